What follows belongs to an exercise in optimizing a design on an open flow for small area and few clock cycles per item; a production flow would make more cautious choices. In this exercise RTL edits were held to simulation tests only and were not proved equivalent to the original. The runs stand in the order in which they began. Some may have run side by side, so a run need not build on the results above it, and the first need not be the original design. The series may have gaps, and a smaller design here may also do less where the tests do not look. No driver is modelled on the clock port, so clocking that relies on it looks cheaper here than on a real chip.

===== flow/design.v =====
module FIFO(
    input clk,
    input reset, 
    input [15:0] data_in,
    input read_en,
    input write_en,
    output reg [15:0] data_out,
    output  full,
    output  empty
    );
    reg [15:0]mem[15:0];
    reg [4:0]rd_pointer;
    reg [4:0]wr_pointer;
    always@(posedge clk)
    begin
        if(reset) begin
            data_out <= 16'd0;
            rd_pointer <= 5'd0;
            wr_pointer <= 5'd0;
        end
        else begin
            if(write_en && !full)
            begin
                    mem[wr_pointer[3:0]] <= data_in;
                    wr_pointer <= wr_pointer + 1; 
            end
            if(read_en && !empty)begin
                data_out <= mem[rd_pointer[3:0]]; 
                rd_pointer <= rd_pointer + 1; 
            end
        end
    end
    assign full = (wr_pointer == {~rd_pointer[4],rd_pointer[3:0]});
    assign empty = wr_pointer == rd_pointer;
endmodule
module cdc_sync (
    input   clk_dest,  
    input   rst_dest,  
    input   signal_in, 
    output  signal_out 
);
    reg s1_sync_reg ;
    reg s2_sync_reg ;
    always @(posedge clk_dest or posedge rst_dest) begin
        if (rst_dest) begin
            s1_sync_reg <= 1'b0;
            s2_sync_reg <= 1'b0;
        end
        else begin
            s1_sync_reg <= signal_in;
            s2_sync_reg <= s1_sync_reg;
        end
    end
    assign signal_out = s2_sync_reg;
endmodule
`timescale 1ns / 1ps
module transmitter (
    input          clk_tx,
    input          rst_tx,
    input   [15:0] data_in,  
    input          wr_en,   
    output         fifo_full, 
    output reg  [15:0] parallel_data_out,
    output reg         parallel_valid_out,
    input          parallel_ready_in
);
    wire [15:0] fifo_rd_data;
    wire        fifo_empty;
    wire        fifo_rd_en; 
    FIFO fifo(
         .clk(clk_tx),
         .reset(rst_tx), 
         .data_in(data_in),
         .read_en(fifo_rd_en),
         .write_en(wr_en),
         .data_out(fifo_rd_data),
         .full(fifo_full),
         .empty(fifo_empty)
    );
    parameter IDLE             = 3'b000;
    parameter DATA_READY        = 3'b001;
    parameter WAIT_ACK         = 3'b010;
    parameter WAIT_READY_LOW   = 3'b100; 
    reg [2:0] state;
    wire ready_sync;
    cdc_sync sync_ready (
        .clk_dest   (clk_tx),
        .rst_dest   (rst_tx),
        .signal_in  (parallel_ready_in),
        .signal_out (ready_sync)
    );
    assign fifo_rd_en = (state == IDLE) && !fifo_empty;
    always @(posedge clk_tx or posedge rst_tx) begin
        if (rst_tx) begin
            state                <= IDLE;
            parallel_data_out    <= 16'b0;
            parallel_valid_out   <= 1'b0;
        end
        else begin
            case (state)
                IDLE: begin
                    parallel_valid_out <= 1'b0;
                    if (fifo_rd_en) begin 
                        state <= DATA_READY;
                    end
                end
                DATA_READY: begin
                    parallel_data_out <= fifo_rd_data; 
                    parallel_valid_out <= 1'b1;      
                    state              <= WAIT_ACK;
            end
                WAIT_ACK: begin
                    if (ready_sync) begin
                        parallel_valid_out <= 1'b0;  
                        state              <= WAIT_READY_LOW;
                    end
                end
                WAIT_READY_LOW: begin
                    if (!ready_sync) begin
                        state <= IDLE; 
                    end
                end
                default: begin
                    state <= IDLE;
                end
            endcase
        end
    end
endmodule
`timescale 1ns / 1ps
module Receiver (
    input  wire        clk_rx,
    input  wire        rst_rx,
    output wire [15:0] data_out,  
    input  wire        rd_en,    
    output wire        fifo_empty, 
    input  wire [15:0] parallel_data_in,
    input  wire        parallel_valid_in,
    output reg         parallel_ready_out
);
    wire        fifo_wr_en;
    wire        fifo_full;
    reg  [15:0] data_to_fifo; 
    FIFO fifo(
         .clk(clk_rx),
         .reset(rst_rx), 
         .data_in(data_to_fifo),
         .read_en(rd_en),
         .write_en(fifo_wr_en),
         .data_out(data_out),
         .full(fifo_full),
         .empty(fifo_empty)
    );
    parameter IDLE             = 2'b00;
    parameter WAIT_VALID_LOW   = 2'b01;
    reg [1:0] state;
    wire valid_sync;
    cdc_sync sync_valid (
        .clk_dest   (clk_rx),
        .rst_dest   (rst_rx),
        .signal_in  (parallel_valid_in),
        .signal_out (valid_sync)
    );
    assign fifo_wr_en = (state == WAIT_VALID_LOW) && !valid_sync;
    always @(posedge clk_rx or posedge rst_rx) begin
        if (rst_rx) begin
            state              <= IDLE;
            parallel_ready_out <= 1'b0;
            data_to_fifo       <= 16'b0;
        end
        else begin
            case (state)
                IDLE: begin
                    parallel_ready_out <= 1'b0;
                    if (valid_sync && !fifo_full) begin 
                        data_to_fifo       <= parallel_data_in; 
                        parallel_ready_out <= 1'b1;         
                        state              <= WAIT_VALID_LOW;
                    end
                end
                WAIT_VALID_LOW: begin
                    if (!valid_sync) begin
                        parallel_ready_out <= 1'b0; 
                        state              <= IDLE;
                    end
                end
                default: begin
                    state <= IDLE;
                end
            endcase
        end
    end
endmodule
`timescale 1ns / 1ps
module link_node (
    input  wire        clk,
    input  wire        rst,
    input  wire [15:0] tx_data_in,
    input  wire        tx_wr_en,
    output wire        tx_fifo_full,
    output wire [15:0] tx_parallel_data_out,
    output wire        tx_parallel_valid_out,
    input  wire        tx_parallel_ready_in,
    output wire [15:0] rx_data_out,
    input  wire        rx_rd_en,
    output wire        rx_fifo_empty,
    input  wire [15:0] rx_parallel_data_in,
    input  wire        rx_parallel_valid_in,
    output wire        rx_parallel_ready_out
);
    transmitter u_tx (
        .clk_tx             (clk),
        .rst_tx             (rst),
        .data_in            (tx_data_in),
        .wr_en              (tx_wr_en),
        .fifo_full          (tx_fifo_full),
        .parallel_data_out  (tx_parallel_data_out),
        .parallel_valid_out (tx_parallel_valid_out),
        .parallel_ready_in  (tx_parallel_ready_in)
    );
    Receiver u_rx (
        .clk_rx             (clk),
        .rst_rx             (rst),
        .data_out           (rx_data_out),
        .rd_en              (rx_rd_en),
        .fifo_empty         (rx_fifo_empty),
        .parallel_data_in   (rx_parallel_data_in),
        .parallel_valid_in  (rx_parallel_valid_in),
        .parallel_ready_out (rx_parallel_ready_out)
    );
endmodule

===== flow/run.sh =====
#!/bin/bash
# synth_recipe.tcl (not shown) runs the flow's synth.tcl, then flattens the netlist and writes it again
# the make line also repeats each setting of config.mk as NAME=value (left out here)
make -C /OpenROAD-flow-scripts/flow DESIGN_CONFIG=/design/flow/config.mk WORK_HOME=/design/flow/orfs CLKGATE_MAP_FILE= SYNTH_SCRIPT=/design/flow/synth_recipe.tcl finish

===== flow/config.mk =====
export PLATFORM = sky130hd
export DESIGN_NAME = link_node
export DESIGN_NICKNAME = link_node
export VERILOG_FILES = /design/flow/design.v
export SDC_FILE = /design/flow/constraint.sdc
export NUM_CORES = 4
export LEC_CHECK = 0
export CAP_MARGIN = 20
export CORE_MARGIN = 2
export CORE_UTILIZATION = 40
export PLACE_DENSITY = 0.6
export SLEW_MARGIN = 20

===== flow/constraint.sdc =====
create_clock -name core_clock -period 10.0 [get_ports {clk}]
set_input_delay 2.0000 -clock core_clock [delete_from_list [all_inputs] [get_ports {clk}]]
set_output_delay 2.0000 -clock core_clock [all_outputs]
set_load 0.01 [all_outputs]

==> flow_summary.toml, run 1 <==
[status]
status = "no timing/DRC/antenna violations"

[sta]
rsz0062_at_grt = "false"
setup_viol = 0
finalHoldViolCount = 0
skew_ns = 0.0402
period_share = 0.491
clock.fmax_mhz = 204
final.min_clock_period_ns = 4.91
max_slew_margin = 0.312
maxSlewViolCount = 0
worstMarginPinSlew_ns = 1.03
setup_tns_ns = 0

[critical_path]
crit_slowest_cell = "dfxtp_1"
rr_startpoint = "u_tx.fifo.rd_pointer[1]"
path_cells = "xnor2_1 -> nand4_1 -> nor2_1 -> clkdlybuf4s50_1"
r2r_slack_ns = 6.82
reg2reg_depth = 6
endpoint_kind = "primary output"
r2r_end = "u_tx.fifo.data_out[7]"
cp.arrival_ns = 2.91
worstPathRequired_ns = 8.00
cp-start-kind = "register"
worst-path-max-fanout = 17
worst-setup-path-type = "reg2out"
crit_buf_inv = 1
cp-endpoint = "tx_fifo_full"
crit_family = "flip-flops"
max_stage_delay_ns = 0.81
crit_start = "u_tx.fifo.wr_pointer[3]"
cp.depth = 4

[cts]
clkLatencyLatePin_ns = 0.63
path_clk_slew_ns = 0.06
cts_tree = "built"
cts-buffers-inserted = 59
htreeDepth = 2
postCtsHoldBufs = 0
cts_sinks = 606
ctsRootBufferMaster = "clkbuf_16"
post-cts-setup-buffers = 0
cts.path.max_buffers = 3
cts-resized-gates = 0

[yosys]
synthFlopType = "edfxtp_1"
synthesis.nets = 1324
synthArstFlopShare = 0.0693
synthCells = 1276
synth_warnings = 4
synth_cell_types = 49
ys_seq_area_frac = 0.742
synth_seq_cells = 606
syn_area_mm2 = 0.0236
synth_edf_count = 512
synth_area_per_cell_um2 = 18.5

[layout]
syn_to_final_growth_pct = 15.9
nNetsFinal = 1413
final_common_cell = "edfxtp_1"
n_antenna_cell = 0
drive_gt1_frac = 0.256
final_cell_mix = "edfxtp_1 (512), mux4_2 (96), mux2_2 (88), clkdlybuf4s50_1 (73), a21oi_1 (71)"

[routing]
drt_iter0_markers = 802
wirelength_um = 49700
vias = 11776
ant_nets = 0
drc = 0
first_pass_iters = 6
avgRoutedWirePerCell_um = 22.8
vias_per_cell = 5.40

[floorplan]
core_area_mm2 = 0.0579
floorplan.rows = 88
die_x_um = 247
ios = 74
die_h_um = 247
initial_utilization = 0.407
die_area_mm2 = 0.0608

[place]
io_buffers = 73
hpwl_um = 30200
globalplace.congestion = 0.791

[global_routing]
grt_pass1_wl_um = 75500
grt_usage = 0.166
grt_pass1_vias = 12144
grt.met2_usage = 0.266
grt-ovfl-total = 0
grtUsageMet3 = 0.0266
use_met1 = 0.232
top_usage_layer = "met2"
grt_max_degree = 65
antenna_found_initial = 0

[min_path]
holdCritPathClass = "reg2reg"

[flow_run]
maxCapViolCount = 0
kinds of logic after synthesis:
logic type	synth area share
AND/OR/NAND/NOR	0.0390
multiplexers	0.141
flip-flops	0.742
AO/OA/AOI/OAI	0.0464
XOR/XNOR	0.00802
buffers and inverters	0.0188
adder cells (fa/ha/maj)	0.00531
synthesized netlist by cell type, drive strengths merged (4+ instances only):
| library cell | count | area, µm² |
|---|---|---|
| o22ai | 32 | 200 |
| nor4b | 4 | 35.0 |
| clkbuf | 37 | 140 |
| o21a | 5 | 37.5 |
| nor2 | 23 | 86.3 |
| nor4 | 8 | 50.1 |
| edfxtp | 512 | 15400 |
| nand3 | 8 | 40.0 |
| xnor2 | 16 | 163 |
| inv | 8 | 30.0 |
| nand2 | 22 | 85.1 |
| dfrtp | 42 | 1050 |
| nor2b | 33 | 206 |
| nor3 | 48 | 240 |
| mux4 | 96 | 2160 |
| ha | 10 | 125 |
| and4 | 9 | 81.3 |
| mux2 | 97 | 1130 |
| buf | 45 | 272 |
| a211oi | 32 | 240 |
| o21ai | 40 | 208 |
| a21oi | 71 | 355 |
| dfxtp | 52 | 1040 |
routing by layer:
metal / part of all wire / up-vias
met5: 0 / -
met4: 0.026 / 0
met3: 0.054 / 80
met2: 0.48 / 305
met1: 0.44 / 6092
li1: - / 5299
metrics by stage:
stage | instance area, µm² | hold slack (ns) | worst slack, ns | cells | utilization
global route | 27300 | 0.364 | 4.79 | 2181 | 0.471
floorplan | 23600 | 0.331 | 5.27 | 1276 | -
detailed placement | 25300 | 0.339 | 5.21 | 2069 | 0.436
CTS | 27300 | 0.355 | 5.02 | 2181 | 0.471
global placement | 25300 | 0.338 | 5.23 | 2069 | 0.436
finish | 27300 | 0.354 | 5.09 | 2181 | 0.471
worst min-delay path by stage:
stage / start / to / slack, ns / depth (start not counted)
floorplan: u_rx.sync_valid.s1_sync_reg / u_rx.sync_valid.s2_sync_reg / 0.33 / 0
global placement: u_tx.sync_ready.s1_sync_reg / u_tx.sync_ready.s2_sync_reg / 0.34 / 0
detailed placement: u_rx.sync_valid.s1_sync_reg / u_rx.sync_valid.s2_sync_reg / 0.34 / 0
CTS: u_tx.sync_ready.s1_sync_reg / u_tx.sync_ready.s2_sync_reg / 0.35 / 0
global route: u_rx.sync_valid.s1_sync_reg / u_rx.sync_valid.s2_sync_reg / 0.36 / 0
finish: u_tx.sync_ready.s1_sync_reg / u_tx.sync_ready.s2_sync_reg / 0.35 / 0
worst register-to-register path, stage by stage (launching register included):
cell,delay (ns)
dfxtp_4,0.64
buf_4,0.63
nand2b_1,0.67
o22ai_1,0.18
nor3_1,0.69
a21oi_1,0.12
a21oi_1,0.18
layout make-up:
class | instances | area (µm²)
Fill cell | 4872 | 30600
Clock inverter | 35 | 445
Clock buffer | 77 | 1600
Timing Repair Buffer | 110 | 1010
Sequential cell | 606 | 17500
Inverter | 8 | 31.3
Multi-Input combinational cell | 580 | 5780
Tap cell | 765 | 957
Testbench counts, summed over its fixed seeds: cycles 6,120, items 1,024.
Power of run 1 is not shown: the default activity estimate is doubtful for this run.
==> run 2: changes to the inputs <==
==> flow/design.v (replaced) <==
module FIFO (
    input         clk,
    input         we,
    input  [3:0]  waddr,
    input  [15:0] wdata,
    input  [3:0]  raddr,
    output [15:0] rdata
);
    reg [15:0] mem [15:0];
    always @(posedge clk) begin
        if (we)
            mem[waddr] <= wdata;
    end
    assign rdata = mem[raddr];
endmodule
module cdc_sync (
    input   clk_dest,  
    input   rst_dest,  
    input   signal_in, 
    output  signal_out 
);
    reg s1_sync_reg ;
    reg s2_sync_reg ;
    always @(posedge clk_dest or posedge rst_dest) begin
        if (rst_dest) begin
            s1_sync_reg <= 1'b0;
            s2_sync_reg <= 1'b0;
        end
        else begin
            s1_sync_reg <= signal_in;
            s2_sync_reg <= s1_sync_reg;
        end
    end
    assign signal_out = s2_sync_reg;
endmodule
`timescale 1ns / 1ps
module transmitter (
    input          clk_tx,
    input          rst_tx,
    input   [15:0] data_in,
    input          wr_en,
    output         fifo_full,
    output  [15:0] parallel_data_out,
    output         parallel_valid_out,
    input          parallel_ready_in
);
    reg  [4:0] wr_ptr;
    reg  [4:0] rd_ptr;
    reg        not_empty;      
    reg        ready_seen;     
    wire ready_sync;
    cdc_sync sync_ready (
        .clk_dest   (clk_tx),
        .rst_dest   (rst_tx),
        .signal_in  (parallel_ready_in),
        .signal_out (ready_sync)
    );
    wire sent  = ready_sync && !ready_seen && not_empty;
    wire held16 = (wr_ptr == {~rd_ptr[4], rd_ptr[3:0]});
    assign fifo_full          = held16 && !sent;
    assign parallel_valid_out = not_empty && !ready_sync;
    wire write = wr_en && !fifo_full;
    wire [4:0] wr_next = wr_ptr + {4'd0, write};
    wire [4:0] rd_next = rd_ptr + {4'd0, sent};
    FIFO fifo (
        .clk   (clk_tx),
        .we    (write),
        .waddr (wr_ptr[3:0]),
        .wdata (data_in),
        .raddr (rd_ptr[3:0]),
        .rdata (parallel_data_out)
    );
    always @(posedge clk_tx or posedge rst_tx) begin
        if (rst_tx) begin
            wr_ptr     <= 5'd0;
            rd_ptr     <= 5'd0;
            not_empty  <= 1'b0;
            ready_seen <= 1'b0;
        end else begin
            wr_ptr     <= wr_next;
            rd_ptr     <= rd_next;
            not_empty  <= (wr_next != rd_next);
            ready_seen <= ready_sync;
        end
    end
endmodule
`timescale 1ns / 1ps
module Receiver (
    input  wire        clk_rx,
    input  wire        rst_rx,
    output wire [15:0] data_out,
    input  wire        rd_en,
    output wire        fifo_empty,
    input  wire [15:0] parallel_data_in,
    input  wire        parallel_valid_in,
    output wire        parallel_ready_out
);
    reg  [4:0] wr_ptr;      
    reg  [4:0] rd_ptr;      
    reg        taking;      
    reg        armed;       
    wire valid_sync;
    cdc_sync sync_valid (
        .clk_dest   (clk_rx),
        .rst_dest   (rst_rx),
        .signal_in  (parallel_valid_in),
        .signal_out (valid_sync)
    );
    wire [4:0] rd_head = rd_ptr + 5'd1;
    wire       full    = (wr_ptr == {~rd_head[4], rd_head[3:0]});
    assign fifo_empty  = (wr_ptr == rd_head);
    assign parallel_ready_out = valid_sync && armed;
    wire load  = !taking && !full && !parallel_ready_out;
    wire take  = !taking && parallel_ready_out;
    wire read  = rd_en && !fifo_empty;
    wire taking_next = taking ? valid_sync : take;
    FIFO fifo (
        .clk   (clk_rx),
        .we    (load),
        .waddr (wr_ptr[3:0]),
        .wdata (parallel_data_in),
        .raddr (rd_ptr[3:0]),
        .rdata (data_out)
    );
    always @(posedge clk_rx or posedge rst_rx) begin
        if (rst_rx) begin
            wr_ptr <= 5'd0;
            rd_ptr <= 5'h1f;
            taking <= 1'b0;
            armed  <= 1'b0;
        end else begin
            wr_ptr <= wr_ptr + {4'd0, take};
            rd_ptr <= rd_ptr + {4'd0, read};
            taking <= taking_next;
            armed  <= taking_next || load;
        end
    end
endmodule
`timescale 1ns / 1ps
module link_node (
    input  wire        clk,
    input  wire        rst,
    input  wire [15:0] tx_data_in,
    input  wire        tx_wr_en,
    output wire        tx_fifo_full,
    output wire [15:0] tx_parallel_data_out,
    output wire        tx_parallel_valid_out,
    input  wire        tx_parallel_ready_in,
    output wire [15:0] rx_data_out,
    input  wire        rx_rd_en,
    output wire        rx_fifo_empty,
    input  wire [15:0] rx_parallel_data_in,
    input  wire        rx_parallel_valid_in,
    output wire        rx_parallel_ready_out
);
    transmitter u_tx (
        .clk_tx             (clk),
        .rst_tx             (rst),
        .data_in            (tx_data_in),
        .wr_en              (tx_wr_en),
        .fifo_full          (tx_fifo_full),
        .parallel_data_out  (tx_parallel_data_out),
        .parallel_valid_out (tx_parallel_valid_out),
        .parallel_ready_in  (tx_parallel_ready_in)
    );
    Receiver u_rx (
        .clk_rx             (clk),
        .rst_rx             (rst),
        .data_out           (rx_data_out),
        .rd_en              (rx_rd_en),
        .fifo_empty         (rx_fifo_empty),
        .parallel_data_in   (rx_parallel_data_in),
        .parallel_valid_in  (rx_parallel_valid_in),
        .parallel_ready_out (rx_parallel_ready_out)
    );
endmodule
==> flow_summary.toml, run 2 <==
[status]
status = "no timing/DRC/antenna violations"

[cts]
cts_tree = "built"
cts.path.max_buffers = 3
path_clk_slew_ns = 0.07
clkLatencyLatePin_ns = 0.61
cts_sinks = 540
htreeDepth = 2
cts-resized-gates = 0
postCtsHoldBufs = 0
cts-buffers-inserted = 56
ctsRootBufferMaster = "clkbuf_16"
post-cts-setup-buffers = 0

[sta]
period_share = 0.601
clock.fmax_mhz = 166
skew_ns = 0.0271
maxSlewViolCount = 0
rsz0062_at_grt = "false"
max_slew_margin = 0.307
final.min_clock_period_ns = 6.01
finalHoldViolCount = 0
setup_tns_ns = 0
worstMarginPinSlew_ns = 1.04
setup_viol = 0

[routing]
vias_per_cell = 5.42
drc = 0
first_pass_iters = 4
wirelength_um = 44500
drt_iter0_markers = 777
ant_nets = 0
avgRoutedWirePerCell_um = 24.4
vias = 9889

[min_path]
worstHoldEndpoint = "u_rx.sync_valid.s2_sync_reg"
holdCritPathClass = "reg2reg"
hp-start = "u_rx.sync_valid.s1_sync_reg"
hold_depth = 0

[yosys]
yosysTopAreaCellShare = 0.731
synthesis.nets = 1019
synthFlopType = "edfxtp_1"
synth_seq_cells = 540
synth_area_per_cell_um2 = 21.6
synth_edf_count = 512
ys_seq_area_frac = 0.765
synth_warnings = 4
synthCells = 972
synthTopCellsByArea = "edfxtp_1 (73%), mux4_2 (10%), mux2i_1 (3.0%)"
synth_cell_types = 40
syn_area_mm2 = 0.0210
synth_common_cells = "edfxtp_1 (512), mux4_2 (96), mux2i_1 (64), a221oi_1 (32), nor3_1 (27)"
synthArstFlopShare = 0.0519
synth_top_area_cell = "edfxtp_1"
synth.most_common_cell = "edfxtp_1"

[floorplan]
floorplan.rows = 84
die_x_um = 233
core_area_mm2 = 0.0522
die_h_um = 233
initial_utilization = 0.403
die_area_mm2 = 0.0544
ios = 74

[critical_path]
worst-path-max-fanout = 54
r2r_end = "u_tx.not_empty"
cp.arrival_ns = 4.01
reg2reg_depth = 11
crit_family = "buffers and inverters"
max_stage_delay_ns = 1.08
rr_startpoint = "u_tx.rd_ptr[0]"
worstPathRequired_ns = 8.00
cp-start-kind = "register"
path_cells = "buf_4 -> mux4_2 -> a22oi_1 -> nand2_1 -> clkdlybuf4s50_1"
endpoint_kind = "primary output"
r2r_slack_ns = 5.25
worst-setup-path-type = "reg2out"
crit_slowest_cell = "dfrtp_4"
crit_buf_inv = 2

[global_routing]
grt_max_degree = 67
grt_pass1_wl_um = 65900
grt_usage = 0.166
grt_pass1_vias = 10203
antenna_found_initial = 1
grt-ovfl-total = 0

[place]
globalplace.congestion = 0.718
hpwl_um = 24500
io_buffers = 73

[layout]
final_common_cell = "edfxtp_1"
n_antenna_cell = 0
syn_to_final_growth_pct = 16.4
nNetsFinal = 1140
final_cell_mix = "edfxtp_1 (512), mux4_2 (96), clkdlybuf4s50_1 (73), mux2i_1 (64), clkbuf_16 (56)"
drive_gt1_frac = 0.223

[flow_run]
maxCapViolCount = 0
run 2: cell types whose count changed after synthesis, sizes merged, moves of 24 or more:
cell / previous run / this run
a221oi: 0 / 32
mux2i: 3 / 64
a21oi: 71 / 1
dfxtp: 52 / 0
a211oi: 32 / 0
o22ai: 32 / 0
o21ai: 40 / 16
mux2: 97 / 0
nor2b: 33 / 2
run 2: worst max-delay path by stage:
stage	from	endpoint	slack, ns	depth (start not counted)
floorplan	tx_wr_en	u_tx.fifo.mem[12][0]	5.82	2
global placement	u_rx.rd_ptr[0]	rx_data_out[0]	4.58	4
detailed placement	u_rx.rd_ptr[0]	rx_data_out[0]	4.57	4
CTS	u_rx.rd_ptr[0]	rx_data_out[0]	3.92	4
global route	u_tx.rd_ptr[0]	tx_parallel_data_out[0]	3.69	6
finish	u_tx.rd_ptr[0]	tx_parallel_data_out[2]	3.99	5
run 2: per-layer routing:
metal  GRT usage  part of all wire  vias up
met5           0           0.00027        -
met4      0.0408             0.019        2
met3      0.0277             0.045       61
met2       0.277              0.50      232
met1       0.228              0.44     5256
li1            -                 -     4338
run 2: worst register-to-register path: stages (launching register included):
cell       delay [ns]
dfrtp_4          1.08
buf_4            0.85
xnor2_1          0.24
o2111ai_1        0.20
o31ai_4          0.94
inv_2            0.04
ha_1             0.22
ha_1             0.23
xor2_1           0.19
xnor2_1          0.13
nand3_1          0.08
or3_1            0.39
run 2: area by class of cell:
cell class                 count  area (µm²)
multi-input combinational    375        4790
clock inverter                34         226
fill                        4334       27800
clock buffer                  67        1440
inverter                       4        15.0
sequential                   540       16100
timing repair buffer         116        1050
tap                          688         861
run 2: per-stage QoR:
step | utilization | hold slack, ns | instance area (µm²) | instances | worst slack, ns
2_1_floorplan | - | 0.331 | 21000 | 972 | 5.82
3_3_place_gp | 0.436 | 0.333 | 22800 | 1722 | 4.58
3_5_place_dp | 0.437 | 0.336 | 22800 | 1723 | 4.57
4_1_cts | 0.469 | 0.363 | 24500 | 1824 | 3.92
5_1_grt | 0.469 | 0.377 | 24500 | 1824 | 3.69
6_report | 0.469 | 0.360 | 24500 | 1824 | 3.99
run 2: cell families after synthesis:
kind of cell	synth area share
XOR/XNOR	0.0129
adder cells (fa/ha/maj)	0.00535
multiplexers	0.153
flip-flops	0.765
AO/OA/AOI/OAI	0.0252
buffers and inverters	0.0170
AND/OR/NAND/NOR	0.0216
Testbench counts for the RTL of run 2, summed over its fixed seeds: cycles 4,080, items 1,024.
Power of run 2 is not shown: the default activity estimate is doubtful for this run.
==> run 3: changes to the inputs <==
--- a/flow/config.mk
+++ b/flow/config.mk
@@ -6,7 +6,9 @@
 export NUM_CORES = 4
 export LEC_CHECK = 0
+export ABC_AREA = 1
 export CAP_MARGIN = 20
 export CORE_MARGIN = 2
-export CORE_UTILIZATION = 40
-export PLACE_DENSITY = 0.6
+export CORE_UTILIZATION = 55
+export CTS_BUF_LIST = sky130_fd_sc_hd__clkbuf_4 sky130_fd_sc_hd__clkbuf_8
+export PLACE_DENSITY = 0.65
 export SLEW_MARGIN = 20
==> flow_summary.toml, run 3 <==
[yosys]
synth_seq_cells = 540
synth.most_common_cell = "edfxtp_1"
yosysTopAreaCellShare = 0.714
synthTopCellsByArea = "edfxtp_1 (71%), nor2_1 (5.0%), o21ai_0 (4.9%)"
synth_cell_types = 31
synth_area_per_cell_um2 = 12.6
synthArstFlopShare = 0.0519
synthFlopType = "edfxtp_1"
synth_edf_count = 512
synthCells = 1713
syn_area_mm2 = 0.0215
synth_common_cells = "edfxtp_1 (512), nor2_1 (284), nand2_1 (265), o21ai_0 (210), nand3_1 (91)"
synthesis.nets = 1760
ys_seq_area_frac = 0.747
synth_warnings = 4
synth_top_area_cell = "edfxtp_1"

[routing]
avgRoutedWirePerCell_um = 21.5
ant_nets = 0
drt_iter0_markers = 1020
drc = 0
first_pass_iters = 8
wirelength_um = 51500
vias = 13609
vias_per_cell = 5.68

[cts]
clkLatencyLatePin_ns = 0.64
ctsRootBufferMaster = "clkbuf_8"
cts.path.max_buffers = 3
path_clk_slew_ns = 0.06
cts-buffers-inserted = 85
htreeDepth = 3
cts_sinks = 540
cts_tree = "built"
cts-resized-gates = 0
post-cts-setup-buffers = 0
postCtsHoldBufs = 0

[global_routing]
antenna_found_initial = 4
grt_usage = 0.257
grt_pass1_wl_um = 78300
grt_max_degree = 78
top_usage_layer = "met2"
grt_pass1_vias = 13131
use_met1 = 0.334
grt.met2_usage = 0.433
grt-ovfl-total = 0
grtUsageMet3 = 0.0535

[sta]
setup_tns_ns = 0
skew_ns = 0.0312
setup_viol = 0
clock.fmax_mhz = 158
worstMarginPinSlew_ns = 1.09
maxSlewViolCount = 0
finalHoldViolCount = 0
period_share = 0.633
final.min_clock_period_ns = 6.33
rsz0062_at_grt = "false"
max_slew_margin = 0.272

[floorplan]
die_h_um = 202
die_area_mm2 = 0.0407
initial_utilization = 0.557
core_area_mm2 = 0.0386
ios = 74
die_x_um = 202
floorplan.rows = 72

[critical_path]
cp-start-kind = "register"
worst-setup-path-type = "reg2out"
worstPathRequired_ns = 8.00
cp.arrival_ns = 4.33
worst-path-max-fanout = 77
endpoint_kind = "primary output"
reg2reg_depth = 8

[layout]
syn_to_final_growth_pct = 13.9
drive_gt1_frac = 0.120
fillers = 2888
final_common_cell = "edfxtp_1"
final_cell_mix = "edfxtp_1 (512), nand2_1 (265), nor2_1 (251), o21ai_0 (210), nand3_1 (91)"
nNetsFinal = 1859

[status]
status = "no timing/DRC/antenna violations"

[place]
globalplace.congestion = 0.785
hpwl_um = 28700
io_buffers = 73

[min_path]
holdCritPathClass = "reg2reg"
hold_depth = 0

[flow_run]
maxCapViolCount = 0
==> run 3: changes by cell type after synthesis, moves of 64 or more <==
cell / before / now
mux2i_1: 64 / 0
mux4_2: 96 / 0
nand2_1: 24 / 265
nand3_1: 12 / 91
nor2_1: 5 / 284
o21ai_0: 16 / 210
==> run 3: layer usage <==
metal,part of all wire,wire length [µm],up-vias
met5,0.00045,23,-
met4,0.025,1300,4
met3,0.071,3670,96
met2,0.50,25700,488
met1,0.41,20900,6654
li1,-,-,6367
==> run 3: path summary, 6_finish.rpt <==
path	to	start	slack [ns]
max	rx_data_out[3]	u_rx.rd_ptr[0]	3.67
min reg2reg	u_rx.sync_valid.s2_sync_reg	u_rx.sync_valid.s1_sync_reg	0.35
max reg2reg	u_tx.fifo.mem[10][5]	u_tx.rd_ptr[0]	5.51
min	u_rx.sync_valid.s2_sync_reg	u_rx.sync_valid.s1_sync_reg	0.35
max in group asynchronous	u_tx.rd_ptr[0]	rst	7.79
min in group asynchronous	u_tx.sync_ready.s1_sync_reg	rst	1.76
==> run 3: cells by family after synthesis <==
group / share of synthesized area
AO/OA/AOI/OAI: 0.0878
XOR/XNOR: 0.00610
adder cells (fa/ha/maj): 0.00523
buffers and inverters: 0.0297
flip-flops: 0.747
AND/OR/NAND/NOR: 0.124
==> run 3: critical path, stage by stage, from the launching register on <==
cell,delay (ns)
dfstp_4,1.01
clkinv_2,0.74
buf_4,0.59
o21ai_0,0.28
o211ai_1,0.11
nand3_1,0.13
nand3_1,0.21
clkdlybuf4s50_1,0.55
==> run 3: final cells by class <==
type	instances	area (µm²)	share of cell area
Sequential cell	540	16100	0.656
Multi-Input combinational cell	1023	4910	0.200
Timing Repair Buffer	111	1040	0.0425
Antenna cell	2	5.00	0.000204
Clock buffer	126	1510	0.0615
Inverter	51	194	0.00791
Clock inverter	25	121	0.00495
Tap cell	518	648	0.0264
==> run 3: metrics by stage <==
stage	area, µm²	hold WS [ns]	std cells	setup WS (ns)	util
2_1_floorplan	21500	0.331	1713	6.52	-
3_3_place_gp	22800	0.338	2241	4.39	0.591
3_5_place_dp	22900	0.340	2242	4.42	0.592
4_1_cts	24500	0.352	2393	3.75	0.634
5_1_grt	24500	0.357	2395	3.40	0.635
6_report	24500	0.349	2396	3.67	0.635
Power of run 3 is not shown: the default activity estimate is doubtful for this run.
==> run 4: changes to the inputs <==
==> flow/flow/run.sh (new file) <==
#!/bin/bash
# Own layout flow: the standard ORFS flow (standard.sh) with two changes:
#  - port buffers are sky130_fd_sc_hd__buf_1 (every input and output port still
#    gets its own buffer, as in the standard flow);
#  - clock tree synthesis without dummy loads, from small clock buffers.
# Everything else (synthesis, floorplan, power grid, placement, routing) is the
# standard flow. make's full output goes to flow_make.log here; ORFS's per-step
# logs stay under orfs/logs.
set -euo pipefail
cd "$(dirname "$0")/.."
export BUFFER_PORTS_ARGS="-buffer_cell sky130_fd_sc_hd__buf_1"
export CTS_ARGS="-sink_clustering_enable -repair_clock_nets -dont_use_dummy_load -buf_list {sky130_fd_sc_hd__clkbuf_4 sky130_fd_sc_hd__clkbuf_8}"
bash standard.sh finish > flow_make.log 2>&1
==> flow/standard.sh (new file) <==
#!/bin/bash
# synth_recipe.tcl (not shown) runs the flow's synth.tcl, then flattens the netlist and writes it again
# the make line also repeats each setting of config.mk as NAME=value (left out here)
make -C /OpenROAD-flow-scripts/flow DESIGN_CONFIG=/design/flow/config.mk WORK_HOME=/design/flow/orfs CLKGATE_MAP_FILE= SYNTH_SCRIPT=/design/flow/synth_recipe.tcl "${@:-finish}"
==> flow/config.mk (replaced) <==
export PLATFORM = sky130hd
export DESIGN_NAME = link_node
export DESIGN_NICKNAME = link_node
export VERILOG_FILES = /design/flow/design.v
export SDC_FILE = /design/flow/constraint.sdc
export NUM_CORES = 4
export LEC_CHECK = 0
export CAP_MARGIN = 20
export CORE_MARGIN = 2
export CORE_UTILIZATION = 40
export PLACE_DENSITY = 0.6
export SLEW_MARGIN = 20
removed: flow/run.sh
==> flow_summary.toml, run 4 <==
[status]
status = "no timing/DRC/antenna violations"

[global_routing]
antenna_found_initial = 1
grt-ovfl-total = 0
grt_usage = 0.168
grt_pass1_wl_um = 66400
grt_max_degree = 65
grt_pass1_vias = 10434

[routing]
wirelength_um = 44600
vias = 9974
drc = 0
drt_iter0_markers = 755
vias_per_cell = 5.50
ant_nets = 0
first_pass_iters = 5
avgRoutedWirePerCell_um = 24.6

[yosys]
synthMuxAreaShare = 0.153
synthXorXnorAreaFrac = 0.0129
synth_compound_area_frac = 0.0252
synth_seq_cells = 540
synth-simple-area-share = 0.0216
synth_warnings = 4
syn_area_mm2 = 0.0210
synth_edf_count = 512
synthArstFlopShare = 0.0519
synth_common_cells = "edfxtp_1 (512), mux4_2 (96), mux2i_1 (64), a221oi_1 (32), nor3_1 (27)"
synth_cell_types = 40
ys_seq_area_frac = 0.765
synthTopCellsByArea = "edfxtp_1 (73%), mux4_2 (10%), mux2i_1 (3.0%)"
yosysTopAreaCellShare = 0.731
synth_fa_ha_area_frac = 0.00535
synth.most_common_cell = "edfxtp_1"
synthFlopType = "edfxtp_1"
synthesis.nets = 1019
synthCells = 972
synth_top_area_cell = "edfxtp_1"
synth_area_per_cell_um2 = 21.6
synth_top_family_by_area = "multiplexers"

[critical_path]
max_stage_delay_ns = 1.00
worst-setup-path-type = "reg2out"
rr_startpoint = "u_rx.rd_ptr[0]"
crit_buf_inv = 2
worst-path-max-fanout = 35
cp-start-kind = "register"
endpoint_kind = "primary output"
worstPathRequired_ns = 8.00
crit_family = "multiplexers"
path_cells = "buf_4 -> mux4_1 -> mux4_2 -> buf_1"
r2r_slack_ns = 6.45
reg2reg_depth = 7
cp.arrival_ns = 3.62
crit_slowest_cell = "dfstp_4"
r2r_end = "u_rx.fifo.mem[13][3]"

[place]
post-place-ws_ns = 4.92
hpwl_um = 24100
placed_area_mm2 = 0.0223
io_buffers = 73
globalplace.congestion = 0.739

[min_path]
holdCritPathClass = "reg2reg"
hp-start = "u_tx.sync_ready.s1_sync_reg"
hold_depth = 0
worstHoldEndpoint = "u_tx.sync_ready.s2_sync_reg"

[sta]
max_slew_margin = 0.294
worstMarginPinSlew_ns = 1.06
skew_ns = 0.0538
fin_ws_ns = 4.38
period_share = 0.562
maxSlewViolCount = 0
setup_viol = 0
final.min_clock_period_ns = 5.62
setup_tns_ns = 0
rsz0062_at_grt = "false"
finalHoldViolCount = 0
clock.fmax_mhz = 178

[cts]
cts-buffers-inserted = 89
cts.path.max_buffers = 3
postCtsHoldBufs = 0
clkLatencyLatePin_ns = 0.66
cts_tree = "built"
post-cts-setup-buffers = 0
path_clk_slew_ns = 0.05
htreeDepth = 3
cts-resized-gates = 0
ctsRootBufferMaster = "clkbuf_8"
cts_sinks = 540

[layout]
syn_to_final_growth_pct = 12.3
drive_gt1_frac = 0.242
final_cell_mix = "edfxtp_1 (512), mux4_2 (96), clkbuf_8 (89), buf_1 (73), mux2i_1 (64)"
fillers = 4406
register_area_mm2 = 0.0161
multi_input_area_mm2 = 0.00480
nNetsFinal = 1173
final_common_cell = "edfxtp_1"
finalInstanceArea_mm2 = 0.0236

[floorplan]
core_area_mm2 = 0.0522
floorplan.rows = 84
die_h_um = 233
die_x_um = 233
ios = 74
die_area_mm2 = 0.0544
initial_utilization = 0.403

[flow_run]
maxCapViolCount = 0
==> run 4: changes by cell type after synthesis, sizes merged, moves of 44 or more <==
cell,delta
nor2,-279
nand3,-81
inv,-44
o211ai,-56
nand2,-242
o21ai,-195
mux4,+112
mux2i,+64
==> run 4: worst max path at each step <==
stage / from / slack [ns] / cells past startpoint / end
floorplan: tx_wr_en / 5.82 / 2 / u_tx.fifo.mem[12][0]
global placement: u_rx.rd_ptr[0] / 4.92 / 4 / rx_data_out[11]
detailed placement: u_rx.rd_ptr[0] / 4.92 / 4 / rx_data_out[11]
CTS: u_rx.rd_ptr[0] / 4.23 / 4 / rx_data_out[11]
global route: u_rx.rd_ptr[0] / 4.14 / 4 / rx_data_out[11]
finish: u_rx.rd_ptr[0] / 4.38 / 4 / rx_data_out[11]
==> run 4: metal layers <==
metal,global-route usage,part of all wire,vias to the layer above
met5,0,0,-
met4,0.0547,0.021,0
met3,0.0392,0.057,70
met2,0.270,0.49,290
met1,0.227,0.44,5281
li1,-,-,4333
==> run 4: area by class of cell <==
cell class / count / area share
sequential: 540 / 0.681
multi-input combinational: 375 / 0.203
clock buffer: 89 / 0.0519
tap: 688 / 0.0365
timing repair buffer: 116 / 0.0263
inverter: 4 / 0.000636
antenna: 1 / 0.000106
==> run 4: cells by family (layout without fill, tap and decap cells) <==
family / count (synthesis) / count (layout)
multiplexers: 176 / 176
AND/OR/NAND/NOR: 89 / 89
other: 0 / 1
adder cells (fa/ha/maj): 9 / 9
XOR/XNOR: 31 / 31
buffers and inverters: 57 / 209
flip-flops: 540 / 540
AO/OA/AOI/OAI: 70 / 70
==> run 4: stage by stage <==
| stage | hold WS (ns) | instances | util |
|---|---|---|---|
| 2_1_floorplan | 0.331 | 972 | - |
| 3_3_place_gp | 0.335 | 1721 | 0.428 |
| 3_5_place_dp | 0.340 | 1721 | 0.428 |
| 4_1_cts | 0.352 | 1810 | 0.451 |
| 5_1_grt | 0.362 | 1812 | 0.452 |
| 6_report | 0.347 | 1813 | 0.452 |
Power of run 4 is not shown: the default activity estimate is doubtful for this run.
==> run 5: changes to the inputs <==
--- a/flow/design.v
+++ b/flow/design.v
@@ -4,5 +4,5 @@
     input  [3:0]  waddr,
     input  [15:0] wdata,
-    input  [3:0]  raddr,
+    input  [15:0] rsel,
     output [15:0] rdata
 );
@@ -12,5 +12,12 @@
             mem[waddr] <= wdata;
     end
-    assign rdata = mem[raddr];
+    reg [15:0] r;
+    integer i;
+    always @(*) begin
+        r = 16'd0;
+        for (i = 0; i < 16; i = i + 1)
+            r = r | (mem[i] & {16{rsel[i]}});
+    end
+    assign rdata = r;
 endmodule
 module cdc_sync (
@@ -45,6 +52,7 @@
     input          parallel_ready_in
 );
-    reg  [4:0] wr_ptr;
-    reg  [4:0] rd_ptr;
+    reg  [3:0] wr_ptr;         
+    reg [15:0] rd_sel;         
+    reg  [4:0] count;          
     reg        not_empty;      
     reg        ready_seen;     
@@ -56,29 +64,30 @@
         .signal_out (ready_sync)
     );
-    wire sent  = ready_sync && !ready_seen && not_empty;
-    wire held16 = (wr_ptr == {~rd_ptr[4], rd_ptr[3:0]});
-    assign fifo_full          = held16 && !sent;
+    wire sent = ready_sync && !ready_seen && not_empty;
+    assign fifo_full          = count[4] && !sent;
     assign parallel_valid_out = not_empty && !ready_sync;
     wire write = wr_en && !fifo_full;
-    wire [4:0] wr_next = wr_ptr + {4'd0, write};
-    wire [4:0] rd_next = rd_ptr + {4'd0, sent};
+    wire [4:0] count_next = count + {4'd0, write} - {4'd0, sent};
     FIFO fifo (
         .clk   (clk_tx),
         .we    (write),
-        .waddr (wr_ptr[3:0]),
+        .waddr (wr_ptr),
         .wdata (data_in),
-        .raddr (rd_ptr[3:0]),
+        .rsel  (rd_sel),
         .rdata (parallel_data_out)
     );
     always @(posedge clk_tx or posedge rst_tx) begin
         if (rst_tx) begin
-            wr_ptr     <= 5'd0;
-            rd_ptr     <= 5'd0;
+            wr_ptr     <= 4'd0;
+            rd_sel     <= 16'd1;
+            count      <= 5'd0;
             not_empty  <= 1'b0;
             ready_seen <= 1'b0;
         end else begin
-            wr_ptr     <= wr_next;
-            rd_ptr     <= rd_next;
-            not_empty  <= (wr_next != rd_next);
+            wr_ptr     <= wr_ptr + {3'd0, write};
+            if (sent)
+                rd_sel <= {rd_sel[14:0], rd_sel[15]};
+            count      <= count_next;
+            not_empty  <= (count_next != 5'd0);
             ready_seen <= ready_sync;
         end
@@ -96,6 +105,7 @@
     output wire        parallel_ready_out
 );
-    reg  [4:0] wr_ptr;      
-    reg  [4:0] rd_ptr;      
+    reg  [3:0] wr_ptr;      
+    reg [15:0] rd_sel;      
+    reg  [4:0] count;       
     reg        taking;      
     reg        armed;       
@@ -107,7 +117,6 @@
         .signal_out (valid_sync)
     );
-    wire [4:0] rd_head = rd_ptr + 5'd1;
-    wire       full    = (wr_ptr == {~rd_head[4], rd_head[3:0]});
-    assign fifo_empty  = (wr_ptr == rd_head);
+    wire full         = count[4];
+    assign fifo_empty = (count == 5'd0);
     assign parallel_ready_out = valid_sync && armed;
     wire load  = !taking && !full && !parallel_ready_out;
@@ -118,18 +127,21 @@
         .clk   (clk_rx),
         .we    (load),
-        .waddr (wr_ptr[3:0]),
+        .waddr (wr_ptr),
         .wdata (parallel_data_in),
-        .raddr (rd_ptr[3:0]),
+        .rsel  (rd_sel),
         .rdata (data_out)
     );
     always @(posedge clk_rx or posedge rst_rx) begin
         if (rst_rx) begin
-            wr_ptr <= 5'd0;
-            rd_ptr <= 5'h1f;
+            wr_ptr <= 4'd0;
+            rd_sel <= 16'h8000;
+            count  <= 5'd0;
             taking <= 1'b0;
             armed  <= 1'b0;
         end else begin
-            wr_ptr <= wr_ptr + {4'd0, take};
-            rd_ptr <= rd_ptr + {4'd0, read};
+            wr_ptr <= wr_ptr + {3'd0, take};
+            if (read)
+                rd_sel <= {rd_sel[14:0], rd_sel[15]};
+            count  <= count + {4'd0, take} - {4'd0, read};
             taking <= taking_next;
             armed  <= taking_next || load;
==> flow/flow/run.sh (replaced) <==
#!/bin/bash
# Own layout flow: the standard ORFS flow (standard.sh, standard synthesis
# unchanged) with two changes made through ORFS's own variables:
#  - BUFFER_PORTS_ARGS: each input and output port still gets its own buffer,
#    as in the standard flow, but a sky130_fd_sc_hd__buf_1;
#  - CTS_ARGS: clock tree synthesis as ORFS runs it, but without dummy loads
#    and with larger sink clusters driven by clkbuf_8/clkbuf_16.
# make's full output goes to flow_make.log in the work folder; ORFS's per-step
# logs are under orfs/logs.
set -euo pipefail
cd "$(dirname "$0")/.."
export BUFFER_PORTS_ARGS="-buffer_cell sky130_fd_sc_hd__buf_1"
export CTS_ARGS="-sink_clustering_enable -repair_clock_nets -dont_use_dummy_load -buf_list {sky130_fd_sc_hd__clkbuf_8 sky130_fd_sc_hd__clkbuf_16} -sink_clustering_size 30 -sink_clustering_max_diameter 120"
bash standard.sh finish > flow_make.log 2>&1
--- a/flow/config.mk
+++ b/flow/config.mk
@@ -8,5 +8,5 @@
 export CAP_MARGIN = 20
 export CORE_MARGIN = 2
-export CORE_UTILIZATION = 40
-export PLACE_DENSITY = 0.6
+export CORE_UTILIZATION = 65
+export PLACE_DENSITY = 0.75
 export SLEW_MARGIN = 20
==> flow_summary.toml, run 5 <==
[cts]
cts-resized-gates = 0
post-cts-setup-buffers = 0
path_clk_slew_ns = 0.11
htreeDepth = 1
cts_sinks = 570
cts_tree = "built"
postCtsHoldBufs = 0
cts.path.max_buffers = 3
cts-buffers-inserted = 22
ctsRootBufferMaster = "clkbuf_16"
clkLatencyLatePin_ns = 0.56

[yosys]
yosysTopAreaCellShare = 0.742
synthCells = 1083
synthArstFlopShare = 0.102
synth_common_cells = "edfxtp_1 (512), a221oi_1 (128), a22o_1 (128), clkbuf_1 (59), dfrtp_1 (56)"
synth_top_area_cell = "edfxtp_1"
ys_seq_area_frac = 0.812
syn_area_mm2 = 0.0207
synthesis.nets = 1138
synth_seq_cells = 570
synth.most_common_cell = "edfxtp_1"
synth_edf_count = 512
synth_area_per_cell_um2 = 19.1
synth_cell_types = 35
synthFlopType = "edfxtp_1"
synthTopCellsByArea = "edfxtp_1 (74%), dfrtp_1 (6.8%), a221oi_1 (5.4%)"
synth_warnings = 4

[floorplan]
die_area_mm2 = 0.0333
initial_utilization = 0.659
ios = 74
die_h_um = 183
floorplan.rows = 65
die_x_um = 183
core_area_mm2 = 0.0315

[layout]
drive_gt1_frac = 0.0992
register_area_mm2 = 0.0168
syn_to_final_growth_pct = 6.60
final_cell_mix = "edfxtp_1 (512), a22o_1 (128), a221oi_1 (128), buf_1 (73), dfrtp_1 (56)"
final_common_cell = "edfxtp_1"
nNetsFinal = 1186
fillers = 1970
multi_input_area_mm2 = 0.00367

[min_path]
holdCritPathClass = "reg2reg"

[sta]
final.min_clock_period_ns = 4.46
setup_tns_ns = 0
rsz0062_at_grt = "false"
maxSlewViolCount = 0
worstMarginPinSlew_ns = 1.14
period_share = 0.446
skew_ns = 0.0274
max_slew_margin = 0.240
finalHoldViolCount = 0
clock.fmax_mhz = 224
setup_viol = 0

[critical_path]
cp.arrival_ns = 2.46
worst-path-max-fanout = 18
crit_family = "flip-flops"
worstPathRequired_ns = 8.00
worst-setup-path-type = "reg2out"
endpoint_kind = "primary output"
cp-start-kind = "register"
path_cells = "a22o_1 -> a221oi_1 -> nand4_1 -> buf_1"
max_stage_delay_ns = 0.76
crit_buf_inv = 1
crit_slowest_cell = "dfrtp_1"

[routing]
wirelength_um = 45800
drt_iter0_markers = 1142
ant_nets = 0
first_pass_iters = 5
drc = 0
avgRoutedWirePerCell_um = 29.8
vias_per_cell = 7.03
vias = 10770

[global_routing]
grt_usage = 0.279
grt_pass1_vias = 10739
grt_max_degree = 59
antenna_found_initial = 1
grt_pass1_wl_um = 67500
grt-ovfl-total = 0

[status]
status = "no timing/DRC/antenna violations"

[flow_run]
maxCapViolCount = 0

[place]
io_buffers = 73
globalplace.congestion = 0.774
hpwl_um = 25400
run 5: cell count changes in the layout (fill, tap and decap cells not counted), sizes merged, moves of 18 or more:
cell and delta:
clkbuf -67, mux2 +31, nand2 -18, nor2 +21, a221oi +96, mux2i -64
a22o +128, dfrtp +33, nand4 +32, buf -22, nor3 -19, mux4 -112
run 5: layout make-up:
type / count / area share
flip-flops and latches: 570 / 0.761
multi-input cells: 423 / 0.166
clock buffers: 22 / 0.0249
well taps: 402 / 0.0228
repair buffers: 94 / 0.0209
inverters: 20 / 0.00340
diodes: 2 / 0.000226
run 5: per-stage QoR:
step                      instances  setup slack [ns]  hold WS [ns]  area, µm²   util
after floorplan                1083              6.09         0.331      20700      -
after detailed placement       1508              5.75         0.341      21500  0.684
after global placement         1506              5.80         0.333      21500  0.682
after CTS                      1530              5.55         0.348      22100  0.701
final                          1533              5.54         0.348      22100  0.702
after global routing           1531              5.51         0.369      22100  0.702
run 5: cell families after synthesis:
logic type / synth area share
DFF: 0.812
AOI/OAI and AO/OA: 0.112
and+or+nand+nor: 0.0256
buffers and inverters: 0.0176
muxes: 0.0168
adders and majority gates: 0.0110
xor gates and xnor gates: 0.00507
run 5: routing by layer:
metal	up-vias	wire [µm]	track usage
met4	2	1450	0.0890
met2	503	23200	0.481
met1	5603	17800	0.378
met5	-	13	0
met3	84	3310	0.0331
li1	4578	-	-
run 5: final timing paths:
kind	to	slack (ns)	start	depth (start not counted)
worst max-delay path	tx_parallel_data_out[8]	5.54	u_tx.rd_sel[9]	4
max in group asynchronous	u_tx.rd_sel[12]	7.88	rst	3
worst max register to register	u_tx.fifo.mem[1][2]	6.53	u_tx.ready_seen	5
worst min register to register	u_rx.sync_valid.s2_sync_reg	0.35	u_rx.sync_valid.s1_sync_reg	0
min in group asynchronous	u_rx.sync_valid.s2_sync_reg	1.63	rst	3
worst min-delay path	u_rx.sync_valid.s2_sync_reg	0.35	u_rx.sync_valid.s1_sync_reg	0
Testbench counts for the RTL of run 5, summed over its fixed seeds: cycles 4,080, items 1,024.
Power of run 5 is not shown: the default activity estimate is doubtful for this run.
==> run 6: changes to the inputs <==
--- a/flow/design.v
+++ b/flow/design.v
@@ -120,5 +120,5 @@
     assign fifo_empty = (count == 5'd0);
     assign parallel_ready_out = valid_sync && armed;
-    wire load  = !taking && !full && !parallel_ready_out;
+    wire load  = !taking && !full && valid_sync && !armed;
     wire take  = !taking && parallel_ready_out;
     wire read  = rd_en && !fifo_empty;
==> flow_summary.toml, run 6 <==
[status]
status = "no timing/DRC/antenna violations"

[global_routing]
grt_max_degree = 59
antenna_found_initial = 2
grt_pass1_wl_um = 69200
grt_usage = 0.287
grt_pass1_vias = 11112
grt-ovfl-total = 0

[place]
io_buffers = 73
hpwl_um = 25800
globalplace.congestion = 0.779
post-place-ws_ns = 5.68

[yosys]
syn_area_mm2 = 0.0208
yosysTopAreaCellShare = 0.741
synth_area_per_cell_um2 = 19.1
synthTopCellsByArea = "edfxtp_1 (74%), dfrtp_1 (6.8%), a221oi_1 (5.4%)"
synthFlopType = "edfxtp_1"
synth_warnings = 4
ys_seq_area_frac = 0.811
synth_top_area_cell = "edfxtp_1"
synth_seq_cells = 570
synth_cell_types = 39
synthesis.nets = 1142
synth.most_common_cell = "edfxtp_1"
synthArstFlopShare = 0.102
synth_common_cells = "edfxtp_1 (512), a221oi_1 (128), a22o_1 (128), clkbuf_1 (57), dfrtp_1 (56)"
synthCells = 1087
synth_edf_count = 512

[critical_path]
max_stage_delay_ns = 0.79
worst-setup-path-type = "reg2out"
crit_slowest_cell = "dfrtp_1"
worstPathRequired_ns = 8.00
path_cells = "a22o_1 -> a221oi_1 -> nand4_1 -> buf_1"
cp-start-kind = "register"
r2r_slack_ns = 6.82
reg2reg_depth = 14
endpoint_kind = "primary output"
r2r_end = "u_rx.count[4]"
cp.arrival_ns = 2.43
rr_startpoint = "u_rx.count[2]"
worst-path-max-fanout = 18

[routing]
wirelength_um = 46900
avgRoutedWirePerCell_um = 30.5
drt_iter0_markers = 1302
drc = 0
vias = 11069
ant_nets = 0
vias_per_cell = 7.18
first_pass_iters = 5

[floorplan]
die_x_um = 183
initial_utilization = 0.659
floorplan.rows = 65
ios = 74
core_area_mm2 = 0.0315
die_area_mm2 = 0.0334
die_h_um = 183

[cts]
path_clk_slew_ns = 0.11
cts.path.max_buffers = 3
postCtsHoldBufs = 0
clkLatencyLatePin_ns = 0.56
cts_tree = "built"
post-cts-setup-buffers = 0
ctsRootBufferMaster = "clkbuf_16"
cts-buffers-inserted = 22
cts-resized-gates = 0
cts_sinks = 570
htreeDepth = 1

[sta]
maxSlewViolCount = 0
fin_ws_ns = 5.57
finalHoldViolCount = 0
clock.fmax_mhz = 226
worstMarginPinSlew_ns = 1.13
final.min_clock_period_ns = 4.43
rsz0062_at_grt = "false"
max_slew_margin = 0.246
setup_viol = 0
period_share = 0.443
setup_tns_ns = 0
whs_ns = 0.361
skew_ns = 0.0166

[min_path]
worstHoldEndpoint = "u_tx.sync_ready.s2_sync_reg"
holdCritPathClass = "reg2reg"
hold_depth = 0
hp-start = "u_tx.sync_ready.s1_sync_reg"

[layout]
final_common_cell = "edfxtp_1"
final_cell_mix = "edfxtp_1 (512), a221oi_1 (128), a22o_1 (128), buf_1 (73), dfrtp_1 (56)"
nNetsFinal = 1195
drive_gt1_frac = 0.107
syn_to_final_growth_pct = 6.67

[flow_run]
maxCapViolCount = 0
==> run 6: cell types whose count changed after synthesis, sizes merged, moves of 2 or more <==
cell    previous run  this run
buf               11        13
clkbuf            59        57
inv               20        23
nor4               0         3
==> run 6: how the worst max path moves through the flow <==
| stage | startpoint | cells after the start | endpoint | slack [ns] |
|---|---|---|---|---|
| 6_report | u_rx.rd_sel[1] | 4 | rx_data_out[1] | 5.57 |
| 5_1_grt | u_tx.rd_sel[11] | 4 | tx_parallel_data_out[1] | 5.45 |
| 4_1_cts | u_rx.rd_sel[1] | 4 | rx_data_out[1] | 5.57 |
| 3_5_place_dp | rx_rd_en | 12 | u_rx.count[4] | 5.68 |
| 3_3_place_gp | rx_rd_en | 12 | u_rx.count[4] | 5.74 |
| 2_1_floorplan | tx_wr_en | 2 | u_tx.fifo.mem[0][0] | 5.75 |
==> run 6: kinds of logic (layout without fill, tap and decap cells) <==
logic type	after synthesis	after routing	synth area share
flops	570	570	0.811
compound gates	265	265	0.111
simple gates	99	99	0.0278
buf+inv	93	144	0.0175
mux	31	31	0.0168
fa+ha+maj	17	17	0.0110
xor+xnor	12	12	0.00506
other cells	0	1	0
==> run 6: cell type report <==
cell class | instances | area [µm²]
flip-flops and latches | 570 | 16800
fillers | 1892 | 9330
multi-input cells | 424 | 3700
clock buffers | 22 | 551
well taps | 402 | 503
repair buffers | 99 | 469
inverters | 23 | 86.3
diodes | 1 | 2.50
==> run 6: per-layer routing <==
| metal | part of all wire | vias to the layer above | global-route usage |
|---|---|---|---|
| li1 | - | 4606 | - |
| met1 | 0.39 | 5650 | 0.430 |
| met2 | 0.47 | 720 | 0.452 |
| met3 | 0.12 | 89 | 0.0489 |
| met4 | 0.022 | 4 | 0.0723 |
| met5 | 0.00064 | - | 0 |
==> run 6: worst max-delay path: cells and delay by family, from the launching register on <==
kind | cells | cell delay [ns]
compound gates | 2 | 0.64
simple gates | 1 | 0.25
flops | 1 | 0.79
buf+inv | 1 | 0.19
==> run 6: stage by stage <==
step | std cells | util | cell area (µm²)
global route | 1540 | 0.703 | 22100
CTS | 1540 | 0.703 | 22100
global placement | 1518 | 0.685 | 21600
detailed placement | 1518 | 0.686 | 21600
finish | 1541 | 0.703 | 22100
floorplan | 1087 | - | 20800
Testbench counts for the RTL of run 6, summed over its fixed seeds: cycles 4,584, items 1,024.
Power of run 6 is not shown: the default activity estimate is doubtful for this run.
==> run 7: changes to the inputs <==
--- a/flow/design.v
+++ b/flow/design.v
@@ -120,5 +120,5 @@
     assign fifo_empty = (count == 5'd0);
     assign parallel_ready_out = valid_sync && armed;
-    wire load  = !taking && !full && valid_sync && !armed;
+    wire load  = !taking && !full && !parallel_ready_out;
     wire take  = !taking && parallel_ready_out;
     wire read  = rd_en && !fifo_empty;
--- a/flow/config.mk
+++ b/flow/config.mk
@@ -8,5 +8,5 @@
 export CAP_MARGIN = 20
 export CORE_MARGIN = 2
-export CORE_UTILIZATION = 65
-export PLACE_DENSITY = 0.75
+export CORE_UTILIZATION = 80
+export PLACE_DENSITY = 0.88
 export SLEW_MARGIN = 20
==> flow_summary.toml, run 7 <==
[critical_path]
r2r_slack_ns = 6.52
max_stage_delay_ns = 0.76
reg2reg_depth = 4
endpoint_kind = "primary output"
worst-path-max-fanout = 18
rr_startpoint = "u_tx.ready_seen"
cp-start-kind = "register"
worst-setup-path-type = "reg2out"
r2r_end = "u_tx.fifo.mem[4][0]"
crit_slowest_cell = "dfrtp_1"
cp.arrival_ns = 2.51
worstPathRequired_ns = 8.00
path_cells = "a22o_1 -> a221oi_1 -> nand4_1 -> buf_1"

[layout]
drive_gt1_frac = 0.0984
register_area_mm2 = 0.0168
stdcell_count = 1458
fillers = 980
n_antenna_cell = 0
finalInstanceArea_mm2 = 0.0220
nNetsFinal = 1185
multi_input_area_mm2 = 0.00367
final_common_cell = "edfxtp_1"
syn_to_final_growth_pct = 5.96
final_cell_mix = "edfxtp_1 (512), a22o_1 (128), a221oi_1 (128), buf_1 (73), dfrtp_1 (56)"

[routing]
drt_iter0_markers = 1734
drc = 0
avgRoutedWirePerCell_um = 32.4
ant_nets = 0
first_pass_iters = 6
wirelength_um = 47200
vias = 11378
vias_per_cell = 7.80

[cts]
cts_tree = "built"
cts.path.max_buffers = 3
cts_sinks = 570
htreeDepth = 1
clkLatencyLatePin_ns = 0.56
ctsRootBufferMaster = "clkbuf_16"
cts-resized-gates = 0
path_clk_slew_ns = 0.11
post-cts-setup-buffers = 0
cts-buffers-inserted = 22
postCtsHoldBufs = 0

[flow_run]
maxCapViolCount = 0

[yosys]
synth_common_cells = "edfxtp_1 (512), a221oi_1 (128), a22o_1 (128), clkbuf_1 (59), dfrtp_1 (56)"
synthTopCellsByArea = "edfxtp_1 (74%), dfrtp_1 (6.8%), a221oi_1 (5.4%)"
synth_warnings = 4
synth.most_common_cell = "edfxtp_1"
yosysTopAreaCellShare = 0.742
synthArstFlopShare = 0.102
synth_cell_types = 35
synthesis.nets = 1138
synth_edf_count = 512
synth_seq_cells = 570
synth_area_per_cell_um2 = 19.1
synthFlopType = "edfxtp_1"
syn_area_mm2 = 0.0207
ys_seq_area_frac = 0.812
synth_top_area_cell = "edfxtp_1"
synthCells = 1083

[sta]
worstMarginPinSlew_ns = 1.15
max_slew_margin = 0.230
period_share = 0.451
fin_ws_ns = 5.49
maxSlewViolCount = 0
clock.fmax_mhz = 222
skew_ns = 0.0192
finalHoldViolCount = 0
setup_tns_ns = 0
final.min_clock_period_ns = 4.51
setup_viol = 0
rsz0062_at_grt = "false"

[place]
hpwl_um = 26700
io_buffers = 73
post-place-ws_ns = 5.76
placed_area_mm2 = 0.0214
place_inst = 1435
globalplace.congestion = 0.835

[min_path]
worstHoldEndpoint = "u_rx.sync_valid.s2_sync_reg"
hold_depth = 0
hp-start = "u_rx.sync_valid.s1_sync_reg"
holdCritPathClass = "reg2reg"

[global_routing]
grt_pass1_wl_um = 69200
use_met1 = 0.467
grtUsageMet3 = 0.0590
grt-ovfl-total = 0
grt_max_degree = 59
top_usage_layer = "met2"
antenna_found_initial = 0
grt_usage = 0.357
grt_pass1_vias = 11433
grt.met2_usage = 0.592

[floorplan]
ios = 74
die_h_um = 165
die_x_um = 165
floorplan.rows = 58
core_area_mm2 = 0.0253
initial_utilization = 0.819
die_area_mm2 = 0.0272

[status]
status = "no timing/DRC/antenna violations"
[run 7: metal layers]
metal / vias up / part of all wire
met5: - / 0
met4: 0 / 0.056
met3: 213 / 0.12
met2: 968 / 0.49
met1: 5622 / 0.33
li1: 4575 / -
[run 7: kinds of logic (layout without fill, tap and decap cells)]
| group | after synthesis | in the layout | synth area share |
|---|---|---|---|
| compound gates | 267 | 267 | 0.112 |
| mux | 31 | 31 | 0.0168 |
| xor+xnor | 12 | 12 | 0.00507 |
| buf+inv | 90 | 135 | 0.0176 |
| simple gates | 96 | 96 | 0.0256 |
| fa+ha+maj | 17 | 17 | 0.0110 |
| flops | 570 | 570 | 0.812 |
[run 7: final cells by class]
type | count | area share
flip-flops and latches | 570 | 0.766
multi-input cells | 423 | 0.167
clock buffers | 22 | 0.0251
repair buffers | 93 | 0.0197
well taps | 330 | 0.0188
inverters | 20 | 0.00342
[run 7: how the worst max path moves through the flow]
| stage | from | end | slack, ns | depth (start not counted) |
|---|---|---|---|---|
| 6_report | u_rx.rd_sel[11] | rx_data_out[11] | 5.49 | 4 |
| 3_5_place_dp | rx_rd_en | u_rx.count[4] | 5.76 | 12 |
| 3_3_place_gp | rx_rd_en | u_rx.count[4] | 5.82 | 12 |
| 5_1_grt | u_rx.rd_sel[11] | rx_data_out[11] | 5.50 | 4 |
| 2_1_floorplan | tx_wr_en | u_tx.fifo.mem[3][0] | 6.09 | 3 |
| 4_1_cts | u_rx.rd_sel[11] | rx_data_out[11] | 5.56 | 4 |
[run 7: critical path, delay by kind of cell, from the launching register on]
kind | cells | cell delay (ns)
simple gates | 1 | 0.22
flops | 1 | 0.76
buf+inv | 1 | 0.17
compound gates | 2 | 0.78
[run 7: per-stage QoR]
step	hold slack, ns	utilization
2_1_floorplan	0.331	-
3_3_place_gp	0.335	0.843
3_5_place_dp	0.336	0.844
4_1_cts	0.361	0.866
5_1_grt	0.367	0.867
6_report	0.361	0.867
Testbench counts for the RTL of run 7, summed over its fixed seeds: cycles 4,080, items 1,024.
Power of run 7 is not shown: the default activity estimate is doubtful for this run.
==> run 8: changes to the inputs <==
--- a/flow/design.v
+++ b/flow/design.v
@@ -4,5 +4,5 @@
     input  [3:0]  waddr,
     input  [15:0] wdata,
-    input  [15:0] rsel,
+    input  [3:0]  raddr,
     output [15:0] rdata
 );
@@ -17,5 +17,5 @@
         r = 16'd0;
         for (i = 0; i < 16; i = i + 1)
-            r = r | (mem[i] & {16{rsel[i]}});
+            r = r | (mem[i] & {16{raddr == i[3:0]}});
     end
     assign rdata = r;
@@ -52,7 +52,6 @@
     input          parallel_ready_in
 );
-    reg  [3:0] wr_ptr;         
-    reg [15:0] rd_sel;         
-    reg  [4:0] count;          
+    reg  [4:0] wr_ptr;
+    reg  [4:0] rd_ptr;
     reg        not_empty;      
     reg        ready_seen;     
@@ -64,30 +63,29 @@
         .signal_out (ready_sync)
     );
-    wire sent = ready_sync && !ready_seen && not_empty;
-    assign fifo_full          = count[4] && !sent;
+    wire sent  = ready_sync && !ready_seen && not_empty;
+    wire held16 = (wr_ptr == {~rd_ptr[4], rd_ptr[3:0]});
+    assign fifo_full          = held16 && !sent;
     assign parallel_valid_out = not_empty && !ready_sync;
     wire write = wr_en && !fifo_full;
-    wire [4:0] count_next = count + {4'd0, write} - {4'd0, sent};
+    wire [4:0] wr_next = wr_ptr + {4'd0, write};
+    wire [4:0] rd_next = rd_ptr + {4'd0, sent};
     FIFO fifo (
         .clk   (clk_tx),
         .we    (write),
-        .waddr (wr_ptr),
+        .waddr (wr_ptr[3:0]),
         .wdata (data_in),
-        .rsel  (rd_sel),
+        .raddr (rd_ptr[3:0]),
         .rdata (parallel_data_out)
     );
     always @(posedge clk_tx or posedge rst_tx) begin
         if (rst_tx) begin
-            wr_ptr     <= 4'd0;
-            rd_sel     <= 16'd1;
-            count      <= 5'd0;
+            wr_ptr     <= 5'd0;
+            rd_ptr     <= 5'd0;
             not_empty  <= 1'b0;
             ready_seen <= 1'b0;
         end else begin
-            wr_ptr     <= wr_ptr + {3'd0, write};
-            if (sent)
-                rd_sel <= {rd_sel[14:0], rd_sel[15]};
-            count      <= count_next;
-            not_empty  <= (count_next != 5'd0);
+            wr_ptr     <= wr_next;
+            rd_ptr     <= rd_next;
+            not_empty  <= (wr_next != rd_next);
             ready_seen <= ready_sync;
         end
@@ -105,7 +103,6 @@
     output wire        parallel_ready_out
 );
-    reg  [3:0] wr_ptr;      
-    reg [15:0] rd_sel;      
-    reg  [4:0] count;       
+    reg  [4:0] wr_ptr;      
+    reg  [4:0] rd_ptr;      
     reg        taking;      
     reg        armed;       
@@ -117,6 +114,7 @@
         .signal_out (valid_sync)
     );
-    wire full         = count[4];
-    assign fifo_empty = (count == 5'd0);
+    wire [4:0] rd_head = rd_ptr + 5'd1;
+    wire       full    = (wr_ptr == {~rd_head[4], rd_head[3:0]});
+    assign fifo_empty  = (wr_ptr == rd_head);
     assign parallel_ready_out = valid_sync && armed;
     wire load  = !taking && !full && !parallel_ready_out;
@@ -127,21 +125,18 @@
         .clk   (clk_rx),
         .we    (load),
-        .waddr (wr_ptr),
+        .waddr (wr_ptr[3:0]),
         .wdata (parallel_data_in),
-        .rsel  (rd_sel),
+        .raddr (rd_ptr[3:0]),
         .rdata (data_out)
     );
     always @(posedge clk_rx or posedge rst_rx) begin
         if (rst_rx) begin
-            wr_ptr <= 4'd0;
-            rd_sel <= 16'h8000;
-            count  <= 5'd0;
+            wr_ptr <= 5'd0;
+            rd_ptr <= 5'h1f;
             taking <= 1'b0;
             armed  <= 1'b0;
         end else begin
-            wr_ptr <= wr_ptr + {3'd0, take};
-            if (read)
-                rd_sel <= {rd_sel[14:0], rd_sel[15]};
-            count  <= count + {4'd0, take} - {4'd0, read};
+            wr_ptr <= wr_ptr + {4'd0, take};
+            rd_ptr <= rd_ptr + {4'd0, read};
             taking <= taking_next;
             armed  <= taking_next || load;
==> flow/flow/run.sh (replaced) <==
#!/bin/bash
# Own layout flow: the standard ORFS flow (standard.sh) with three changes,
# all made through ORFS's own variables:
#  - synthesis: ORFS's synthesis scripts and the standard flow's synthesis script as they
#    are, run from a copy of ORFS's scripts folder in which abc_speed.script is
#    replaced by flow/abc_speed.script: ABC maps the logic for area (&nf with
#    delay relaxed; the 10 ns clock leaves ample slack) and leaves buffering and
#    sizing to the placer's repair. Registers are untouched (same yosys passes,
#    dfflibmap before abc), so they match the standard synthesis;
#  - BUFFER_PORTS_ARGS: each input and output port still gets its own buffer,
#    as in the standard flow, but a sky130_fd_sc_hd__buf_1;
#  - CTS_ARGS: clock tree synthesis as ORFS runs it, but without dummy loads
#    and with larger sink clusters driven by clkbuf_8/clkbuf_16.
# make's full output goes to flow_make.log in the work folder; ORFS's per-step
# logs are under orfs/logs.
set -euo pipefail
cd "$(dirname "$0")/.."
rm -rf orfs_scripts
cp -r "$FLOW_HOME/scripts" orfs_scripts
cp flow/abc_speed.script orfs_scripts/abc_speed.script
export BUFFER_PORTS_ARGS="-buffer_cell sky130_fd_sc_hd__buf_1"
export CTS_ARGS="-sink_clustering_enable -repair_clock_nets -dont_use_dummy_load -buf_list {sky130_fd_sc_hd__clkbuf_8 sky130_fd_sc_hd__clkbuf_16} -sink_clustering_size 30 -sink_clustering_max_diameter 120"
bash standard.sh finish SCRIPTS_DIR="$PWD/orfs_scripts" > flow_make.log 2>&1
==> flow/flow/abc_speed.script (new file) <==
&get -n
&st
&dch
&nf -R 1000 -p
&put
topo
stime -c
==> flow_summary.toml, run 8 <==
[sta]
skew_ns = 0.0239
setup_viol = 0
setup_tns_ns = 0
final.min_clock_period_ns = 6.51
period_share = 0.651
worstMarginPinSlew_ns = 1.16
finalHoldViolCount = 0
clock.fmax_mhz = 154
maxSlewViolCount = 0
max_slew_margin = 0.225
rsz0062_at_grt = "false"

[routing]
first_pass_iters = 11
ant_nets = 0
vias_per_cell = 7.81
avgRoutedWirePerCell_um = 31.9
drc = 0
wirelength_um = 48000
drt_iter0_markers = 2778
vias = 11753

[yosys]
syn_area_mm2 = 0.0195
synth_common_cells = "edfxtp_1 (512), nand2_1 (105), a222oi_1 (86), a221o_1 (50), nor2_1 (26)"
synth_seq_cells = 540
synth_area_per_cell_um2 = 18.9
synth_top_area_cell = "edfxtp_1"
synthCells = 1033
synth_warnings = 4
synthTopCellsByArea = "edfxtp_1 (79%), a222oi_1 (4.4%), dfrtp_1 (3.0%)"
synthArstFlopShare = 0.0519
yosysTopAreaCellShare = 0.788
ys_seq_area_frac = 0.824
synth_edf_count = 512
synth.most_common_cell = "edfxtp_1"
synth_cell_types = 31
synthFlopType = "edfxtp_1"
synthesis.nets = 1083

[layout]
register_area_mm2 = 0.0161
nNetsFinal = 1233
n_antenna_cell = 0
fillers = 916
finalInstanceArea_mm2 = 0.0213
final_common_cell = "edfxtp_1"
drive_gt1_frac = 0.0889
syn_to_final_growth_pct = 9.05
multi_input_area_mm2 = 0.00355
final_cell_mix = "edfxtp_1 (512), nand2_1 (105), a222oi_1 (86), buf_1 (73), buf_4 (53)"

[place]
hpwl_um = 27200
io_buffers = 73
globalplace.congestion = 0.810
placed_area_mm2 = 0.0207

[critical_path]
r2r_end = "u_rx.fifo.mem[4][13]"
worstPathRequired_ns = 8.00
r2r_slack_ns = 6.25
rr_startpoint = "u_rx.rd_ptr[1]"
endpoint_kind = "primary output"
critPathMostFrequentCell = "a221o_1"
crit_start = "u_rx.rd_ptr[1]"
cp-start-kind = "register"
crit_buf_inv = 2
cp.arrival_ns = 4.51
crit_slowest_cell = "a222oi_1"
worst-path-max-fanout = 16
worst-setup-path-type = "reg2out"
reg2reg_depth = 7
crit_family = "compound AO/OA/AOI/OAI gates"
path_cells = "clkinv_1 -> ha_1 -> and2_0 -> a222oi_1 -> a21boi_0 -> nand3_1 -> a221o_1 -> a221o_1 -> a221o_1 -> a221o_1 -> buf_1"
max_stage_delay_ns = 0.63

[global_routing]
grt_max_degree = 31
grt_usage = 0.380
grt_pass1_vias = 11339
grt_pass1_wl_um = 71200
grt-ovfl-total = 0
antenna_found_initial = 0

[cts]
ctsRootBufferMaster = "clkbuf_16"
postCtsHoldBufs = 0
post-cts-setup-buffers = 0
cts.path.max_buffers = 3
cts_tree = "built"
cts-buffers-inserted = 21
path_clk_slew_ns = 0.11
clkLatencyLatePin_ns = 0.55
cts_sinks = 540
htreeDepth = 1
cts-resized-gates = 0

[min_path]
holdCritPathClass = "reg2reg"
worstHoldEndpoint = "u_tx.sync_ready.s2_sync_reg"
hold_depth = 0
hp-start = "u_tx.sync_ready.s1_sync_reg"

[floorplan]
die_area_mm2 = 0.0257
ios = 74
core_area_mm2 = 0.0241
die_h_um = 160
floorplan.rows = 57
die_x_um = 160
initial_utilization = 0.809

[flow_run]
maxCapViolCount = 0

[status]
status = "no timing/DRC/antenna violations"
==> run 8: changes by cell type after synthesis, sizes merged, moves of 33 or more <==
cell    delta
dfrtp     -33
a221o     +50
a221oi   -114
a222oi    +86
nand2     +99
a22o     -126
clkbuf    -59
==> run 8: layout make-up <==
cell class | count | share of cell area
timing repair buffer | 127 | 0.0328
tap | 324 | 0.0191
inverter | 4 | 0.000706
sequential | 540 | 0.756
clock buffer | 21 | 0.0247
multi-input combinational | 489 | 0.167
==> run 8: worst max path at each step <==
stage	end	slack (ns)	depth (start not counted)
after floorplan	rx_data_out[14]	5.04	10
after CTS	rx_data_out[4]	3.68	11
final	rx_data_out[4]	3.49	11
after global routing	rx_data_out[5]	3.46	11
after global placement	rx_data_out[5]	4.53	11
after detailed placement	rx_data_out[5]	4.46	11
==> run 8: kinds of logic (layout without fill, tap and decap cells) <==
group,Yosys count,count (layout),share of synthesized area
AOI/OAI and AO/OA,191,191,0.0909
adders and majority gates,12,12,0.00770
and+or+nand+nor,257,257,0.0632
DFF,540,540,0.824
xor gates and xnor gates,29,29,0.0130
buffers and inverters,4,152,0.000769
==> run 8: per-stage QoR <==
step	setup WS [ns]	hold WS (ns)	utilization	cells
4_1_cts	3.68	0.359	0.881	1504
3_5_place_dp	4.46	0.340	0.860	1483
6_report	3.49	0.357	0.883	1505
5_1_grt	3.46	0.360	0.883	1505
3_3_place_gp	4.53	0.339	0.859	1483
2_1_floorplan	5.04	0.331	-	1033
==> run 8: layer usage <==
metal / part of all wire / up-vias / wire (µm) / global-route usage
met3: 0.17 / 153 / 8100 / 0.0956
met2: 0.47 / 1346 / 22700 / 0.598
met5: 0 / - / 0 / 0
met1: 0.33 / 5596 / 15800 / 0.561
met4: 0.030 / 0 / 1460 / 0.0917
li1: - / 4658 / - / -
Testbench counts for the RTL of run 8, summed over its fixed seeds: cycles 4,080, items 1,024.
Power of run 8 is not shown: the default activity estimate is doubtful for this run.
==> run 9: changes to the inputs <==
--- a/flow/design.v
+++ b/flow/design.v
@@ -118,5 +118,5 @@
     assign fifo_empty  = (wr_ptr == rd_head);
     assign parallel_ready_out = valid_sync && armed;
-    wire load  = !taking && !full && !parallel_ready_out;
+    wire load  = !taking && !full && valid_sync && !armed;
     wire take  = !taking && parallel_ready_out;
     wire read  = rd_en && !fifo_empty;
--- a/flow/config.mk
+++ b/flow/config.mk
@@ -8,5 +8,5 @@
 export CAP_MARGIN = 20
 export CORE_MARGIN = 2
-export CORE_UTILIZATION = 80
-export PLACE_DENSITY = 0.88
+export CORE_UTILIZATION = 70
+export PLACE_DENSITY = 0.8
 export SLEW_MARGIN = 20
==> flow_summary.toml, run 9 <==
[sta]
skew_ns = 0.0219
final.min_clock_period_ns = 6.02
clock.fmax_mhz = 166
worstMarginPinSlew_ns = 1.06
setup_tns_ns = 0
setup_viol = 0
period_share = 0.602
max_slew_margin = 0.294
maxSlewViolCount = 0
finalHoldViolCount = 0
rsz0062_at_grt = "false"

[critical_path]
crit_slowest_cell = "dfstp_2"
r2r_slack_ns = 6.33
worst-setup-path-type = "reg2out"
max_stage_delay_ns = 0.61
worst-path-max-fanout = 16
critPathMostFrequentCell = "a221o_1"
path_cells = "clkinv_1 -> ha_1 -> and2_0 -> buf_4 -> a222oi_1 -> nand4_1 -> a221o_1 -> a221o_1 -> a221o_1 -> a221o_1 -> a221o_1 -> buf_1"
cp.arrival_ns = 4.02
endpoint_kind = "primary output"
worstPathRequired_ns = 8.00
cp-start-kind = "register"

[min_path]
holdCritPathClass = "reg2reg"

[layout]
final_common_cell = "edfxtp_1"
syn_to_final_growth_pct = 9.30
nNetsFinal = 1243
drive_gt1_frac = 0.0856
final_cell_mix = "edfxtp_1 (512), nand2_1 (111), a222oi_1 (86), buf_1 (73), buf_4 (59)"

[routing]
avgRoutedWirePerCell_um = 26.8
ant_nets = 0
first_pass_iters = 6
drc = 0
drt_iter0_markers = 1895
wirelength_um = 42100
vias_per_cell = 6.86
vias = 10782

[yosys]
synthCells = 1038
synth_common_cells = "edfxtp_1 (512), nand2_1 (111), a222oi_1 (86), a221o_1 (38), nor2_1 (38)"
synthFlopType = "edfxtp_1"
synthArstFlopShare = 0.0519
synth_cell_types = 30
syn_area_mm2 = 0.0195
synth.most_common_cell = "edfxtp_1"
synth_warnings = 4
synth_area_per_cell_um2 = 18.8
ys_seq_area_frac = 0.825
synthesis.nets = 1088
synth_top_area_cell = "edfxtp_1"
yosysTopAreaCellShare = 0.789
synth_seq_cells = 540
synthTopCellsByArea = "edfxtp_1 (79%), a222oi_1 (4.4%), dfrtp_1 (3.0%)"
synth_edf_count = 512

[global_routing]
grtUsageMet3 = 0.0530
top_usage_layer = "met2"
antenna_found_initial = 3
grt_pass1_vias = 10352
use_met1 = 0.430
grt-ovfl-total = 0
grt_pass1_wl_um = 61500
grt_usage = 0.291
grt_max_degree = 31
grt.met2_usage = 0.462

[cts]
cts.path.max_buffers = 3
postCtsHoldBufs = 0
cts-resized-gates = 0
htreeDepth = 1
path_clk_slew_ns = 0.11
cts_sinks = 540
clkLatencyLatePin_ns = 0.55
cts-buffers-inserted = 21
ctsRootBufferMaster = "clkbuf_16"
cts_tree = "built"
post-cts-setup-buffers = 0

[floorplan]
core_area_mm2 = 0.0276
floorplan.rows = 61
die_h_um = 171
initial_utilization = 0.705
die_x_um = 171
die_area_mm2 = 0.0292
ios = 74

[flow_run]
maxCapViolCount = 0

[status]
status = "no timing/DRC/antenna violations"

[place]
hpwl_um = 25400
globalplace.congestion = 0.836
io_buffers = 73
run 9: cell types whose count changed after synthesis, moves of 6 or more:
| cell | before | now |
|---|---|---|
| a221o_1 | 50 | 38 |
| nor2_1 | 26 | 38 |
| nand2_1 | 105 | 111 |
| nor4_1 | 7 | 1 |
run 9: final timing paths:
path / startpoint / endpoint / depth (start not counted)
setup / recovery: u_rx.rd_ptr[0] / rx_data_out[3] / 12
hold / removal: u_rx.sync_valid.s1_sync_reg / u_rx.sync_valid.s2_sync_reg / 0
setup reg to reg: u_rx.rd_ptr[0] / u_rx.fifo.mem[4][5] / 7
hold reg to reg: u_rx.sync_valid.s1_sync_reg / u_rx.sync_valid.s2_sync_reg / 0
max in group asynchronous: rst / u_rx.rd_ptr[0] / 2
min in group asynchronous: rst / u_tx.wr_ptr[0] / 2
run 9: kinds of logic (layout without fill, tap and decap cells):
family | Yosys count | after routing | share of synthesized area
AOI/OAI and AO/OA | 182 | 182 | 0.0866
buffers and inverters | 3 | 156 | 0.000578
DFF | 540 | 540 | 0.825
other | 0 | 2 | 0
xor gates and xnor gates | 29 | 29 | 0.0130
adders and majority gates | 12 | 12 | 0.00771
and+or+nand+nor | 272 | 272 | 0.0666
run 9: layout make-up:
type / instances / area (µm²)
Multi-Input combinational cell: 495 / 3480
Clock buffer: 21 / 526
Antenna cell: 2 / 5.00
Timing Repair Buffer: 132 / 717
Sequential cell: 540 / 16100
Tap cell: 378 / 473
Fill cell: 1537 / 6330
Inverter: 3 / 11.3
run 9: critical path: cells and delay by family, from the launching register on:
family          cells  cell delay (ns)
flops               1             0.61
fa+ha+maj           1             0.25
buf+inv             3             0.46
compound gates      6             1.86
simple gates        2             0.30
run 9: per-stage QoR:
stage	cells	worst slack [ns]	util	instance area (µm²)	hold slack (ns)
after detailed placement	1548	4.62	0.752	20800	0.337
final	1571	3.98	0.771	21300	0.360
after floorplan	1038	5.01	-	19500	0.331
after global placement	1548	4.77	0.752	20800	0.331
after global routing	1571	3.85	0.771	21300	0.373
after CTS	1569	4.01	0.771	21300	0.363
run 9: per-layer routing:
layer  share of wire  vias up
met4           0.021        2
li1                -     4667
met3            0.12       73
met5         0.00031        -
met1            0.38     5309
met2            0.47      731
Testbench counts for the RTL of run 9, summed over its fixed seeds: cycles 4,584, items 1,024.
Power of run 9 is not shown: the default activity estimate is doubtful for this run.

-- afterwards: timing with drivers on the ports --
No port has a modelled driver above. Below, the same layouts with a new extraction and two added sets of constraints. Step 1 sets driving cells, clkbuf_16 on the clock port and buf_2 on the other inputs (assumed; they add their load-dependent delay and slew). Step 2 moves the port delays by t, midway between the first and last clock arrival at a register: inputs arrive t later, outputs are due t later. That takes back most of the time a late clock gives input paths. a / b / c = no drivers / after step 1 / after step 2; a / b = the first two.
run	shift t [ns]	setup WS [ns]	worst hold slack (ns)	worst setup path after step 2	worst slew at a driven data input, ns
run 1	0.672	5.095 / 5.036 / 5.250	0.354 / 0.354 / 0.354	input to register	0.07
run 2	0.653	3.992 / 3.938 / 4.590	0.360 / 0.360 / 0.360	register to output	0.08
run 3	0.666	3.675 / 3.630 / 4.296	0.349 / 0.349 / 0.349	register to output	0.12
run 4	0.679	4.381 / 4.334 / 5.013	0.347 / 0.347 / 0.347	register to output	0.10
run 5	0.598	5.536 / 5.487 / 5.761	0.348 / 0.348 / 0.348	input to register	0.07
run 6	0.603	5.568 / 5.513 / 5.689	0.361 / 0.361 / 0.361	input to register	0.08
run 7	0.593	5.492 / 5.442 / 5.732	0.361 / 0.361 / 0.361	input to register	0.07
run 8	0.587	3.492 / 3.442 / 4.028	0.357 / 0.357 / 0.357	register to output	0.07
run 9	0.585	3.978 / 3.927 / 4.512	0.360 / 0.360 / 0.360	register to output	0.09
After both steps setup and hold are still met in every run listed.
